This design comes from an exercise in tuning for small area, a short achievable clock period and few clock cycles on the open sky130 flow, not from production work. In this exercise RTL edits were held to simulation tests only and were not proved equivalent to the original. Runs are listed by start time; runs that overlapped did not see each other's results, and the first one shown may already differ from the original design. Not every run is shown, and edits may drop behaviour that the tests do not exercise. Power and IR drop assume default switching activity.

===== flow/config.mk =====
export PLATFORM = sky130hd
export DESIGN_NAME = core
export DESIGN_NICKNAME = core
export VERILOG_FILES = /design/flow/design.v
export SDC_FILE = /design/flow/constraint.sdc
export NUM_CORES = 4
export LEC_CHECK = 0
export CAP_MARGIN = 20
export CORE_MARGIN = 2
export CORE_UTILIZATION = 30
export PLACE_DENSITY = 0.5
export SLEW_MARGIN = 20

===== flow/constraint.sdc =====
create_clock -name core_clock -period 24.0 [get_ports {clock}]
set_input_delay 4.8000 -clock core_clock [delete_from_list [all_inputs] [get_ports {clock}]]
set_output_delay 4.8000 -clock core_clock [all_outputs]
set_load 0.01 [all_outputs]

===== flow/design.v =====
module core #(parameter WIDTH = 32) (
  input wire clock, nreset,
  input wire [31:0] programdata,
  input wire [WIDTH-1:0] readramdata,
  output wire writeram,
  output wire [WIDTH-1:0] programaddress,
  output wire [WIDTH-1:0] ramaddress,
  output wire [WIDTH-1:0] writeramdata
);
  wire [6:0] function7;
  wire [2:0] function3;
  wire [6:0] operation;
  wire [4:0] rs1, rs2, rd;
  assign function7 = programdata[31:25];
  assign function3 = programdata[14:12];
  assign operation = programdata[6:0];
  assign rs2 = programdata[24:20];
  assign rs1 = programdata[19:15];
  assign rd  = programdata[11:7];
  wire [WIDTH-1:0] newpc;
  pc #(WIDTH) pc(.clk(clock), .nrst(nreset), .addressin(newpc), .addressout(programaddress));
  wire memload, memstore, regwrite, aluimm;
  control control(.op(operation), .meml(memload), .mems(memstore), .regw(regwrite), .aluimm);
  assign writeram = memstore;
  wire [13:0] aluoperation;
  alucontrol alucontrol(.funct7(function7), .funct3(function3), .op(operation), .aluop(aluoperation));
  wire [WIDTH-1:0] imm;
  immextend #(WIDTH) immextend(.inst(programdata), .imm);
  wire [WIDTH-1:0] readdata1, readdata2, writebackdata;
  regfile #(WIDTH) regfile(.clk(clock), .nrst(nreset), .enw(regwrite), 
    .rs1addr(rs1), .rs2addr(rs2), .rdaddr(rd), 
    .rddata(writebackdata), .rs1data(readdata1), .rs2data(readdata2));
  wire [WIDTH-1:0] aludata2;
  mux #(WIDTH) immmux(.data1(imm), .data2(readdata2), .sel(aluimm), .datao(aludata2));
  wire signed [WIDTH-1:0] result;
  wire zero;
  alu #(WIDTH) alu(.aluop(aluoperation), .datain1(readdata1), .datain2(aludata2), .result, .zero);
  pccontrol #(WIDTH) pccontrol(.flag(zero), .pcoffset(imm), .pcin(programaddress), .pcout(newpc));
  mux #(WIDTH) wbmux(.data1(readramdata), .data2(result), .sel(memload), .datao(writebackdata));
  assign ramaddress = result;
  assign writeramdata = readdata2;
endmodule
module pc #(WIDTH = 32) (
  input wire clk, nrst,
  input wire [WIDTH-1:0] addressin,
  output reg [WIDTH-1:0] addressout
);
  always_ff @(posedge clk, negedge nrst)
    if (~nrst)
      addressout <= 0;
    else
      addressout <= addressin;
endmodule
module control (
  input wire [6:0] op,
  output wire meml, mems, regw, aluimm
);
  assign meml = op[6:4] == 3'b000;
  assign mems = op[6:4] == 3'b010;
  assign regw = (op[5:4] != 2'b10);
  assign aluimm = (~op[6]) & (op[5:4] != 2'b11);
endmodule
module alucontrol (
  input wire [6:0] funct7,
  input wire [2:0] funct3,
  input wire [6:0] op,
  output wire [13:0] aluop
);
  logic ADD, SLL, SRA, XOR, AND, OR, MUL, MULH, RBUS0;
  logic EQ, NE, LT, GE, BBUS0;
  assign EQ = op[6] & ~funct3[2] & ~funct3[0];
  assign NE = op[6] & ~funct3[2] &  funct3[0];
  assign LT = op[6] &  funct3[2] & ~funct3[0];
  assign GE = op[6] &  funct3[2] &  funct3[0];
  assign BBUS0 = ~op[6];
  assign RBUS0 = op[6];
  always_comb begin
    ADD  = 0;
    SLL  = 0;
    SRA  = 0;
    XOR  = 0;
    AND  = 0;
    OR   = 0;
    MUL  = 0;
    MULH = 0;
    if (~op[6])
      if (op[5:4] == 2'b11)  
        case (funct3)
          3'b000 : begin ADD  = ~funct7[0]; MUL  = funct7[0]; end
          3'b111 : AND  = 1;
          3'b110 : OR   = 1;
          3'b001 : begin SLL  = ~funct7[0]; MULH = funct7[0]; end
          3'b101 : SRA  = 1;
        endcase
      else if (funct3 == 3'b110)  
        XOR = 1;
      else  
        ADD = 1;
  end
  assign aluop = {
    ADD, SLL, SRA, XOR, AND, OR, MUL, MULH, RBUS0, 
    EQ, NE, LT, GE, BBUS0};
endmodule
module immextend #(WIDTH = 32) (
  input wire [31:0] inst,
  output logic [WIDTH-1:0] imm
);
  wire [11:0] immi, imms, immb;
  assign immb = {inst[31], inst[7], inst[30:25], inst[11:8]};
  assign imms = {inst[31:25], inst[11:7]};
  assign immi = inst[31:20];
  always_comb begin
    imm = 0;
    case (inst[6:4])
      3'b001: imm = {{(WIDTH-12){immi[11]}}, immi};  
      3'b000: imm = {{(WIDTH-12){immi[11]}}, immi};  
      3'b010: imm = {{(WIDTH-12){imms[11]}}, imms};  
      3'b110: imm = {{(WIDTH-13){immb[11]}}, immb, 1'b0};  
    endcase
  end
endmodule
module regfile #(parameter WIDTH = 32) (
  input wire clk, nrst, enw,
  input wire [4:0] rs1addr, rs2addr, rdaddr,
  input wire [WIDTH-1:0] rddata,
  output wire [WIDTH-1:0] rs1data, rs2data
);
  reg [WIDTH-1:0] x [31:0];
  assign rs1data = x[rs1addr];
  assign rs2data = x[rs2addr];
  always_ff @(posedge clk, negedge nrst) begin
    if (~nrst)
      for(int addr = 0; addr < 32; addr = addr + 1)
        x[addr] <= 0;
    else begin
      if (rdaddr != 0 && enw)
        x[rdaddr] <= rddata;
    end
  end
endmodule
module mux #(parameter WIDTH = 32) (
  input wire [WIDTH-1:0] data1, data2,
  input wire sel,
  output wire [WIDTH-1:0] datao
);
  assign datao = sel ? data1 : data2;
endmodule
module alu #(parameter WIDTH = 32)(
    input wire [13:0] aluop,
    input wire signed [WIDTH-1:0] datain1, datain2,
    output wire signed [WIDTH-1:0] result,
    output wire zero
);
    logic [2*WIDTH-1:0] databus;
    wire signed [2*WIDTH-1:0] data1, data2;
    assign data1 = {{WIDTH{datain1[WIDTH-1]}}, datain1};
    assign data2 = {{WIDTH{datain2[WIDTH-1]}}, datain2};
    always_comb begin
      databus = '0;
      if (aluop[13]) databus = {{WIDTH{1'b0}}, datain1} + {{WIDTH{1'b0}}, datain2};
      if (aluop[12]) databus = {{WIDTH{1'b0}}, datain1} << datain2[4:0];
      if (aluop[11]) databus = {{WIDTH{datain1[WIDTH-1]}}, (datain1 >>> datain2[4:0])};
      if (aluop[10]) databus = {{WIDTH{1'b0}}, datain1 ^ datain2};
      if (aluop[ 9]) databus = {{WIDTH{1'b0}}, datain1 & datain2};
      if (aluop[ 8]) databus = {{WIDTH{1'b0}}, datain1 | datain2};
      if (aluop[7] | aluop[6]) databus = data1 * data2;
      if (aluop[ 5]) databus = '0;
    end
    assign result[WIDTH-2:0]  = aluop[6] ? databus[2*WIDTH-1:WIDTH-1] : databus[WIDTH-2:0];  
    assign result[WIDTH-1]  = aluop[7] | aluop[6] ? databus[2*WIDTH-1] : databus[WIDTH-1];
    wire equal, less;
    assign equal = data1 == data2;
    assign less = data1 < data2;
    assign zero = aluop[4] ? equal : aluop[3] ? ~equal : aluop[2] ? less : aluop[1] ? (~less | equal) : 1'b0;
endmodule
module pccontrol #(parameter WIDTH = 32) (
  input wire flag,
  input wire [WIDTH-1:0] pcoffset,
  input wire [WIDTH-1:0] pcin,
  output wire [WIDTH-1:0] pcout
);
  assign pcout = flag ? pcin + pcoffset : pcin + 4;
endmodule

===== flow/run.sh =====
#!/bin/bash
# synth_recipe.tcl (not shown) runs the flow's synth.tcl, then flattens the netlist and writes it again
# the make line also repeats each setting of config.mk as NAME=value (left out here)
make -C /OpenROAD-flow-scripts/flow DESIGN_CONFIG=/design/flow/config.mk WORK_HOME=/design/flow/orfs CLKGATE_MAP_FILE= SYNTH_SCRIPT=/design/flow/synth_recipe.tcl finish

==> summary.txt, run 1 <==
* Most frequent CP cell: fa_1
* FP Rows at 209
* Worst Hold Launch: regfile.x[0][14]$_DFFE_PN0P_
* Nets at 12400
* Critical Path Max Stage Delay at 0.83 ns
* Root buf cell: clkbuf_16
* Status: finished clean
* Power Density at 139 nW/um^2
* Setup Viol. Count Final at 0
* Capturing point of the worst reg2reg path: regfile.x[19][21]$_DFFE_PN0P_
* R2R Setup Slk at 11.63 ns
* Die X at 576 um
* Die Y at 576 um
* Tot GR Track Use at 31.2%
* Post-route cell area at 110000 um^2
* Worst-skew pair later-pin latency at 0.81 ns
* Crit path kind: primary input to primary output
* Hold-fix buffer count after cts at 0
* Worst-Margin Slew at 1.32 ns
* TritonCTS clock tree: done
* CP Data Arrival Time at 18.68 ns
* Main synth FF type: dfrtp_1
* Die area at 331000 um^2
* Setup Fix Bufs, Post-CTS at 0
* Critical R2R Launch: regfile.x[21][0]$_DFFE_PN0P_
* Crit Path Max Fanout at 18
* Worst Path Required at 19.20 ns
* Post-synth EDFFs at 0
* Slew headroom at 12.1%
* Core box area at 325000 um^2
* Commonest non-fill, non-tap cells in the layout: 1486 x nand2_1, 1126 x inv_1, 1085 x fa_1, 1056 x dfrtp_1, 846 x o21ai_0
* CP Launch Type: primary input
* Clock transition at path regs at 0.07 ns
* Seq cells post-synth at 1056
* Routability congestion estimate from global placement at 1.00
* DR iter-0 viols at 14500
* Vias/cell at 6.09
* Leak pwr at 49.7 nW
* Post-route setup slack at 0.523 ns
* Avg Cell Area, Syn at 8.85 um^2
* Max cap viols at 0
* Routed Antenna Nets at 0
* Via Count at 93500
* Pre-antenna DRT Iters at 10
* Worst Reg2Reg Path Length in Cells at 35
* IO Pins at 163
* Worst IR drop on VDD at 0.255 mV
* Post-DP Area at 106000 um^2
* Final worst path period share at 97.8%
* Dpl hpwl at 371000 um
* Area grow syn2layout at 11.9%
* Slowest-stage cell, CP: fa_1
* IO Port Bufs at 158
* Syn Nets at 12500
* Sinks on Clock Net at 1056
* Area of the multi-input gates at 64500 um^2
* Area occupied by registers at 26400 um^2
* Hold Crit Depth at 0
* Post-layout min period at 23.48 ns
* Level count of the clock H-tree at 3
* Syn. warnings at 6
* F_max at 42.6 MHz
* Most common cell after layout, fill and taps aside: nand2_1
* Global-route wire length before repair at 732000 um
* DRC violations left at 0
* Initial antenna violation count at 38
* # fillers at 33600
* Netlist cell types at 112
* Sequential area share after synthesis at 27.0%
* Share of cells above drive strength 1 at 10.6%
* Cell area after synthesis at 98000 um^2
* Post-CTS resize count at 0
* Number of global-route vias before repair at 91700
* Setup TNS at 0 ns
* Routed length per instance at 34.4 um
* Ys async rst share at 100%
* Worst hold path class: flip-flop to flip-flop
* Hold EP: regfile.x[0][14]$_DFFE_PN0P_
* Starting density of the core at 30.2%
* Final hold viol count at 0
* Largest net degree at the start of global routing at 180
* Total Wirelength at 527000 um
* Dpl ws at 0.640 ns
* Pins over their slew limit at 0
* Worst Setup End Kind: primary output
* RSZ-0062 raised after global routing: no
* Synth Instances at 11100
* Clock buffer depth at 3
* Overflow after GRT at 0
* Num CTS Buffers at 109
* Clock skew at 0.0922 ns
routing by layer:
layer / vias up / routed length, um / part of all wire (%) / GRT usage, %
li1: 37200 / - / - / -
met1: 47400 / 203000 / 39 / 40.8
met2: 7062 / 219000 / 41 / 45.1
met3: 1783 / 64900 / 12 / 9.10
met4: 26 / 40000 / 7.6 / 19.3
met5: - / 216 / 0.041 / 0
cells in the mapped netlist, types with 19 or more instances:
master     number  share of area, %
buf_6          29              0.33
o32a_1         25              0.26
nand4_1       203               1.3
nor2b_1        37              0.24
mux2_2        273               3.1
o31ai_1        80              0.61
nand2b_1       37              0.24
buf_4          38              0.29
dfrtp_1      1056                27
ha_1          313               4.0
o211ai_1       47              0.36
fa_1         1085                22
buf_1          49              0.19
a2111oi_0      35              0.31
nor4_1         35              0.22
nor3_1         77              0.39
a221oi_1       98              0.88
a21oi_1       276               1.4
nand3_1       662               3.4
and3_1        124              0.79
o21ai_0       848               4.3
inv_1        1127               4.3
o21a_1         23              0.18
or3_1          19              0.12
a22oi_1       395               3.0
xnor2_1        99              0.88
mux2i_1        56              0.57
a211oi_1       27              0.21
xor2_1         41              0.37
clkinv_1       21             0.080
o22ai_1        38              0.24
nand3b_1       23              0.18
a21o_1         61              0.47
a22o_1        105              0.94
o21bai_1       22              0.17
a222oi_1       19              0.19
a31oi_1        38              0.24
and2_1         21              0.13
clkbuf_1      614               2.4
buf_2         161              0.82
nand2_1      1517               5.8
nor2_1        795               3.0
o21ai_1        65              0.33
cell families after synthesis:
kind of cell               share of synthesized area [%]
and+or+nand+nor                                     17.0
AOI/OAI and AO/OA                                   16.2
buffers and inverters                               8.42
adders and majority gates                           26.1
DFF                                                 27.0
muxes                                               4.06
xor gates and xnor gates                            1.25
critical path: cells and delay by family:
family	cells	cell delay, ns
compound gates	12	3.22
fa+ha+maj	9	4.99
buf+inv	7	3.43
mux	2	0.63
simple gates	5	1.56
report_power, final:
part / switching, mW / leakage [nW] / internal (mW)
clock network: 0.821 / 1.89 / 1.07
registers: 0.387 / 14.2 / 2.15
logic: 6.85 / 33.6 / 3.96
total: 8.06 / 49.7 / 7.18
state kept, by name, indices dropped and copies added (netlist names):
register,cells
regfile.x,1024
pc.addressout,32
worst max path at each step:
stage,start,to,slack (ns),depth (start not counted)
final,programdata[24],ramaddress[31],0.52,35
after CTS,programdata[24],ramaddress[11],0.59,35
after global placement,programdata[24],ramaddress[11],0.65,35
after floorplan,programdata[21],ramaddress[31],3.98,41
after detailed placement,programdata[24],ramaddress[11],0.64,35
after global routing,programdata[24],ramaddress[31],0.37,35
per-stage QoR:
step	util, %	std cells	total power [mW]	hold WS (ns)
global placement	32.5	15100	13.0	0.387
CTS	33.7	15300	15.0	0.401
finish	33.8	15300	15.2	0.408
floorplan	-	11100	9.09	0.445
global route	33.8	15300	16.2	0.416
detailed placement	32.5	15100	13.1	0.388
final cells by class:
| class | instances | share of cell area [%] |
|---|---|---|
| clock buffer | 155 | 2.88 |
| timing repair buffer | 596 | 4.68 |
| sequential | 1056 | 24.1 |
| clock inverter | 48 | 0.613 |
| multi-input combinational | 7974 | 58.8 |
| inverter | 1154 | 3.95 |
| tap | 4325 | 4.93 |
| antenna | 31 | 0.0707 |
Testbench counts, summed over its fixed seeds: cycles 99,859.
==> run 2: too many edits to list; what changed since run 1 <==
flow/design.v: 183 -> 3257 lines; modules unchanged: 0
  core: edited, 42 -> 162 lines
  regfile: edited, 19 -> 15 lines
  multree: new, 3080 lines, shown in part
  removed: pc, control, alucontrol, immextend, mux, alu, pccontrol
==> module core as of run 2 <==
module core #(parameter WIDTH = 32) (
  input wire clock, nreset,
  input wire [31:0] programdata,
  input wire [WIDTH-1:0] readramdata,
  output wire writeram,
  output wire [WIDTH-1:0] programaddress,
  output wire [WIDTH-1:0] ramaddress,
  output wire [WIDTH-1:0] writeramdata
);
  reg [31:0] pc_f;                        
  reg [31:0] ir, pc_x;                    
  reg        v_x;
  reg        v_m, wen_m, ld_m, st_m, mul_m, mulh_m;
  reg [4:0]  rd_m;
  reg [31:0] res_m, a_m, b_m;
  reg        wen_w, mul_w, mulh_w;
  reg [4:0]  rd_w;
  reg [31:0] res_w;
  reg [63:0] ms_w, mc_w;                  
  reg        rst_q;                       
  reg        btb_v, pred_x;               
  reg [9:0]  btb_tag;
  reg [29:0] btb_tgt;
  reg        fbt_v;
  reg        upb_m, upf_m;                
  reg [9:0]  tag_m;
  reg [9:0]  fbt_tag;
  reg [29:0] fbt_tgt;
  assign programaddress = pc_f;
  wire hitb = btb_v & (pc_f[11:2] == btb_tag);
  wire hitf = fbt_v & (pc_f[11:2] == fbt_tag);
  wire hit = hitb | hitf;
  wire [31:0] pc_seq = hitb ? {btb_tgt, 2'b00} : hitf ? {fbt_tgt, 2'b00} : pc_f + 4;
  wire [2:0] f3  = ir[14:12];
  wire [4:0] rs1 = ir[19:15];
  wire [4:0] rs2 = ir[24:20];
  wire [4:0] rd  = ir[11:7];
  wire is_ld  = ir[6:4] == 3'b000;
  wire is_imm = ir[6:4] == 3'b001;
  wire is_st  = ir[6:4] == 3'b010;
  wire is_r   = ir[6:4] == 3'b011;
  wire is_br  = ir[6];
  wire is_mul = is_r & ir[25];
  wire use2   = is_r | is_st | is_br;
  wire wr     = (is_ld | is_imm | is_r) & (rd != 5'd0);
  wire [31:0] imm_i = {{20{ir[31]}}, ir[31:20]};
  wire [31:0] imm_s = {{20{ir[31]}}, ir[31:25], ir[11:7]};
  wire [31:0] imm_b = {{19{ir[31]}}, ir[31], ir[7], ir[30:25], ir[11:8], 1'b0};
  wire [31:0] target = pc_x + imm_b;
  wire [31:0] rf1, rf2;
  regfile rf(.clk(clock), .rst_q(rst_q), .we(wen_w), .wa(rd_w), .wd(wd_w),
             .ra1(rs1), .ra2(rs2), .rd1(rf1), .rd2(rf2));
  reg fm1, fm2, fw1, fw2;
  wire [31:0] a = fm1 ? res_m : fw1 ? res_w : rf1;
  wire [31:0] b = fm2 ? res_m : fw2 ? res_w : rf2;
  wire stall = v_x & (((ld_m | mul_m) & (fm1 | (use2 & fm2))) |
                      (mul_w & (fw1 | (use2 & fw2))));
  wire [31:0] op2  = is_r ? b : is_st ? imm_s : imm_i;
  wire [31:0] sum  = a + op2;
  wire [31:0] shl  = a << b[4:0];
  wire signed [31:0] as = a, bs = b;
  wire [31:0] shr  = as >>> b[4:0];
  reg  [31:0] res;
  always_comb begin
    case (f3)
      3'b111:  res = a & b;
      3'b110:  res = is_r ? (a | b) : (a ^ imm_i);
      3'b001:  res = shl;
      3'b101:  res = shr;
      default: res = sum;
    endcase
    if (is_ld | is_st) res = sum;
    if (is_br) res = target;             
  end
  wire eq = a == b;
  wire lt = as < bs;
  wire cond  = f3[2] ? (lt ^ f3[0]) : (eq ^ f3[0]);
  wire br_t  = is_br & cond;
  wire redirect = v_x & ~stall & (pred_x ? ~(br_t & (target == pc_f)) : br_t);
  wire [31:0] fix_pc = br_t ? target : pc_x + 4;
  wire [63:0] ms, mc;
  multree mt(.a(a_m), .b(b_m), .s(ms), .c(mc));
  wire [63:0] prod = ms_w + mc_w;
  wire [31:0] mres = mulh_w ? {prod[63], prod[61:31]} : {prod[63], prod[30:0]};
  wire [31:0] wd_w = mul_w ? mres : res_w;
  assign ramaddress   = res_m;
  assign writeramdata = b_m;
  assign writeram     = v_m & st_m;
  always_ff @(posedge clock, negedge nreset)
    if (~nreset) begin
      pc_f  <= 0;
      v_x   <= 0;
      v_m   <= 0;
      wen_m <= 0;
      wen_w <= 0;
      rst_q <= 0;
      btb_v <= 0;
      fbt_v <= 0;
      upb_m <= 0;
      upf_m <= 0;
    end else begin
      rst_q <= 1;
      if (redirect) begin
        pc_f <= fix_pc;
        v_x  <= 0;
      end else if (~stall) begin
        pc_f <= pc_seq;
        v_x  <= 1;
      end
      upb_m <= v_x & ~stall & br_t & ir[31];
      upf_m <= v_x & ~stall & br_t & ~ir[31];
      if (upb_m)
        btb_v <= 1;
      if (upf_m)
        fbt_v <= 1;
      v_m   <= v_x & ~stall;
      wen_m <= v_x & ~stall & wr;
      wen_w <= wen_m;
    end
  wire pm1 = programdata[19:15] == rd;
  wire pm2 = programdata[24:20] == rd;
  wire pw1 = programdata[19:15] == rd_m;
  wire pw2 = programdata[24:20] == rd_m;
  wire sw1 = rs1 == rd_m;
  wire sw2 = rs2 == rd_m;
  always_ff @(posedge clock) begin
    fm1 <= pm1 & (~stall & v_x & wr);
    fm2 <= pm2 & (~stall & v_x & wr);
    fw1 <= stall ? (wen_m & sw1) : (wen_m & pw1);
    fw2 <= stall ? (wen_m & sw2) : (wen_m & pw2);
  end
  always_ff @(posedge clock) begin
    tag_m <= pc_x[11:2];
    if (upb_m) begin
      btb_tag <= tag_m;
      btb_tgt <= res_m[31:2];
    end
    if (upf_m) begin
      fbt_tag <= tag_m;
      fbt_tgt <= res_m[31:2];
    end
    if (~stall) begin
      ir     <= programdata;
      pc_x   <= pc_f;
      pred_x <= hit;
    end
    ld_m   <= is_ld;
    st_m   <= is_st;
    mul_m  <= is_mul;
    mulh_m <= f3[0];
    rd_m   <= rd;
    res_m  <= res;
    a_m    <= a;
    b_m    <= b;
    rd_w   <= rd_m;
    mul_w  <= mul_m;
    mulh_w <= mulh_m;
    ms_w   <= ms;
    mc_w   <= mc;
    res_w  <= ld_m ? readramdata : res_m;
  end
endmodule
==> module regfile as of run 2 <==
module regfile (
  input wire clk, rst_q, we,
  input wire [4:0] wa, ra1, ra2,
  input wire [31:0] wd,
  output wire [31:0] rd1, rd2
);
  reg [31:0] x [1:31];
  assign rd1 = ra1 == 5'd0 ? 32'd0 : x[ra1];
  assign rd2 = ra2 == 5'd0 ? 32'd0 : x[ra2];
  wire [31:0] wdz = wd & {32{rst_q}};
  always_ff @(posedge clk)
    for (int i = 1; i < 32; i++)
      if (~rst_q | (we & wa == i))
        x[i] <= wdz;
endmodule
==> module multree as of run 2, first 122 of 3080 lines <==
module multree (
  input  wire [31:0] a, b,
  output wire [63:0] s, c
);
  wire [32:0] ax = {a[31], a};
  wire one0;
  wire two0;
  wire neg0;
  wire pp0_0;
  wire pp0_1;
  wire pp0_2;
  wire pp0_3;
  wire pp0_4;
  wire pp0_5;
  wire pp0_6;
  wire pp0_7;
  wire pp0_8;
  wire pp0_9;
  wire pp0_10;
  wire pp0_11;
  wire pp0_12;
  wire pp0_13;
  wire pp0_14;
  wire pp0_15;
  wire pp0_16;
  wire pp0_17;
  wire pp0_18;
  wire pp0_19;
  wire pp0_20;
  wire pp0_21;
  wire pp0_22;
  wire pp0_23;
  wire pp0_24;
  wire pp0_25;
  wire pp0_26;
  wire pp0_27;
  wire pp0_28;
  wire pp0_29;
  wire pp0_30;
  wire pp0_31;
  wire pp0_32;
  wire one1;
  wire two1;
  wire neg1;
  wire pp1_0;
  wire pp1_1;
  wire pp1_2;
  wire pp1_3;
  wire pp1_4;
  wire pp1_5;
  wire pp1_6;
  wire pp1_7;
  wire pp1_8;
  wire pp1_9;
  wire pp1_10;
  wire pp1_11;
  wire pp1_12;
  wire pp1_13;
  wire pp1_14;
  wire pp1_15;
  wire pp1_16;
  wire pp1_17;
  wire pp1_18;
  wire pp1_19;
  wire pp1_20;
  wire pp1_21;
  wire pp1_22;
  wire pp1_23;
  wire pp1_24;
  wire pp1_25;
  wire pp1_26;
  wire pp1_27;
  wire pp1_28;
  wire pp1_29;
  wire pp1_30;
  wire pp1_31;
  wire pp1_32;
  wire one2;
  wire two2;
  wire neg2;
  wire pp2_0;
  wire pp2_1;
  wire pp2_2;
  wire pp2_3;
  wire pp2_4;
  wire pp2_5;
  wire pp2_6;
  wire pp2_7;
  wire pp2_8;
  wire pp2_9;
  wire pp2_10;
  wire pp2_11;
  wire pp2_12;
  wire pp2_13;
  wire pp2_14;
  wire pp2_15;
  wire pp2_16;
  wire pp2_17;
  wire pp2_18;
  wire pp2_19;
  wire pp2_20;
  wire pp2_21;
  wire pp2_22;
  wire pp2_23;
  wire pp2_24;
  wire pp2_25;
  wire pp2_26;
  wire pp2_27;
  wire pp2_28;
  wire pp2_29;
  wire pp2_30;
  wire pp2_31;
  wire pp2_32;
  wire one3;
  wire two3;
  wire neg3;
  wire pp3_0;
  wire pp3_1;
  wire pp3_2;
  wire pp3_3;
  wire pp3_4;
  wire pp3_5;
--- a/flow/config.mk
+++ b/flow/config.mk
@@ -5,8 +5,9 @@
 export SDC_FILE = /design/flow/constraint.sdc
 export NUM_CORES = 4
 export LEC_CHECK = 0
+export ABC_AREA = 1
 export CAP_MARGIN = 20
 export CORE_MARGIN = 2
-export CORE_UTILIZATION = 30
-export PLACE_DENSITY = 0.5
+export CORE_UTILIZATION = 50
+export PLACE_DENSITY = 0.6
 export SLEW_MARGIN = 20
==> summary.txt, run 2 <==
* Avg Cell Area, Syn at 8.42 um^2 (-4.9%)
* Clock skew at 0.0955 ns (+0.00333 ns)
* IO Pins at 163 (unchanged)
* Tot GR Track Use at 48.2% (+17 points)
* Top-count cell post-synth: nand2_1
* Total Wirelength at 489000 um (-7.3%)
* Synth Instances at 11600 (+4.4%)
* DR iter-0 viols at 15900 (+9.3%)
* Largest net degree at the start of global routing at 75 (-58%)
* Overflow after GRT at 0 (unchanged)
* Most frequent CP cell: nand2_1
* Critical R2R Launch: ir[24]$_DFFE_PN_
* Mux contribution to synthesized area at 0.0309% (-4.0 points)
* Dpl hpwl at 318000 um (-14%)
* Sequential area share after synthesis at 41.8% (+15 points)
* Share of cells above drive strength 1 at 6.85% (-3.8 points)
* Cell area after synthesis at 97300 um^2 (-0.76%)
* Die area at 198000 um^2 (-40%)
* Clock transition at path regs at 0.06 ns (about the same)
* RSZ-0062 raised after global routing: no
* Synth Area in Compound Gates at 12.2% (-4.0 points)
* Ys async rst share at 2.81% (-97 points)
* DRC violations left at 0 (unchanged)
* Synth Area in Adders at 12.1% (-14 points)
* Worst Reg2Reg Path Length in Cells at 32 (-8.6%)
* Area grow syn2layout at 12.0% (about the same)
* Clock buffer depth at 3 (unchanged)
* Level count of the clock H-tree at 4 (+1)
* Final hold viol count at 0 (unchanged)
* Biggest register: rf.x
* FP Rows at 161 (-23%)
* Worst Hold Launch: mulh_m$_DFF_P_
* Setup Viol. Count Final at 0 (unchanged)
* Core box area at 193000 um^2 (-41%)
* Worst hold path class: flip-flop to flip-flop
* Main synth FF type: edfxtp_1
* Post-synth EDFFs at 1133 (+1133)
* Setup TNS at 0 ns (unchanged)
* Crit Path Max Fanout at 36 (+18)
* Largest regs: rf.x (992), ms_w (63), mc_w (62)
* Via Count at 94600 (+1.2%)
* Slowest-stage cell, CP: clkinv_1
* TritonCTS clock tree: done
* Most common cell after layout, fill and taps aside: nand2_1
* XOR/XNOR Fraction of Synth Area at 5.61% (+4.4 points)
* Leading area contributor after synthesis: edfxtp_1
* Slew headroom at 14.9% (+2.8 points)
* Max cap viols at 0 (unchanged)
* Worst-skew pair later-pin latency at 0.90 ns (+0.09 ns)
* Starting density of the core at 50.4% (+20 points)
* Routed length per instance at 34.2 um (-0.53%)
* F_max at 91.8 MHz (+120%)
* Hold-fix buffer count after cts at 0 (unchanged)
* Area of the multi-input gates at 50800 um^2 (-21%)
* Seq cells post-synth at 1457 (+38%)
* CP Launch Type: flip-flop
* Vias/cell at 6.61 (+8.5%)
* Netlist cell types at 65 (-42%)
* Pre-antenna DRT Iters at 9 (-1)
* Crit path kind: flip-flop to flip-flop
* Initial antenna violation count at 38 (unchanged)
* IO Port Bufs at 158 (unchanged)
* Post-synth top area share at 35.0% (+8.0 points)
* # fillers at 17500 (-48%)
* Die X at 445 um (-23%)
* Syn. warnings at 35 (+29)
* Worst-Margin Slew at 1.26 ns (-0.0534 ns)
* Hold EP: mulh_w$_DFF_P_
* CP Data Arrival Time at 11.58 ns (-7.10 ns)
* Post-Synth Simple-Gate Area at 21.2% (+4.2 points)
* Routed Antenna Nets at 0 (unchanged)
* Commonest non-fill, non-tap cells in the layout: 3168 x nand2_1, 1133 x edfxtp_1, 1087 x inv_1, 834 x nor2_1, 672 x nand3_1
* Final worst path period share at 45.4% (-52 points)
* Worst Setup End Kind: flip-flop
* Capturing point of the worst reg2reg path: pc_f[1]$_DFFE_PN0P_
* Synth top area cells: edfxtp_1 35%, nand2_1 12%, fa_1 8.6%
* Post-layout min period at 10.89 ns (-12.59 ns)
* Syn Nets at 12300 (-1.8%)
* R2R Setup Slk at 13.11 ns (+1.48 ns)
* Nets at 12400 (+0.089%)
* Pins over their slew limit at 0 (unchanged)
* Root buf cell: clkbuf_16
* Number of global-route vias before repair at 88800 (-3.2%)
* Top post-synthesis cells by count: 3174 x nand2_1, 1133 x edfxtp_1, 1090 x inv_1
* Critical Path Max Stage Delay at 1.09 ns (+0.26 ns)
* Sinks on Clock Net at 1457 (+38%)
* Max reg flops at 992 (-3.1%)
* Routability congestion estimate from global placement at 1.01 (+0.98%)
* Hold Crit Depth at 0 (unchanged)
* Die Y at 445 um (-23%)
* Area occupied by registers at 40700 um^2 (+54%)
* Post-CTS resize count at 0 (unchanged)
* Largest family of logic cells by synthesized area: simple AND/OR/NAND/NOR gates
* Status: finished clean
* Num CTS Buffers at 165 (+51%)
* Worst Path Required at 24.69 ns (+5.49 ns)
* Global-route wire length before repair at 674000 um (-8.0%)
* Setup Fix Bufs, Post-CTS at 0 (unchanged)
run 2: cell count changes after synthesis, moves of 78 or more:
cell      delta
nand2_1   +1657
edfxtp_1  +1133
dfrtp_1   -1015
fa_1       -669
xor2_1     +535
o22ai_1    +445
a22oi_1    -380
dfxtp_1    +283
mux2_2     -273
o21ai_0    -202
clkbuf_1   -183
a21oi_1    +132
and3_1     -117
o31ai_1     -78
run 2: worst max path at each step:
stage / start / endpoint / slack, ns / depth (start not counted)
finish: ir[24]$_DFFE_PN_ / pc_f[1]$_DFFE_PN0P_ / 13.11 / 32
global route: ir[24]$_DFFE_PN_ / pc_f[30]$_DFFE_PN0P_ / 13.21 / 34
CTS: ir[24]$_DFFE_PN_ / pc_f[1]$_DFFE_PN0P_ / 14.10 / 32
detailed placement: ir[24]$_DFFE_PN_ / pc_f[7]$_DFFE_PN0P_ / 14.16 / 34
global placement: ir[24]$_DFFE_PN_ / pc_f[30]$_DFFE_PN0P_ / 14.25 / 34
floorplan: programdata[19] / fw1$_DFF_P_ / 18.56 / 4
run 2: metal layers:
metal	wire, um	part of all wire (%)	up-vias	global-route usage (%)
met5	197	0.040	-	0
met1	172000	35	44700	60.6
li1	-	-	39000	-
met3	72300	15	2394	16.7
met2	198000	40	8451	68.1
met4	46600	9.5	28	36.7
run 2: metrics by stage:
stage	utilization [%]	hold WS, ns	cell area [um^2]	instances	worst slack, ns
detailed placement	53.4	0.323	103000	14000	14.16
global route	56.4	0.344	109000	14300	13.21
finish	56.5	0.336	109000	14300	13.11
global placement	53.4	0.315	103000	14000	14.25
CTS	56.4	0.337	109000	14300	14.10
floorplan	-	0.310	97300	11600	18.56
run 2: final cells by class:
| type | count | share of cell area (%) |
|---|---|---|
| diodes | 28 | 0.0643 |
| inverters | 1131 | 3.90 |
| clock buffers | 211 | 4.03 |
| well taps | 2526 | 2.90 |
| multi-input cells | 8349 | 46.6 |
| flip-flops and latches | 1457 | 37.4 |
| repair buffers | 502 | 3.87 |
| clock inverters | 94 | 1.25 |
run 2: logic make-up after synthesis:
group,after synthesis
other,1
AOI/OAI and AO/OA,1985
DFF,1457
adders and majority gates,694
buffers and inverters,1755
muxes,3
and+or+nand+nor,5051
xor gates and xnor gates,615
run 2: worst max-delay path: cells and delay by family, from the launching register on:
family / cells / cell delay (ns)
compound gates: 4 / 1.63
fa+ha+maj: 1 / 0.36
buf+inv: 9 / 3.39
flops: 1 / 0.38
simple gates: 18 / 4.83
Testbench counts for the RTL of run 2, summed over its fixed seeds: cycles 103,201.
Power of run 2 is not shown: the default activity estimate is doubtful for this run.
==> run 3: changes to the inputs <==
--- a/flow/design.v
+++ b/flow/design.v
@@ -8,9 +8,11 @@
   output wire [WIDTH-1:0] writeramdata
 );
   reg [31:0] pc_f;                        
-  reg [31:0] ir, pc_x;                    
-  reg        v_x;
-  reg        v_m, wen_m, ld_m, st_m, mul_m, mulh_m;
+  reg [31:0] ir_d, pc_d;                  
+  reg        v_d, pred_d;
+  reg [31:0] ir_x, pc_x, a_x, b_x;        
+  reg        v_x, pred_x;
+  reg        wen_m, ld_m, mul_m, mulh_m;
   reg [4:0]  rd_m;
   reg [31:0] res_m, a_m, b_m;
   reg        wen_w, mul_w, mulh_w;
@@ -18,48 +20,52 @@
   reg [31:0] res_w;
   reg [63:0] ms_w, mc_w;                  
   reg        rst_q;                       
-  reg        btb_v, pred_x;               
-  reg [9:0]  btb_tag;
-  reg [29:0] btb_tgt;
-  reg        fbt_v;
+  reg        fm1, fm2, fw1, fw2;          
+  reg        bw1, bw2;                    
+  reg        btb_v, fbt_v;                
+  reg [9:0]  btb_tag, fbt_tag;
+  reg [29:0] btb_tgt, fbt_tgt;
   reg        upb_m, upf_m;                
   reg [9:0]  tag_m;
-  reg [9:0]  fbt_tag;
-  reg [29:0] fbt_tgt;
-  assign programaddress = pc_f;
+  reg [31:0] pa_o, ra_o, wd_o;            
+  reg        we_o;
+  assign programaddress = pa_o;
   wire hitb = btb_v & (pc_f[11:2] == btb_tag);
   wire hitf = fbt_v & (pc_f[11:2] == fbt_tag);
-  wire hit = hitb | hitf;
   wire [31:0] pc_seq = hitb ? {btb_tgt, 2'b00} : hitf ? {fbt_tgt, 2'b00} : pc_f + 4;
-  wire [2:0] f3  = ir[14:12];
-  wire [4:0] rs1 = ir[19:15];
-  wire [4:0] rs2 = ir[24:20];
-  wire [4:0] rd  = ir[11:7];
-  wire is_ld  = ir[6:4] == 3'b000;
-  wire is_imm = ir[6:4] == 3'b001;
-  wire is_st  = ir[6:4] == 3'b010;
-  wire is_r   = ir[6:4] == 3'b011;
-  wire is_br  = ir[6];
-  wire is_mul = is_r & ir[25];
+  wire [4:0] rs1_d = ir_d[19:15];
+  wire [4:0] rs2_d = ir_d[24:20];
+  wire [31:0] rf1, rf2;
+  wire [31:0] wd_w;
+  regfile rf(.clk(clock), .rst_q(rst_q), .we(wen_w), .wa(rd_w), .wd(wd_w),
+             .ra1(rs1_d), .ra2(rs2_d), .rd1(rf1), .rd2(rf2));
+  wire [31:0] a_d = bw1 ? wd_w : rf1;
+  wire [31:0] b_d = bw2 ? wd_w : rf2;
+  wire [2:0] f3  = ir_x[14:12];
+  wire [4:0] rs1 = ir_x[19:15];
+  wire [4:0] rs2 = ir_x[24:20];
+  wire [4:0] rd  = ir_x[11:7];
+  wire is_ld  = ir_x[6:4] == 3'b000;
+  wire is_imm = ir_x[6:4] == 3'b001;
+  wire is_st  = ir_x[6:4] == 3'b010;
+  wire is_r   = ir_x[6:4] == 3'b011;
+  wire is_br  = ir_x[6];
+  wire is_mul = is_r & ir_x[25];
   wire use2   = is_r | is_st | is_br;
   wire wr     = (is_ld | is_imm | is_r) & (rd != 5'd0);
-  wire [31:0] imm_i = {{20{ir[31]}}, ir[31:20]};
-  wire [31:0] imm_s = {{20{ir[31]}}, ir[31:25], ir[11:7]};
-  wire [31:0] imm_b = {{19{ir[31]}}, ir[31], ir[7], ir[30:25], ir[11:8], 1'b0};
+  wire [31:0] imm_i = {{20{ir_x[31]}}, ir_x[31:20]};
+  wire [31:0] imm_s = {{20{ir_x[31]}}, ir_x[31:25], ir_x[11:7]};
+  wire [31:0] imm_b = {{19{ir_x[31]}}, ir_x[31], ir_x[7], ir_x[30:25], ir_x[11:8], 1'b0};
   wire [31:0] target = pc_x + imm_b;
-  wire [31:0] rf1, rf2;
-  regfile rf(.clk(clock), .rst_q(rst_q), .we(wen_w), .wa(rd_w), .wd(wd_w),
-             .ra1(rs1), .ra2(rs2), .rd1(rf1), .rd2(rf2));
-  reg fm1, fm2, fw1, fw2;
-  wire [31:0] a = fm1 ? res_m : fw1 ? res_w : rf1;
-  wire [31:0] b = fm2 ? res_m : fw2 ? res_w : rf2;
+  wire [31:0] a = fm1 ? res_m : fw1 ? res_w : a_x;
+  wire [31:0] b = fm2 ? res_m : fw2 ? res_w : b_x;
   wire stall = v_x & (((ld_m | mul_m) & (fm1 | (use2 & fm2))) |
                       (mul_w & (fw1 | (use2 & fw2))));
-  wire [31:0] op2  = is_r ? b : is_st ? imm_s : imm_i;
-  wire [31:0] sum  = a + op2;
-  wire [31:0] shl  = a << b[4:0];
+  wire [31:0] op2 = is_r ? b : is_st ? imm_s : imm_i;
+  wire [31:0] sum = a + op2;
   wire signed [31:0] as = a, bs = b;
-  wire [31:0] shr  = as >>> b[4:0];
+  wire [31:0] shl = a << b[4:0];
+  wire [31:0] shr = as >>> b[4:0];
   reg  [31:0] res;
   always_comb begin
     case (f3)
@@ -74,23 +80,24 @@
   end
   wire eq = a == b;
   wire lt = as < bs;
-  wire cond  = f3[2] ? (lt ^ f3[0]) : (eq ^ f3[0]);
-  wire br_t  = is_br & cond;
-  wire redirect = v_x & ~stall & (pred_x ? ~(br_t & (target == pc_f)) : br_t);
+  wire cond = f3[2] ? (lt ^ f3[0]) : (eq ^ f3[0]);
+  wire br_t = is_br & cond;
+  wire redirect = v_x & ~stall & (pred_x ? ~(br_t & (target == pc_d)) : br_t);
   wire [31:0] fix_pc = br_t ? target : pc_x + 4;
   wire [63:0] ms, mc;
   multree mt(.a(a_m), .b(b_m), .s(ms), .c(mc));
   wire [63:0] prod = ms_w + mc_w;
   wire [31:0] mres = mulh_w ? {prod[63], prod[61:31]} : {prod[63], prod[30:0]};
-  wire [31:0] wd_w = mul_w ? mres : res_w;
-  assign ramaddress   = res_m;
-  assign writeramdata = b_m;
-  assign writeram     = v_m & st_m;
+  assign wd_w = mul_w ? mres : res_w;
+  assign ramaddress   = ra_o;
+  assign writeramdata = wd_o;
+  assign writeram     = we_o;
   always_ff @(posedge clock, negedge nreset)
     if (~nreset) begin
       pc_f  <= 0;
+      we_o  <= 0;
+      v_d   <= 0;
       v_x   <= 0;
-      v_m   <= 0;
       wen_m <= 0;
       wen_w <= 0;
       rst_q <= 0;
@@ -102,61 +109,76 @@
       rst_q <= 1;
       if (redirect) begin
         pc_f <= fix_pc;
+        v_d  <= 0;
         v_x  <= 0;
       end else if (~stall) begin
         pc_f <= pc_seq;
-        v_x  <= 1;
+        v_d  <= 1;
+        v_x  <= v_d;
       end
-      upb_m <= v_x & ~stall & br_t & ir[31];
-      upf_m <= v_x & ~stall & br_t & ~ir[31];
-      if (upb_m)
-        btb_v <= 1;
-      if (upf_m)
-        fbt_v <= 1;
-      v_m   <= v_x & ~stall;
+      we_o  <= v_x & ~stall & is_st;
       wen_m <= v_x & ~stall & wr;
       wen_w <= wen_m;
+      upb_m <= v_x & ~stall & br_t & ir_x[31];
+      upf_m <= v_x & ~stall & br_t & ~ir_x[31];
+      if (upb_m) btb_v <= 1;
+      if (upf_m) fbt_v <= 1;
     end
-  wire pm1 = programdata[19:15] == rd;
-  wire pm2 = programdata[24:20] == rd;
-  wire pw1 = programdata[19:15] == rd_m;
-  wire pw2 = programdata[24:20] == rd_m;
-  wire sw1 = rs1 == rd_m;
-  wire sw2 = rs2 == rd_m;
+  wire [4:0] prs1 = programdata[19:15];
+  wire [4:0] prs2 = programdata[24:20];
+  wire wr_x = v_x & wr;
   always_ff @(posedge clock) begin
-    fm1 <= pm1 & (~stall & v_x & wr);
-    fm2 <= pm2 & (~stall & v_x & wr);
-    fw1 <= stall ? (wen_m & sw1) : (wen_m & pw1);
-    fw2 <= stall ? (wen_m & sw2) : (wen_m & pw2);
+    fm1 <= ~stall & wr_x & (rs1_d == rd);
+    fm2 <= ~stall & wr_x & (rs2_d == rd);
+    fw1 <= wen_m & (stall ? (rs1 == rd_m) : (rs1_d == rd_m));
+    fw2 <= wen_m & (stall ? (rs2 == rd_m) : (rs2_d == rd_m));
+    bw1 <= wen_m & (stall ? (rs1_d == rd_m) : (prs1 == rd_m));
+    bw2 <= wen_m & (stall ? (rs2_d == rd_m) : (prs2 == rd_m));
   end
+  always_ff @(posedge clock)
+    if (~nreset)
+      pa_o <= 0;
+    else if (redirect)
+      pa_o <= fix_pc;
+    else if (~stall)
+      pa_o <= pc_seq;
   always_ff @(posedge clock) begin
-    tag_m <= pc_x[11:2];
-    if (upb_m) begin
-      btb_tag <= tag_m;
-      btb_tgt <= res_m[31:2];
-    end
-    if (upf_m) begin
-      fbt_tag <= tag_m;
-      fbt_tgt <= res_m[31:2];
-    end
     if (~stall) begin
-      ir     <= programdata;
-      pc_x   <= pc_f;
-      pred_x <= hit;
+      ir_d   <= programdata;
+      pc_d   <= pc_f;
+      pred_d <= hitb | hitf;
+      ir_x   <= ir_d;
+      pc_x   <= pc_d;
+      pred_x <= pred_d;
+      a_x    <= a_d;
+      b_x    <= b_d;
+    end else begin
+      a_x    <= (fw1 & ~fm1 & mul_w) ? mres : a;
+      b_x    <= (fw2 & ~fm2 & mul_w) ? mres : b;
     end
     ld_m   <= is_ld;
-    st_m   <= is_st;
     mul_m  <= is_mul;
     mulh_m <= f3[0];
     rd_m   <= rd;
     res_m  <= res;
+    if (is_ld | is_st) ra_o <= sum;
+    if (is_st) wd_o <= b;
     a_m    <= a;
     b_m    <= b;
-    rd_w   <= rd_m;
+    tag_m  <= pc_x[11:2];
+    if (upb_m) begin
+      btb_tag <= tag_m;
+      btb_tgt <= res_m[31:2];
+    end
+    if (upf_m) begin
+      fbt_tag <= tag_m;
+      fbt_tgt <= res_m[31:2];
+    end
     mul_w  <= mul_m;
     mulh_w <= mulh_m;
     ms_w   <= ms;
     mc_w   <= mc;
+    rd_w   <= rd_m;
     res_w  <= ld_m ? readramdata : res_m;
   end
 endmodule
--- a/flow/config.mk
+++ b/flow/config.mk
@@ -6,8 +6,8 @@
 export NUM_CORES = 4
 export LEC_CHECK = 0
 export ABC_AREA = 1
-export CAP_MARGIN = 20
+export CAP_MARGIN = 50
 export CORE_MARGIN = 2
 export CORE_UTILIZATION = 50
 export PLACE_DENSITY = 0.6
-export SLEW_MARGIN = 20
+export SLEW_MARGIN = 50
==> summary.txt, run 3 <==
* Status: finished clean
* Pre-antenna DRT Iters at 9 (unchanged)
* Num CTS Buffers at 181 (+9.7%)
* Die Y at 460 um (+3.3%)
* Seq cells post-synth at 1680 (+15%)
* Sinks on Clock Net at 1680 (+15%)
* DRC violations left at 0 (unchanged)
* Root buf cell: clkbuf_16
* Leading area contributor after synthesis: edfxtp_1
* Sequential area share after synthesis at 44.7% (+2.9 points)
* Slew headroom at 41.6% (+27 points)
* Post-CTS resize count at 0 (unchanged)
* Routed Antenna Nets at 0 (unchanged)
* Overflow after GRT at 0 (unchanged)
* Routed length per instance at 35.2 um (+3.1%)
* Ys async rst share at 2.50% (-0.31 points)
* FP Rows at 167 (+3.7%)
* Syn Nets at 12100 (-1.9%)
* Post-layout min period at 6.83 ns (-4.06 ns)
* Initial antenna violation count at 46 (+21%)
* IO Port Bufs at 158 (unchanged)
* Core box area at 207000 um^2 (+7.1%)
* DR iter-0 viols at 16300 (+2.7%)
* Clock skew at 0.128 ns (+0.0320 ns)
* IO Pins at 163 (unchanged)
* CP Launch Type: flip-flop
* Top-count cell post-synth: nand2_1
* Hold-fix buffer count after cts at 0 (unchanged)
* Global-route wire length before repair at 691000 um (+2.6%)
* Clock buffer depth at 3 (unchanged)
* Die area at 211000 um^2 (+6.6%)
* Crit path cell chain: clkdlybuf4s50_1
* Pins over their slew limit at 0 (unchanged)
* Most common cell after layout, fill and taps aside: nand2_1
* Netlist cell types at 77 (+18%)
* Slowest-stage cell, CP: clkdlybuf4s50_1
* TritonCTS clock tree: done
* Worst Setup End Kind: primary output
* Final worst path period share at 28.5% (-17 points)
* Setup Fix Bufs, Post-CTS at 0 (unchanged)
* Worst hold path class: flip-flop to flip-flop
* Final hold viol count at 0 (unchanged)
* Die X at 460 um (+3.3%)
* Synth top area cells: edfxtp_1 36%, fa_1 8.0%, nand2_1 7.8%
* Clock transition at path regs at 0.06 ns (about the same)
* CP Data Arrival Time at 2.03 ns (-9.55 ns)
* Crit path kind: flip-flop to primary output
* Largest net degree at the start of global routing at 117 (+56%)
* Commonest non-fill, non-tap cells in the layout: 2160 x nand2_1, 1387 x inv_1, 1258 x edfxtp_1, 694 x o22ai_1, 629 x o21ai_0
* Setup TNS at 0 ns (unchanged)
* Number of global-route vias before repair at 89500 (+0.82%)
* Final Util at 56.5% (about the same)
* Area grow syn2layout at 12.4%
* Level count of the clock H-tree at 4 (unchanged)
* Critical Path Max Stage Delay at 0.62 ns (-0.47 ns)
* Vias/cell at 6.69 (+1.2%)
* Avg Cell Area, Syn at 9.16 um^2 (+8.9%)
* Synth Instances at 11300 (-2.0%)
* Share of cells above drive strength 1 at 8.79% (+1.9 points)
* Worst Path Required at 19.20 ns (-5.49 ns)
* F_max at 146 MHz (+59%)
* Starting density of the core at 50.2% (-0.18 points)
* Routability congestion estimate from global placement at 1.10 (+8.2%)
* Worst-skew pair later-pin latency at 0.91 ns (about the same)
* Dpl hpwl at 339000 um (+6.8%)
* Syn. warnings at 35 (unchanged)
* Max cap viols at 0 (unchanged)
* RSZ-0062 raised after global routing: no
* Worst-Margin Slew at 0.874 ns (-0.391 ns)
* Crit Path Max Fanout at 2 (-94%)
* Tot GR Track Use at 46.7% (-1.5 points)
* Biggest register: rf.x
* Total Wirelength at 503000 um (+3.0%)
* Max reg flops at 992 (unchanged)
* Via Count at 95500 (+1.0%)
* Post-synth top area share at 36.4% (+1.4 points)
* Setup Viol. Count Final at 0 (unchanged)
* Post-synth EDFFs at 1258 (+11%)
* CP delay by family, top: buffers and inverters
* Top post-synthesis cells by count: 2167 x nand2_1, 1432 x inv_1, 1258 x edfxtp_1
* WP buf/inv at 1 (-8)
* Main synth FF type: edfxtp_1
* Cell area after synthesis at 104000 um^2 (+6.7%)
* Nets at 12200 (-1.7%)
* R2R Setup Slk at 17.36 ns (+4.25 ns)
* Largest regs: rf.x (992), ms_w (63), mc_w (62)
==> run 3: logic make-up after synthesis <==
family / count (synthesis) / synth area share (%)
xor gates and xnor gates: 645 / 5.51
DFF: 1680 / 44.7
buffers and inverters: 2128 / 7.84
adders and majority gates: 694 / 11.4
and+or+nand+nor: 3534 / 14.4
muxes: 40 / 0.418
AOI/OAI and AO/OA: 2607 / 15.7
other: 1 / 0.00361
==> run 3: through the flow <==
stage	area, um^2	setup WS, ns	hold WS [ns]	instances
2_1_floorplan	104000	18.45	0.310	11300
3_3_place_gp	110000	17.70	0.316	13900
3_5_place_dp	110000	17.71	0.312	13900
4_1_cts	116000	17.15	0.342	14200
5_1_grt	117000	17.09	0.346	14300
6_report	117000	17.17	0.351	14300
==> run 3: final timing paths <==
kind	from	end	depth (start not counted)
worst min-delay path	mulh_m$_DFF_P_	mulh_w$_DFF_P_	0
worst max register to register	fw2$_DFF_P_	pc_f[16]$_DFFE_PN0P_	25
worst min register to register	mulh_m$_DFF_P_	mulh_w$_DFF_P_	0
max in group asynchronous	nreset	upf_m$_DFF_PN0_	2
min in group asynchronous	nreset	pc_f[1]$_DFFE_PN0P_	1
worst max-delay path	pa_o[28]$_SDFFE_PN0P_	programaddress[28]	1
==> run 3: metal layers <==
layer	GRT usage (%)	wire length [um]	up-vias
met5	0.138	364	-
met4	36.2	47700	32
met3	15.5	69800	1936
met2	65.5	204000	8015
met1	59.3	181000	46100
li1	-	-	39400
==> run 3: final cells by class <==
| class | instances | area (um^2) |
|---|---|---|
| multi-input cells | 7521 | 50500 |
| well taps | 2704 | 3380 |
| inverters | 1471 | 5560 |
| repair buffers | 539 | 4750 |
| clock buffers | 232 | 4800 |
| clock inverters | 101 | 1170 |
| diodes | 28 | 70.1 |
| fillers | 18400 | 90000 |
| flip-flops and latches | 1680 | 46500 |
Testbench counts for the RTL of run 3, summed over its fixed seeds: cycles 105,224.
Power of run 3 is not shown: the default activity estimate is doubtful for this run.
==> run 4: changes to the inputs <==
--- a/flow/design.v
+++ b/flow/design.v
@@ -82,8 +82,14 @@
   wire lt = as < bs;
   wire cond = f3[2] ? (lt ^ f3[0]) : (eq ^ f3[0]);
   wire br_t = is_br & cond;
-  wire redirect = v_x & ~stall & (pred_x ? ~(br_t & (target == pc_d)) : br_t);
-  wire [31:0] fix_pc = br_t ? target : pc_x + 4;
+  wire go = v_x & ~stall;
+  wire redir0 = go & pred_x;                                    
+  wire redir1 = go & (pred_x ? ~(is_br & (target == pc_d)) : is_br);   
+  wire redirect = cond ? redir1 : redir0;
+  wire [31:0] pc_hold = ~stall ? pc_seq : pc_f;
+  wire [31:0] next0 = redir0 ? pc_x + 4 : pc_hold;
+  wire [31:0] next1 = redir1 ? (is_br ? target : pc_x + 4) : pc_hold;
+  wire [31:0] pc_next = cond ? next1 : next0;
   wire [63:0] ms, mc;
   multree mt(.a(a_m), .b(b_m), .s(ms), .c(mc));
   wire [63:0] prod = ms_w + mc_w;
@@ -107,12 +113,11 @@
       upf_m <= 0;
     end else begin
       rst_q <= 1;
+      pc_f <= pc_next;
       if (redirect) begin
-        pc_f <= fix_pc;
         v_d  <= 0;
         v_x  <= 0;
       end else if (~stall) begin
-        pc_f <= pc_seq;
         v_d  <= 1;
         v_x  <= v_d;
       end
@@ -138,10 +143,8 @@
   always_ff @(posedge clock)
     if (~nreset)
       pa_o <= 0;
-    else if (redirect)
-      pa_o <= fix_pc;
-    else if (~stall)
-      pa_o <= pc_seq;
+    else
+      pa_o <= pc_next;
   always_ff @(posedge clock) begin
     if (~stall) begin
       ir_d   <= programdata;
==> flow/flow/run.sh (new file) <==
#!/bin/bash
set -euo pipefail
export BUFFER_PORTS_ARGS="-buffer_cell sky130_fd_sc_hd__buf_4"
bash standard.sh > standard.log 2>&1
==> flow/standard.sh (new file) <==
#!/bin/bash
# synth_recipe.tcl (not shown) runs the flow's synth.tcl, then flattens the netlist and writes it again
# the make line also repeats each setting of config.mk as NAME=value (left out here)
make -C /OpenROAD-flow-scripts/flow DESIGN_CONFIG=/design/flow/config.mk WORK_HOME=/design/flow/orfs CLKGATE_MAP_FILE= SYNTH_SCRIPT=/design/flow/synth_recipe.tcl "${@:-finish}"
removed: flow/run.sh
==> summary.txt, run 4 <==
* TritonCTS clock tree: done
* Cell area after synthesis at 105000 um^2 (+1.0%)
* F_max at 160 MHz (+9.3%)
* Dpl hpwl at 345000 um (+1.6%)
* Netlist cell types at 78 (+1.3%)
* Synth Instances at 11600 (+2.3%)
* Ys async rst share at 2.50% (unchanged)
* WP buf/inv at 1 (unchanged)
* Area grow syn2layout at 12.8%
* Largest net degree at the start of global routing at 86 (-26%)
* Status: finished clean
* IO Port Bufs at 158 (unchanged)
* Clock buffer depth at 3 (unchanged)
* Worst Setup End Kind: primary output
* Commonest non-fill, non-tap cells in the layout: 2222 x nand2_1, 1469 x inv_1, 1258 x edfxtp_1, 753 x o22ai_1, 616 x o21ai_0
* Setup TNS at 0 ns (unchanged)
* Initial antenna violation count at 49 (+6.5%)
* Worst hold path class: flip-flop to flip-flop
* CP Launch Type: flip-flop
* Avg Cell Area, Syn at 9.05 um^2 (-1.2%)
* Synth top area cells: edfxtp_1 36%, nand2_1 8.0%, fa_1 7.9%
* Die area at 213000 um^2 (+1.0%)
* Nets at 12400 (+2.4%)
* Final worst path period share at 26.0% (-2.4 points)
* RSZ-0062 raised after global routing: no
* Hold-fix buffer count after cts at 0 (unchanged)
* Global-route wire length before repair at 693000 um (+0.22%)
* Top-count cell post-synth: nand2_1
* Slew headroom at 40.8% (-0.78 points)
* Post-route cell area at 118000 um^2 (+1.4%)
* Routed Antenna Nets at 0 (unchanged)
* Synth Area in Compound Gates at 16.0% (+0.22 points)
* Routability congestion estimate from global placement at 1.09 (-0.76%)
* Setup Viol. Count Final at 0 (unchanged)
* Post-DP Area at 111000 um^2 (+0.72%)
* Critical Path Max Stage Delay at 0.42 ns (-0.20 ns)
* Root buf cell: clkbuf_16
* Crit Path Max Fanout at 1 (-1)
* Max reg flops at 992 (unchanged)
* Leading area contributor after synthesis: edfxtp_1
* Total Wirelength at 503000 um (-0.10%)
* Number of global-route vias before repair at 91500 (+2.2%)
* R2R Setup Slk at 17.91 ns (+0.55 ns)
* Clock skew at 0.101 ns (-0.0266 ns)
* Largest family of logic cells by synthesized area: compound AO/OA/AOI/OAI gates
* Pins over their slew limit at 0 (unchanged)
* Mux contribution to synthesized area at 0.395% (-0.023 points)
* DR iter-0 viols at 15700 (-3.6%)
* Crit path kind: flip-flop to primary output
* Post-synth top area share at 36.0% (-0.36 points)
* FP Rows at 168 (+0.60%)
* XOR/XNOR Fraction of Synth Area at 5.17% (-0.34 points)
* Sequential area share after synthesis at 44.3% (-0.45 points)
* Main synth FF type: edfxtp_1
* Slowest-stage cell, CP: edfxtp_1
* CP Data Arrival Time at 1.45 ns (-0.58 ns)
* Clock transition at path regs at 0.07 ns (about the same)
* Post-synth EDFFs at 1258 (unchanged)
* Most common cell after layout, fill and taps aside: nand2_1
* Top post-synthesis cells by count: 2231 x nand2_1, 1492 x inv_1, 1258 x edfxtp_1
* Routed length per instance at 34.2 um (-2.8%)
* Worst-Margin Slew at 0.879 ns (+0.00495 ns)
* Syn Nets at 12300 (+2.1%)
* Tot GR Track Use at 46.4% (-0.34 points)
* Vias/cell at 6.58 (-1.6%)
* Max cap viols at 0 (unchanged)
* IO Pins at 163 (unchanged)
* Syn. warnings at 35 (unchanged)
* Starting density of the core at 50.2% (about the same)
* Share of cells above drive strength 1 at 10.6% (+1.8 points)
* Post-layout min period at 6.25 ns (-0.581 ns)
* Die Y at 462 um (+0.50%)
* Worst Path Required at 19.20 ns (about the same)
* Final hold viol count at 0 (unchanged)
* DRC violations left at 0 (unchanged)
* Sinks on Clock Net at 1680 (unchanged)
* Die X at 462 um (+0.50%)
* Overflow after GRT at 0 (unchanged)
* # fillers at 18800 (+2.3%)
* CP delay by family, top: flip-flops
* Crit path cell chain: buf_4
* Biggest register: rf.x
* Post-CTS resize count at 0 (unchanged)
* Core box area at 209000 um^2 (+1.1%)
* Post-Synth Simple-Gate Area at 15.0% (+0.60 points)
* Level count of the clock H-tree at 4 (unchanged)
* Worst-skew pair later-pin latency at 0.91 ns (about the same)
* Num CTS Buffers at 188 (+3.9%)
* Synth Area in Adders at 11.3% (-0.11 points)
* Pre-antenna DRT Iters at 7 (-2)
* Setup Fix Bufs, Post-CTS at 0 (unchanged)
* Seq cells post-synth at 1680 (unchanged)
* Largest regs: rf.x (992), ms_w (63), mc_w (62)
* Via Count at 96600 (+1.1%)
run 4: changes by cell type after synthesis, sizes merged, moves of 25 or more:
| cell | delta |
|---|---|
| nand4 | -28 |
| nand2 | +73 |
| nor3 | +25 |
| o22ai | +60 |
| inv | +66 |
| nand3 | +73 |
run 4: metal layers:
metal,global-route usage (%),wire (um)
met5,0,337
met4,35.5,47400
met3,15.7,69500
met2,66.2,207000
met1,57.8,179000
run 4: kinds of logic after synthesis:
group	Yosys count
compound gates	2662
xor+xnor	616
fa+ha+maj	694
buf+inv	2185
flops	1680
mux	38
other cells	1
simple gates	3712
run 4: final cells by class:
class                   count  area [um^2]  share of cell area, %
multi-input cells        7723        51500                   43.6
flip-flops and latches   1680        46400                   39.3
inverters                1540         5790                   4.90
clock buffers             241         5230                   4.42
repair buffers            549         4440                   3.76
well taps                2805         3510                   2.97
clock inverters           114         1280                   1.09
diodes                     25         62.6                 0.0529
run 4: stage by stage:
| stage | hold WS, ns | utilization, % | setup WS (ns) | cells |
|---|---|---|---|---|
| 6_report | 0.335 | 56.6 | 17.75 | 14700 |
| 5_1_grt | 0.350 | 56.6 | 17.72 | 14700 |
| 4_1_cts | 0.342 | 56.3 | 17.73 | 14600 |
| 3_5_place_dp | 0.332 | 53.2 | 17.72 | 14300 |
| 3_3_place_gp | 0.317 | 52.9 | 17.75 | 14300 |
| 2_1_floorplan | 0.310 | - | 18.50 | 11600 |
run 4: final timing paths:
kind / cells past startpoint / from / end
worst max register to register: 27 / fw2$_DFF_P_ / pa_o[0]$_SDFF_PN0_
worst min-delay path: 0 / mul_m$_DFF_P_ / mul_w$_DFF_P_
max in group asynchronous: 2 / nreset / upf_m$_DFF_PN0_
worst min register to register: 0 / mul_m$_DFF_P_ / mul_w$_DFF_P_
worst max-delay path: 1 / ra_o[4]$_DFFE_PP_ / ramaddress[4]
min in group asynchronous: 2 / nreset / pc_f[25]$_DFF_PN0_
Testbench counts for the RTL of run 4, summed over its fixed seeds: cycles 105,224.
Power of run 4 is not shown: the default activity estimate is doubtful for this run.
## Run 5: large edit since run 4, in outline
flow/design.v: 3282 -> 3213 lines; modules unchanged: 1
  core: edited, 187 -> 213 lines
  multree: edited, 3080 -> 2985 lines, shown in part
==> module core, changes in run 5 <==
@@ -14,7 +14,8 @@
   reg        v_x, pred_x;
   reg        wen_m, ld_m, mul_m, mulh_m;
   reg [4:0]  rd_m;
-  reg [31:0] res_m, a_m, b_m;
+  reg [31:0] res_m, a_m;
+  reg [15:0] one_m, two_m, neg_m;         
   reg        wen_w, mul_w, mulh_w;
   reg [4:0]  rd_w;
   reg [31:0] res_w;
@@ -22,6 +23,7 @@
   reg        rst_q;                       
   reg        fm1, fm2, fw1, fw2;          
   reg        bw1, bw2;                    
+  reg        sx1, sx2, sm1, sm2;          
   reg        btb_v, fbt_v;                
   reg [9:0]  btb_tag, fbt_tag;
   reg [29:0] btb_tgt, fbt_tgt;
@@ -35,6 +37,8 @@
   wire [31:0] pc_seq = hitb ? {btb_tgt, 2'b00} : hitf ? {fbt_tgt, 2'b00} : pc_f + 4;
   wire [4:0] rs1_d = ir_d[19:15];
   wire [4:0] rs2_d = ir_d[24:20];
+  wire [4:0] rd_d  = ir_d[11:7];
+  wire wr_d = (ir_d[6:4] == 3'b000 || ir_d[6:4] == 3'b001 || ir_d[6:4] == 3'b011) && rd_d != 5'd0;
   wire [31:0] rf1, rf2;
   wire [31:0] wd_w;
   regfile rf(.clk(clock), .rst_q(rst_q), .we(wen_w), .wa(rd_w), .wd(wd_w),
@@ -57,8 +61,8 @@
   wire [31:0] imm_s = {{20{ir_x[31]}}, ir_x[31:25], ir_x[11:7]};
   wire [31:0] imm_b = {{19{ir_x[31]}}, ir_x[31], ir_x[7], ir_x[30:25], ir_x[11:8], 1'b0};
   wire [31:0] target = pc_x + imm_b;
-  wire [31:0] a = fm1 ? res_m : fw1 ? res_w : a_x;
-  wire [31:0] b = fm2 ? res_m : fw2 ? res_w : b_x;
+  wire [31:0] a = a_x;
+  wire [31:0] b = b_x;
   wire stall = v_x & (((ld_m | mul_m) & (fm1 | (use2 & fm2))) |
                       (mul_w & (fw1 | (use2 & fw2))));
   wire [31:0] op2 = is_r ? b : is_st ? imm_s : imm_i;
@@ -90,8 +94,19 @@
   wire [31:0] next0 = redir0 ? pc_x + 4 : pc_hold;
   wire [31:0] next1 = redir1 ? (is_br ? target : pc_x + 4) : pc_hold;
   wire [31:0] pc_next = cond ? next1 : next0;
+  wire [31:0] mdata = ld_m ? readramdata : res_m;
+  wire [31:0] a_n = sx1 ? res : sm1 ? mdata : a_d;
+  wire [31:0] b_n = sx2 ? res : sm2 ? mdata : b_d;
+  wire [32:0] bb = {b, 1'b0};
+  reg  [15:0] bd_one, bd_two, bd_neg;
+  always_comb
+    for (int i = 0; i < 16; i++) begin
+      bd_one[i] = bb[2*i] ^ bb[2*i+1];
+      bd_two[i] = (bb[2*i+2] & ~bb[2*i+1] & ~bb[2*i]) | (~bb[2*i+2] & bb[2*i+1] & bb[2*i]);
+      bd_neg[i] = bb[2*i+2];
+    end
   wire [63:0] ms, mc;
-  multree mt(.a(a_m), .b(b_m), .s(ms), .c(mc));
+  multree mt(.a(a_m), .one(one_m), .two(two_m), .neg(neg_m), .s(ms), .c(mc));
   wire [63:0] prod = ms_w + mc_w;
   wire [31:0] mres = mulh_w ? {prod[63], prod[61:31]} : {prod[63], prod[30:0]};
   assign wd_w = mul_w ? mres : res_w;
@@ -139,6 +154,15 @@
     fw2 <= wen_m & (stall ? (rs2 == rd_m) : (rs2_d == rd_m));
     bw1 <= wen_m & (stall ? (rs1_d == rd_m) : (prs1 == rd_m));
     bw2 <= wen_m & (stall ? (rs2_d == rd_m) : (prs2 == rd_m));
+    if (~stall) begin
+      sx1 <= v_d & wr_d & (prs1 == rd_d);
+      sx2 <= v_d & wr_d & (prs2 == rd_d);
+      sm1 <= wr_x & (prs1 == rd);
+      sm2 <= wr_x & (prs2 == rd);
+    end else begin
+      sm1 <= 0;
+      sm2 <= 0;
+    end
   end
   always_ff @(posedge clock)
     if (~nreset)
@@ -153,21 +177,23 @@
       ir_x   <= ir_d;
       pc_x   <= pc_d;
       pred_x <= pred_d;
-      a_x    <= a_d;
-      b_x    <= b_d;
+      a_x    <= a_n;
+      b_x    <= b_n;
     end else begin
-      a_x    <= (fw1 & ~fm1 & mul_w) ? mres : a;
-      b_x    <= (fw2 & ~fm2 & mul_w) ? mres : b;
+      a_x    <= (fm1 & ld_m) ? readramdata : (fw1 & ~fm1 & mul_w) ? mres : a_x;
+      b_x    <= (fm2 & ld_m) ? readramdata : (fw2 & ~fm2 & mul_w) ? mres : b_x;
     end
     ld_m   <= is_ld;
     mul_m  <= is_mul;
     mulh_m <= f3[0];
     rd_m   <= rd;
     res_m  <= res;
-    if (is_ld | is_st) ra_o <= sum;
+    ra_o   <= sum;
     if (is_st) wd_o <= b;
     a_m    <= a;
-    b_m    <= b;
+    one_m  <= bd_one;
+    two_m  <= bd_two;
+    neg_m  <= bd_neg;
     tag_m  <= pc_x[11:2];
     if (upb_m) begin
       btb_tag <= tag_m;
==> module multree as of run 5, first 119 of 2985 lines <==
module multree (
  input  wire [31:0] a,
  input  wire [15:0] one, two, neg,     
  output wire [63:0] s, c
);
  wire [32:0] ax = {a[31], a};
  wire pp0_0;
  wire pp0_1;
  wire pp0_2;
  wire pp0_3;
  wire pp0_4;
  wire pp0_5;
  wire pp0_6;
  wire pp0_7;
  wire pp0_8;
  wire pp0_9;
  wire pp0_10;
  wire pp0_11;
  wire pp0_12;
  wire pp0_13;
  wire pp0_14;
  wire pp0_15;
  wire pp0_16;
  wire pp0_17;
  wire pp0_18;
  wire pp0_19;
  wire pp0_20;
  wire pp0_21;
  wire pp0_22;
  wire pp0_23;
  wire pp0_24;
  wire pp0_25;
  wire pp0_26;
  wire pp0_27;
  wire pp0_28;
  wire pp0_29;
  wire pp0_30;
  wire pp0_31;
  wire pp0_32;
  wire pp1_0;
  wire pp1_1;
  wire pp1_2;
  wire pp1_3;
  wire pp1_4;
  wire pp1_5;
  wire pp1_6;
  wire pp1_7;
  wire pp1_8;
  wire pp1_9;
  wire pp1_10;
  wire pp1_11;
  wire pp1_12;
  wire pp1_13;
  wire pp1_14;
  wire pp1_15;
  wire pp1_16;
  wire pp1_17;
  wire pp1_18;
  wire pp1_19;
  wire pp1_20;
  wire pp1_21;
  wire pp1_22;
  wire pp1_23;
  wire pp1_24;
  wire pp1_25;
  wire pp1_26;
  wire pp1_27;
  wire pp1_28;
  wire pp1_29;
  wire pp1_30;
  wire pp1_31;
  wire pp1_32;
  wire pp2_0;
  wire pp2_1;
  wire pp2_2;
  wire pp2_3;
  wire pp2_4;
  wire pp2_5;
  wire pp2_6;
  wire pp2_7;
  wire pp2_8;
  wire pp2_9;
  wire pp2_10;
  wire pp2_11;
  wire pp2_12;
  wire pp2_13;
  wire pp2_14;
  wire pp2_15;
  wire pp2_16;
  wire pp2_17;
  wire pp2_18;
  wire pp2_19;
  wire pp2_20;
  wire pp2_21;
  wire pp2_22;
  wire pp2_23;
  wire pp2_24;
  wire pp2_25;
  wire pp2_26;
  wire pp2_27;
  wire pp2_28;
  wire pp2_29;
  wire pp2_30;
  wire pp2_31;
  wire pp2_32;
  wire pp3_0;
  wire pp3_1;
  wire pp3_2;
  wire pp3_3;
  wire pp3_4;
  wire pp3_5;
  wire pp3_6;
  wire pp3_7;
  wire pp3_8;
  wire pp3_9;
  wire pp3_10;
  wire pp3_11;
  wire pp3_12;
  wire pp3_13;
--- a/flow/config.mk
+++ b/flow/config.mk
@@ -8,6 +8,6 @@
 export ABC_AREA = 1
 export CAP_MARGIN = 50
 export CORE_MARGIN = 2
-export CORE_UTILIZATION = 50
-export PLACE_DENSITY = 0.6
+export CORE_UTILIZATION = 55
+export PLACE_DENSITY = 0.65
 export SLEW_MARGIN = 50
==> summary.txt, run 5 <==
* Crit path cell chain: buf_4
* Worst-Margin Slew at 0.895 ns (+0.0161 ns)
* Pre-antenna DRT Iters at 11 (+4)
* Ys async rst share at 2.47% (-0.029 points)
* Critical R2R Launch: ir_x[6]$_DFFE_PN_
* Total Wirelength at 517000 um (+2.8%)
* Nets at 12900 (+3.6%)
* Routed length per instance at 34.7 um (+1.3%)
* Clock buffer depth at 3 (unchanged)
* Core box area at 193000 um^2 (-7.7%)
* Setup Viol. Count Final at 0 (unchanged)
* Synth top area cells: edfxtp_1 36%, nand2_1 8.9%, fa_1 7.8%
* Initial antenna violation count at 51 (+4.1%)
* Commonest non-fill, non-tap cells in the layout: 2532 x nand2_1, 1619 x inv_1, 1292 x edfxtp_1, 672 x o22ai_1, 666 x o21ai_0
* Leading area contributor after synthesis: edfxtp_1
* Overflow after GRT at 0 (unchanged)
* TritonCTS clock tree: done
* Biggest register: rf.x
* Die area at 198000 um^2 (-7.2%)
* Placed cells at 14500 (+1.3%)
* Pins over their slew limit at 0 (unchanged)
* Root buf cell: clkbuf_16
* Post-layout min period at 6.37 ns (+0.123 ns)
* DRC violations left at 0 (unchanged)
* Avg Cell Area, Syn at 8.85 um^2 (-2.2%)
* Post-DP Area at 112000 um^2 (+0.83%)
* Crit path kind: flip-flop to primary output
* Synth Instances at 12100 (+4.3%)
* Global-route wire length before repair at 712000 um (+2.8%)
* Vias/cell at 6.87 (+4.3%)
* Clock skew at 0.101 ns (+0.0000390 ns)
* DR iter-0 viols at 19500 (+24%)
* Cell area after synthesis at 107000 um^2 (+2.0%)
* Area grow syn2layout at 11.1%
* Critical Path Max Stage Delay at 0.51 ns (+0.09 ns)
* Post-CTS resize count at 0 (unchanged)
* Max cap viols at 0 (unchanged)
* Final worst path period share at 26.6% (+0.51 points)
* Num CTS Buffers at 183 (-2.7%)
* Share of cells above drive strength 1 at 8.98% (-1.6 points)
* Setup Fix Bufs, Post-CTS at 0 (unchanged)
* Crit Path Max Fanout at 1 (unchanged)
* Hold-fix buffer count after cts at 0 (unchanged)
* Top-count cell post-synth: nand2_1
* Status: finished clean
* Via Count at 102000 (+5.9%)
* Worst Hold Launch: mul_m$_DFF_P_
* Largest regs: rf.x (992), ms_w (63), mc_w (62)
* Max reg flops at 992 (unchanged)
* Post-synth EDFFs at 1292 (+2.7%)
* Top post-synthesis cells by count: 2547 x nand2_1, 1653 x inv_1, 1292 x edfxtp_1
* RSZ-0062 raised after global routing: no
* CP Data Arrival Time at 1.57 ns (+0.12 ns)
* CP delay by family, top: flip-flops
* Syn Nets at 12800 (+4.0%)
* Slew headroom at 39.7% (-1.1 points)
* Clock transition at path regs at 0.06 ns (about the same)
* WP buf/inv at 1 (unchanged)
* Final Instance Count excl. Fillers at 14900 (+1.5%)
* Critical path origin: wd_o[0]$_DFFE_PP_
* Sequential area share after synthesis at 44.1% (-0.16 points)
* Largest net degree at the start of global routing at 112 (+30%)
* Tot GR Track Use at 51.1% (+4.7 points)
* Post-route setup slack at 17.63 ns (-0.123 ns)
* Seq cells post-synth at 1700 (+1.2%)
* Level count of the clock H-tree at 4 (unchanged)
* Worst Setup End Kind: primary output
* IO Pins at 163 (unchanged)
* Final hold viol count at 0 (unchanged)
* Routability congestion estimate from global placement at 1.09 (about the same)
* CP Launch Type: flip-flop
* IO Port Bufs at 158 (unchanged)
* Post-route cell area at 119000 um^2 (+0.47%)
* Most common cell after layout, fill and taps aside: nand2_1
* Dpl ws at 17.77 ns (+0.0442 ns)
* Sinks on Clock Net at 1700 (+1.2%)
* Starting density of the core at 55.5% (+5.3 points)
* Die X at 445 um (-3.7%)
* Die Y at 445 um (-3.7%)
* Number of global-route vias before repair at 94500 (+3.2%)
* FP Rows at 161 (-4.2%)
* Main synth FF type: edfxtp_1
* Setup TNS at 0 ns (unchanged)
* Worst Path Required at 19.20 ns (about the same)
* Slowest-stage cell, CP: edfxtp_1
* Worst hold path class: flip-flop to flip-flop
* Dpl hpwl at 344000 um (-0.28%)
* F_max at 157 MHz (-1.9%)
* Syn. warnings at 35 (unchanged)
* Netlist cell types at 70 (-10%)
* Routed Antenna Nets at 0 (unchanged)
* Worst-skew pair later-pin latency at 0.91 ns (about the same)
* Post-synth top area share at 36.3% (+0.26 points)
==> run 5: final timing paths <==
| check | to | slack, ns | cells after the start |
|---|---|---|---|
| max in group asynchronous | upf_m$_DFF_PN0_ | 19.68 | 1 |
| setup / recovery | writeramdata[0] | 17.63 | 1 |
| min in group asynchronous | wen_m$_DFF_PN0_ | 3.87 | 1 |
| hold / removal | mul_w$_DFF_P_ | 0.37 | 0 |
| setup reg to reg | b_x[28]$_DFFE_PP_ | 17.63 | 23 |
| hold reg to reg | mul_w$_DFF_P_ | 0.37 | 0 |
==> run 5: logic make-up (layout without fill, tap and decap cells) <==
logic type / count (synthesis) / after routing / share of synthesized area (%)
mux: 15 / 15 / 0.143
buf+inv: 2344 / 2550 / 8.34
compound gates: 2510 / 2510 / 14.5
fa+ha+maj: 694 / 694 / 11.0
flops: 1700 / 1700 / 44.1
xor+xnor: 669 / 669 / 5.51
other cells: 1 / 84 / 0.00351
simple gates: 4149 / 4149 / 16.3
==> run 5: routing by layer <==
metal,vias to the layer above,GRT usage [%],wire length [um]
li1,41300,-,-
met3,3027,24.2,86700
met2,9938,70.1,203000
met1,48000,61.5,173000
met4,32,39.2,53900
met5,-,1.44,710
==> run 5: cell type report <==
cell class,count,area (um^2)
fillers,16500,73900
multi-input cells,8038,51600
flip-flops and latches,1700,47200
inverters,1720,6500
clock buffers,241,4990
repair buffers,490,3940
well taps,2526,3160
clock inverters,99,1260
diodes,83,208
==> run 5: worst reg2reg max path, stage by stage (launching register included) <==
cell and delay [ns]:
edfxtp_1 0.35, buf_4 0.31, inv_2 0.68, nand3_1 0.15, buf_4 0.30, inv_1 0.09
buf_4 0.52, nor2_1 0.13, inv_1 0.46, o21ai_0 0.22, ha_1 0.42, nand2_1 0.12
nor2_1 0.24, inv_1 0.06, o21ai_0 0.50, nand4_1 0.26, nand3_1 0.15, nand2_1 0.19
o211ai_1 0.23, nand2_1 0.34, nand2_1 0.17, nand2_1 0.06, nand2_1 0.06, nand2_1 0.10
==> run 5: stage by stage <==
stage	util, %	hold WS, ns
2_1_floorplan	-	0.310
3_3_place_gp	57.9	0.338
3_5_place_dp	58.1	0.354
4_1_cts	61.4	0.364
5_1_grt	61.6	0.363
6_report	61.6	0.367
Testbench counts for the RTL of run 5, summed over its fixed seeds: cycles 105,224.
Power of run 5 is left out: the tool's default activity adds up to more than one toggle a clock period on the data nets, which glitch-free logic cannot reach.
==> run 6: changes to the inputs <==
--- a/flow/config.mk
+++ b/flow/config.mk
@@ -9,5 +9,7 @@
 export CAP_MARGIN = 50
 export CORE_MARGIN = 2
 export CORE_UTILIZATION = 55
+export CTS_CLUSTER_DIAMETER = 80
+export CTS_CLUSTER_SIZE = 30
 export PLACE_DENSITY = 0.65
 export SLEW_MARGIN = 50
==> summary.txt, run 6 <==
* Worst Reg2Reg Path Length in Cells at 24 (+4.3%)
* Final worst path period share at 26.6% (+0.072 points)
* Critical Path Max Stage Delay at 0.69 ns (+0.18 ns)
* Synth Instances at 12100 (unchanged)
* Setup Fix Bufs, Post-CTS at 0 (unchanged)
* CP delay by family, top: buffers and inverters
* Leading area contributor after synthesis: edfxtp_1
* Syn. warnings at 35 (unchanged)
* Area of the multi-input gates at 51600 um^2 (about the same)
* Routed length per instance at 34.8 um (+0.46%)
* Worst Hold Launch: pred_d$_DFFE_PN_
* Most frequent CP cell: inv_1
* Tightest hold margin at 0.392 ns (+0.0253 ns)
* Area occupied by registers at 47200 um^2 (unchanged)
* Hold-fix buffer count after cts at 0 (unchanged)
* Largest regs: rf.x (992), ms_w (63), mc_w (62)
* Vias/cell at 6.89 (+0.34%)
* Ys async rst share at 2.47% (unchanged)
* Area grow syn2layout at 9.04%
* Dpl hpwl at 344000 um (unchanged)
* Placed cells at 14500 (unchanged)
* Avg Cell Area, Syn at 8.85 um^2 (unchanged)
* Status: finished clean
* Post-layout min period at 6.39 ns (+0.0173 ns)
* Clock buffer depth at 3 (unchanged)
* Worst Path Required at 24.69 ns (+5.49 ns)
* Root buf cell: clkbuf_16
* Routability congestion estimate from global placement at 1.09 (unchanged)
* Final hold viol count at 0 (unchanged)
* Overflow after GRT at 0 (unchanged)
* Critical R2R Launch: ir_x[6]$_DFFE_PN_
* Die X at 445 um (unchanged)
* Share of cells above drive strength 1 at 8.32% (-0.67 points)
* Worst-skew pair later-pin latency at 0.87 ns (-0.04 ns)
* Tot GR Track Use at 50.7% (-0.37 points)
* Netlist cell types at 70 (unchanged)
* Slowest-stage cell, CP: o21ai_1
* Post-synth EDFFs at 1292 (unchanged)
* Worst Setup End Kind: flip-flop
* Clock transition at path regs at 0.11 ns (+0.05 ns)
* Total Wirelength at 513000 um (-0.69%)
* Worst hold path class: flip-flop to flip-flop
* # fillers at 16700 (+1.3%)
* Pins over their slew limit at 0 (unchanged)
* Number of global-route vias before repair at 93300 (-1.2%)
* Post-synth top area share at 36.3% (unchanged)
* Main synth FF type: edfxtp_1
* RSZ-0062 raised after global routing: no
* Crit Path Max Fanout at 50 (+49)
* Syn Nets at 12800 (unchanged)
* CP Launch Type: flip-flop
* Worst-Margin Slew at 0.869 ns (-0.0255 ns)
* Die area at 198000 um^2 (unchanged)
* Top-count cell post-synth: nand2_1
* CP Data Arrival Time at 7.08 ns (+5.51 ns)
* Num CTS Buffers at 102 (-44%)
* DRC violations left at 0 (unchanged)
* TritonCTS clock tree: done
* DR iter-0 viols at 19500 (+0.21%)
* FP Rows at 161 (unchanged)
* Setup Viol. Count Final at 0 (unchanged)
* Clock skew at 0.0999 ns (-0.00106 ns)
* Initial antenna violation count at 45 (-12%)
* Commonest non-fill, non-tap cells in the layout: 2532 x nand2_1, 1619 x inv_1, 1292 x edfxtp_1, 672 x o22ai_1, 665 x o21ai_0
* Cell area after synthesis at 107000 um^2 (unchanged)
* Pre-antenna DRT Iters at 11 (unchanged)
* Hold EP: pred_x$_DFFE_PN_
* Max cap viols at 0 (unchanged)
* Level count of the clock H-tree at 3 (-1)
* Most common cell after layout, fill and taps aside: nand2_1
* WP buf/inv at 8 (+7)
* Via Count at 101000 (-0.80%)
* Crit path cell chain: buf_4, inv_2, nand3_1, buf_4, inv_1, buf_4, nor2_1, inv_1, o21ai_0, ha_1, nand2_1, nor2_1, inv_1, nor3_1, nand3_1, nand3_1, a21oi_1, xor2_1, nor2_1, o21ai_1, o21ai_0, inv_1, nand2_1, nand2_1
* Final Instance Count excl. Fillers at 14700 (-1.1%)
* Routed Antenna Nets at 0 (unchanged)
* R2R Setup Slk at 17.61 ns (-0.02 ns)
* Starting density of the core at 55.5% (unchanged)
* F_max at 156 MHz (-0.27%)
* Largest net degree at the start of global routing at 112 (unchanged)
* Core box area at 193000 um^2 (unchanged)
* Max reg flops at 992 (unchanged)
* Crit path kind: flip-flop to flip-flop
* Nets at 12800 (-0.60%)
* IO Port Bufs at 158 (unchanged)
* Global-route wire length before repair at 707000 um (-0.71%)
* Biggest register: rf.x
* Die Y at 445 um (unchanged)
* Slew headroom at 41.8% (+2.1 points)
* Synth top area cells: edfxtp_1 36%, nand2_1 8.9%, fa_1 7.8%
* Setup TNS at 0 ns (unchanged)
* Post-CTS resize count at 0 (unchanged)
* Capturing point of the worst reg2reg path: a_x[26]$_DFFE_PP_
* Seq cells post-synth at 1700 (unchanged)
* Sinks on Clock Net at 1700 (unchanged)
* Hold Crit Depth at 0 (unchanged)
* Sequential area share after synthesis at 44.1% (unchanged)
* Top post-synthesis cells by count: 2547 x nand2_1, 1653 x inv_1, 1292 x edfxtp_1
* IO Pins at 163 (unchanged)
## run 6: cell counts after synthesis
No cell type changed its count.
## run 6: cells by family (layout without fill, tap and decap cells)
logic type | Yosys count | in the layout | synth area share, %
simple gates | 4149 | 4149 | 16.3
compound gates | 2510 | 2510 | 14.5
other cells | 1 | 59 | 0.00351
fa+ha+maj | 694 | 694 | 11.0
mux | 15 | 15 | 0.143
buf+inv | 2344 | 2405 | 8.34
xor+xnor | 669 | 669 | 5.51
flops | 1700 | 1700 | 44.1
## run 6: worst reg2reg max path, stage by stage (launching register included)
cell      delay (ns)
edfxtp_1        0.37
buf_4           0.30
inv_2           0.67
nand3_1         0.15
buf_4           0.29
inv_1           0.09
buf_4           0.52
nor2_1          0.15
inv_1           0.47
o21ai_0         0.22
ha_1            0.42
nand2_1         0.11
nor2_1          0.11
inv_1           0.06
nor3_1          0.34
nand3_1         0.18
nand3_1         0.16
a21oi_1         0.09
xor2_1          0.43
nor2_1          0.08
o21ai_1         0.69
o21ai_0         0.17
inv_1           0.09
nand2_1         0.05
nand2_1         0.06
## run 6: how the worst max path moves through the flow
stage,cells past startpoint,to,startpoint,slack (ns)
3_3_place_gp,24,b_x[30]$_DFFE_PP_,ir_x[6]$_DFFE_PN_,17.48
6_report,24,a_x[26]$_DFFE_PP_,ir_x[6]$_DFFE_PN_,17.61
4_1_cts,1,writeramdata[0],wd_o[0]$_DFFE_PP_,17.64
3_5_place_dp,24,b_x[30]$_DFFE_PP_,ir_x[6]$_DFFE_PN_,17.77
2_1_floorplan,6,b_x[31]$_DFFE_PP_,readramdata[31],18.49
5_1_grt,24,a_x[26]$_DFFE_PP_,ir_x[6]$_DFFE_PN_,17.35
## run 6: metrics by stage
stage / worst slack [ns] / util (%) / cell area (um^2)
floorplan: 18.49 / - / 107000
global placement: 17.48 / 57.9 / 112000
detailed placement: 17.77 / 58.1 / 112000
CTS: 17.64 / 60.2 / 116000
global route: 17.35 / 60.4 / 116000
finish: 17.61 / 60.5 / 117000
## run 6: area by class of cell
type                    count  area share, %
diodes                     58          0.124
clock buffers             108           2.30
clock inverters            83           1.16
inverters                1720           5.58
multi-input cells        8038           44.2
flip-flops and latches   1700           40.5
well taps                2526           2.71
repair buffers            494           3.42
## run 6: layer usage
metal	part of all wire [%]	GRT usage, %	up-vias
met5	0.12	2.81	-
met4	9.9	38.4	34
met3	17	23.0	2876
met2	40	70.1	9924
met1	33	61.4	47600
li1	-	-	41000
Power of run 6 is left out for the same reason.

==> re-timing with driven ports <==
The results above use ideal ports. As a check the final layouts listed here were re-extracted and re-timed, cells and wires unchanged.
Step 1 assumes that a clkbuf_16 drives the clock port and a buf_2 every other input.
Step 2 times the ports against the registers' clock, not the clock port: input delays grow and output delays shrink by t, the midpoint of the rising clock arrivals with the driver on.
a / b / c = ideal ports / drivers / drivers and shift; a / b = the first two.
run	shift t [ns]	setup WS [ns]	worst setup path at the end	worst register clock-pin slew, ns	worst slew at a driven data input, ns
run 1	0.871	0.523 / 0.494 / 0.494	input to output	0.08 / 0.08	0.15
run 2	0.948	13.108 / 13.108 / 13.108	register to register	0.08 / 0.08	0.08
run 3	0.942	17.169 / 17.074 / 17.360	register to register	0.07 / 0.07	0.07
run 4	0.976	17.749 / 17.637 / 17.648	input to register	0.07 / 0.07	0.24
run 5	0.962	17.626 / 17.528 / 17.629	register to register	0.07 / 0.07	0.22
run 6	0.913	17.609 / 17.556 / 17.609	register to register	0.12 / 0.12	0.22
After both steps setup and hold are still met in every run listed. The setup slack of run 4, which loses most, moves by -0.112 ns with the drivers and by -0.101 ns with both steps.
